This is an optimization exercise on Yosys and OpenROAD, whose aim is small area, a short achievable clock period and few clock cycles, not a production implementation. In this exercise RTL edits were held to simulation tests only and were not proved equivalent to the original. Runs are listed by start time; runs that overlapped did not see each other's results, and the first one shown may already differ from the original design. Not every run is shown, and edits may drop behaviour that the tests do not exercise. No activity file was given, so power comes from the tool's default toggle rates.

===== flow/config.mk =====
export PLATFORM = sky130hd
export DESIGN_NAME = cpu
export DESIGN_NICKNAME = cpu
export VERILOG_FILES = /design/flow/design.v
export SDC_FILE = /design/flow/constraint.sdc
export NUM_CORES = 4
export LEC_CHECK = 0
export CAP_MARGIN = 20
export CORE_MARGIN = 2
export CORE_UTILIZATION = 30
export SLEW_MARGIN = 20

===== flow/constraint.sdc =====
create_clock -name core_clock -period 12.0 [get_ports {clk}]
set_input_delay 2.4000 -clock core_clock [delete_from_list [all_inputs] [get_ports {clk}]]
set_output_delay 2.4000 -clock core_clock [all_outputs]
set_load 0.01 [all_outputs]

===== flow/design.v =====
	`default_nettype none	    
module alu (
    input  wire [31:0] in_0,  
    input  wire [31:0] in_1,  
    input  wire [3:0]    op,    
    output reg  [31:0] out,   
    output reg                 of     
);
    wire signed [31:0] s_in_0 = $signed(in_0); 
    wire signed [31:0] s_in_1 = $signed(in_1); 
    wire signed [31:0] s_out  = $signed(out);  
    always @(*) begin
        case (op)
            4'h1  : begin 
                out   = in_0 & in_1;
            end
            4'h2   : begin 
                out   = in_0 | in_1;
            end
            4'h3  : begin 
                out   = in_0 ^ in_1;
            end
            4'h4 : begin 
                out   = in_0 + in_1;
            end
            4'h5 : begin 
                out   = in_0 + in_1;
            end
            4'h6 : begin 
                out   = in_0 - in_1;
            end
            4'h7 : begin 
                out   = in_0 - in_1;
            end
            4'h8 : begin 
                out   = in_0 >> in_1[4:0];
            end
            4'h9 : begin 
                out   = in_0 << in_1[4:0];
            end
            default      : begin 
                out   = in_0;
            end
        endcase
    end
    always @(*) begin
        case (op)
            4'h4 : begin 
                if (((s_in_0 > 0) && (s_in_1 > 0) && (s_out < 0)) ||
                    ((s_in_0 < 0) && (s_in_1 < 0) && (s_out > 0))) begin
                    of = 1'b1;
                end else begin
                    of = 1'b0;
                end
            end
            4'h6 : begin 
                if (((s_in_0 < 0) && (s_in_1 > 0) && (s_out > 0)) ||
                    ((s_in_0 > 0) && (s_in_1 < 0) && (s_out < 0))) begin
                    of = 1'b1;
                end else begin
                    of = 1'b0;
                end
            end
            default     : begin 
                of = 1'b0;
            end
        endcase
    end
endmodule
module bus_if (
    input  wire                clk,             
    input  wire                reset,           
    input  wire                stall,           
    input  wire                flush,           
    output reg                 busy,            
    input  wire [29:0] addr,            
    input  wire                as_n,            
    input  wire                rw,              
    input  wire [31:0] wr_data,         
    output reg  [31:0] rd_data,         
    input  wire [31:0] spm_rd_data,     
    output wire [29:0] spm_addr,        
    output reg                 spm_as_n,        
    output wire                spm_rw,          
    output wire [31:0] spm_wr_data,    
    input  wire [31:0] bus_rd_data,     
    input  wire                bus_rdy_n,       
    input  wire                bus_grant_n,       
    output reg                 bus_req_n,       
    output reg  [29:0] bus_addr,        
    output reg                 bus_as_n,        
    output reg                 bus_rw,         
    output reg  [31:0] bus_wr_data     
);
    reg  [1:0]      state;           
    reg  [31:0]        rd_buf;          
    wire [2:0]   s_index;         
    assign s_index     = addr[29:27];
    assign spm_addr    = addr;
    assign spm_rw      = rw;
    assign spm_wr_data = wr_data;
    always @(*) begin
        rd_data  = 32'h0;
        spm_as_n = 1'b1;
        busy     = 1'b0;
        case (state)
            2'h0   : begin  
                if ((flush == 1'b0) && (as_n == 1'b0)) begin
                    if (s_index == 1) begin  
                        if (stall == 1'b0) begin  
                            spm_as_n  = 1'b0;
                            if (rw == 1'b1) begin  
                                rd_data  = spm_rd_data;
                            end
                        end
                    end else begin                      
                        busy     = 1'b1;
                    end
                end
            end
            2'h1    : begin  
                busy     = 1'b1;
            end
            2'h2 : begin  
                if (bus_rdy_n == 1'b0) begin  
                    if (rw == 1'b1) begin  
                        rd_data  = bus_rd_data;
                    end
                end else begin                   
                    busy     = 1'b1;
                end
            end
            2'h3  : begin  
                if (rw == 1'b1) begin  
                    rd_data  = rd_buf;
                end
            end
        endcase
    end
   always @(posedge clk or negedge reset) begin
        if (reset == 1'b0) begin
            state       <= 2'h0;
            bus_req_n   <= 1'b1;
            bus_addr    <= 30'h0;
            bus_as_n    <= 1'b1;
            bus_rw      <= 1'b1;
            bus_wr_data <= 32'h0;
            rd_buf      <= 32'h0;
        end else begin
            case (state)
                2'h0   : begin  
                    if ((flush == 1'b0) && (as_n == 1'b0)) begin 
                        if (s_index != 1) begin  
                            state       <= 2'h1;
                            bus_req_n   <= 1'b0;
                            bus_addr    <= addr;
                            bus_rw      <= rw;
                            bus_wr_data <= wr_data;
                        end
                    end
                end
                2'h1    : begin  
                    if (bus_grant_n == 1'b0) begin  
                        state       <= 2'h2;
                        bus_as_n    <= 1'b0;
                    end
                end
                2'h2 : begin  
                    bus_as_n     <= 1'b1;
                    if (bus_rdy_n == 1'b0) begin  
                        bus_req_n   <= 1'b1;
                        bus_addr    <= 30'h0;
                        bus_rw      <= 1'b1;
                        bus_wr_data <= 32'h0;
                        if (bus_rw == 1'b1) begin  
                            rd_buf      <= bus_rd_data;
                        end
                        if (stall == 1'b1) begin  
                            state       <= 2'h3;
                        end else begin               
                            state       <= 2'h0;
                        end
                    end
                end
                2'h3  : begin  
                    if (stall == 1'b0) begin  
                        state       <= 2'h0;
                    end
                end
            endcase
        end
    end
endmodule    
module ctrl (
    input  wire                   clk,          
    input  wire                   reset,        
    input  wire [4:0]     creg_rd_addr, 
    output reg  [31:0]    creg_rd_data, 
    output reg  [0:0]  exe_mode,     
    input  wire [8-1:0] irq,          
    output reg                    int_detect,   
    input  wire [29:0]    id_pc,        
    input  wire [29:0]    mem_pc,       
    input  wire                   mem_en,       
    input  wire                   mem_br_flag,  
    input  wire [1:0]      mem_ctrl_op,  
    input  wire [4:0]     mem_dst_addr, 
    input  wire [2:0]      mem_exp_code, 
    input  wire [31:0]    mem_out,      
    input  wire                   if_busy,      
    input  wire                   ld_hazard,    
    input  wire                   mem_busy,     
    output wire                   if_stall,     
    output wire                   id_stall,     
    output wire                   ex_stall,     
    output wire                   mem_stall,    
    output wire                   if_flush,     
    output wire                   id_flush,     
    output wire                   ex_flush,     
    output wire                   mem_flush,    
    output reg  [29:0]    new_pc        
);
    reg                          int_en;        
    reg  [0:0]        pre_exe_mode;  
    reg                          pre_int_en;    
    reg  [29:0]          epc;           
    reg  [29:0]          exp_vector;    
    reg  [2:0]            exp_code;      
    reg                          dly_flag;      
    reg  [8-1:0]       mask;          
    reg [29:0]        pre_pc;           
    reg                       br_flag;          
    wire   stall     = if_busy | mem_busy;
    assign if_stall  = stall | (ld_hazard & ~flush);
    assign id_stall  = stall;
    assign ex_stall  = stall;
    assign mem_stall = stall;
    reg    flush;
    assign if_flush  = flush;
    assign id_flush  = flush | ld_hazard;
    assign ex_flush  = flush;
    assign mem_flush = flush;
    always @(*) begin
        new_pc = 30'h0;
        flush  = 1'b0;
        if (mem_en == 1'b1) begin 
            if (mem_exp_code != 3'h0) begin       
                new_pc = exp_vector;
                flush  = 1'b1;
            end else if (mem_ctrl_op == 2'h2) begin 
                new_pc = epc;
                flush  = 1'b1;
            end else if (mem_ctrl_op == 2'h1) begin 
                new_pc = mem_pc;
                flush  = 1'b1;
            end
        end
    end
    always @(*) begin
        if ((int_en == 1'b1) && ((|((~mask) & irq)) == 1'b1)) begin
            int_detect = 1'b1;
        end else begin
            int_detect = 1'b0;
        end
    end
    always @(*) begin
        case (creg_rd_addr)
           5'h0     : begin 
               creg_rd_data = {{32-2{1'b0}}, int_en, exe_mode};
           end
           5'h1 : begin 
               creg_rd_data = {{32-2{1'b0}}, 
                               pre_int_en, pre_exe_mode};
           end
           5'h2         : begin 
               creg_rd_data = {id_pc, 2'h0};
           end
           5'h3        : begin 
               creg_rd_data = {epc, 2'h0};
           end
           5'h4 : begin 
               creg_rd_data = {exp_vector, 2'h0};
           end
           5'h5      : begin 
               creg_rd_data = {{32-1-3{1'b0}}, 
                               dly_flag, exp_code};
           end
           5'h6   : begin 
               creg_rd_data = {{32-8{1'b0}}, mask};
           end
           5'h7        : begin 
               creg_rd_data = {{32-8{1'b0}}, irq};
           end
           5'h1d   : begin 
               creg_rd_data = $unsigned(8192);
           end
           5'h1e   : begin 
               creg_rd_data = $unsigned(16384);
           end
           5'h1f   : begin 
               creg_rd_data = {8'd41, 8'd7, 
                               8'd1, 8'd0};
           end
           default               : begin 
               creg_rd_data = 32'h0;
           end
        endcase
    end
    always @(posedge clk or negedge reset) begin
        if (reset == 1'b0) begin
            exe_mode     <= 1'b0;
            int_en       <= 1'b0;
            pre_exe_mode <= 1'b0;
            pre_int_en   <= 1'b0;
            exp_code     <= 3'h0;
            mask         <= {8{1'b1}};
            dly_flag     <= 1'b0;
            epc          <= 30'h0;
            exp_vector   <= 30'h0;
            pre_pc       <= 30'h0;
            br_flag      <= 1'b0;
        end else begin
            if ((mem_en == 1'b1) && (stall == 1'b0)) begin
                pre_pc       <= mem_pc;
                br_flag      <= mem_br_flag;
                if (mem_exp_code != 3'h0) begin       
                    exe_mode     <= 1'b0;
                    int_en       <= 1'b0;
                    pre_exe_mode <= exe_mode;
                    pre_int_en   <= int_en;
                    exp_code     <= mem_exp_code;
                    dly_flag     <= br_flag;
                    epc          <= pre_pc;
                end else if (mem_ctrl_op == 2'h2) begin 
                    exe_mode     <= pre_exe_mode;
                    int_en       <= pre_int_en;
                end else if (mem_ctrl_op == 2'h1) begin 
                    case (mem_dst_addr)
                        5'h0     : begin 
                            exe_mode     <= mem_out[0];
                            int_en       <= mem_out[1];
                        end
                        5'h1 : begin 
                            pre_exe_mode <= mem_out[0];
                            pre_int_en   <= mem_out[1];
                        end
                        5'h3        : begin 
                            epc          <= mem_out[31:2];
                        end
                        5'h4 : begin 
                            exp_vector   <= mem_out[31:2];
                        end
                        5'h5      : begin 
                            dly_flag     <= mem_out[3];
                            exp_code     <= mem_out[2:0];
                        end
                        5'h6   : begin 
                            mask         <= mem_out[8-1:0];
                        end
                    endcase
                end
            end
        end
    end
endmodule
module decoder (
    input  wire [29:0]   if_pc          ,          
    input  wire [31:0]   if_insn        ,       
    input  wire                  if_en          ,        
    input  wire [31:0]   gpr_rd_data_0  , 
    input  wire [31:0]   gpr_rd_data_1  , 
    output wire [4:0]    gpr_rd_addr_0  , 
    output wire [4:0]    gpr_rd_addr_1  , 
    input  wire                  id_en          ,         
    input  wire [4:0]    id_dst_addr    ,   
    input  wire                  id_gpr_we_n    ,    
    input  wire [1:0]      id_mem_op      ,     
    input  wire                  ex_en          ,         
    input  wire [4:0]    ex_dst_addr    ,   
    input  wire                  ex_gpr_we_n    ,    
    input  wire [31:0]   ex_fwd_data    ,   
    input  wire [31:0]   mem_fwd_data   ,  
    input  wire [0:0] exe_mode       ,      
    input  wire [31:0]   creg_rd_data   ,  
    output wire [4:0]    creg_rd_addr   ,  
    output reg  [3:0]      alu_op         ,        
    output reg  [31:0]   alu_in_0       ,      
    output reg  [31:0]   alu_in_1       ,      
    output reg  [29:0]   br_addr        ,       
    output reg                   br_taken       ,      
    output reg                   br_flag        ,       
    output reg  [1:0]      mem_op         ,        
    output wire [31:0]   mem_wr_data    ,   
    output reg  [1:0]     ctrl_op        ,       
    output reg  [4:0]    dst_addr       ,      
    output reg                   gpr_we_n       ,       
    output reg  [2:0]     exp_code       ,      
    output reg                   ld_hazard      
);
    reg         [31:0]  ra_data;                          
    reg         [31:0]  rb_data;                          
    wire [5:0]    op      = if_insn[31:26];     
    wire [4:0]  ra_addr = if_insn[25:21]; 
    wire [4:0]  rb_addr = if_insn[20:16]; 
    wire [4:0]  rc_addr = if_insn[15:11]; 
    wire [15:0]   imm     = if_insn[15:0];    
    wire [31:0] imm_s = {{16{imm[15]}}, imm};
    wire [31:0] imm_u = {{16{1'b0}}, imm};
    assign gpr_rd_addr_0 = ra_addr; 
    assign gpr_rd_addr_1 = rb_addr;
    assign creg_rd_addr  = ra_addr; 
    wire signed [31:0]  s_ra_data = $signed(ra_data);     
    wire signed [31:0]  s_rb_data = $signed(rb_data);     
    assign mem_wr_data = rb_data; 
    wire [29:0] ret_addr  = if_pc + 1'b1;                    
    wire [29:0] br_target = if_pc + imm_s[29:0]; 
    wire [29:0] jr_target = ra_data[31:2];         
    always @(*) begin
        if ((id_en == 1'b1) && (id_gpr_we_n == 1'b0) && 
            (id_dst_addr == ra_addr)) begin
            ra_data = ex_fwd_data;   
        end else if ((ex_en == 1'b1) && (ex_gpr_we_n == 1'b0) && 
                     (ex_dst_addr == ra_addr)) begin
            ra_data = mem_fwd_data;  
        end else begin
            ra_data = gpr_rd_data_0; 
        end
        if ((id_en == 1'b1) && (id_gpr_we_n == 1'b0) && 
            (id_dst_addr == rb_addr)) begin
            rb_data = ex_fwd_data;   
        end else if ((ex_en == 1'b1) && (ex_gpr_we_n == 1'b0) && 
                     (ex_dst_addr == rb_addr)) begin
            rb_data = mem_fwd_data;  
        end else begin
            rb_data = gpr_rd_data_1; 
        end
    end
    always @(*) begin
        if ((id_en == 1'b1) && (id_mem_op == 2'h1) &&
            ((id_dst_addr == ra_addr) || (id_dst_addr == rb_addr))) begin
            ld_hazard = 1'b1;  
        end else begin
            ld_hazard = 1'b0; 
        end
    end
    always @(*) begin
        alu_op   = 4'h0;
        alu_in_0 = ra_data;
        alu_in_1 = rb_data;
        br_taken = 1'b0;
        br_flag  = 1'b0;
        br_addr  = {30{1'b0}};
        mem_op   = 2'h0;
        ctrl_op  = 2'h0;
        dst_addr = rb_addr;
        gpr_we_n  = 1'b1;
        exp_code = 3'h0;
        if (if_en == 1'b1) begin
            case (op)
                6'h00  : begin 
                    alu_op   = 4'h1;
                    dst_addr = rc_addr;
                    gpr_we_n  = 1'b0;
                end
                6'h01  : begin 
                    alu_op   = 4'h1;
                    alu_in_1 = imm_u;
                    gpr_we_n  = 1'b0;
                end
                6'h02   : begin 
                    alu_op   = 4'h2;
                    dst_addr = rc_addr;
                    gpr_we_n  = 1'b0;
                end
                6'h03   : begin 
                    alu_op   = 4'h2;
                    alu_in_1 = imm_u;
                    gpr_we_n  = 1'b0;
                end
                6'h04  : begin 
                    alu_op   = 4'h3;
                    dst_addr = rc_addr;
                    gpr_we_n  = 1'b0;
                end
                6'h05  : begin 
                    alu_op   = 4'h3;
                    alu_in_1 = imm_u;
                    gpr_we_n  = 1'b0;
                end
                6'h06 : begin 
                    alu_op   = 4'h4;
                    dst_addr = rc_addr;
                    gpr_we_n  = 1'b0;
                end
                6'h07 : begin 
                    alu_op   = 4'h4;
                    alu_in_1 = imm_s;
                    gpr_we_n  = 1'b0;
                end
                6'h08 : begin 
                    alu_op   = 4'h5;
                    dst_addr = rc_addr;
                    gpr_we_n  = 1'b0;
                end
                6'h09 : begin 
                    alu_op   = 4'h5;
                    alu_in_1 = imm_s;
                    gpr_we_n  = 1'b0;
                end
                6'h0a : begin 
                    alu_op   = 4'h6;
                    dst_addr = rc_addr;
                    gpr_we_n  = 1'b0;
                end
                6'h0b : begin 
                    alu_op   = 4'h7;
                    dst_addr = rc_addr;
                    gpr_we_n  = 1'b0;
                end
                6'h0c : begin 
                    alu_op   = 4'h8;
                    dst_addr = rc_addr;
                    gpr_we_n  = 1'b0;
                end
                6'h0d : begin 
                    alu_op   = 4'h8;
                    alu_in_1 = imm_u;
                    gpr_we_n  = 1'b0;
                end
                6'h0e : begin 
                    alu_op   = 4'h9;
                    dst_addr = rc_addr;
                    gpr_we_n  = 1'b0;
                end
                6'h0f : begin 
                    alu_op   = 4'h9;
                    alu_in_1 = imm_u;
                    gpr_we_n  = 1'b0;
                end
                6'h10    : begin 
                    br_addr  = br_target;
                    br_taken = (ra_data == rb_data) ? 1'b1 : 1'b0;
                    br_flag  = 1'b1;
                end
                6'h11   : begin 
                    br_addr  = br_target;
                    br_taken = (ra_data != rb_data) ? 1'b1 : 1'b0;
                    br_flag  = 1'b1;
                end
                6'h12  : begin 
                    br_addr  = br_target;
                    br_taken = (s_ra_data < s_rb_data) ? 1'b1 : 1'b0;
                    br_flag  = 1'b1;
                end
                6'h13  : begin 
                    br_addr  = br_target;
                    br_taken = (ra_data < rb_data) ? 1'b1 : 1'b0;
                    br_flag  = 1'b1;
                end
                6'h14   : begin 
                    br_addr  = jr_target;
                    br_taken = 1'b1;
                    br_flag  = 1'b1;
                end
                6'h15  : begin 
                    alu_in_0 = {ret_addr, {2{1'b0}}};
                    br_addr  = jr_target;
                    br_taken = 1'b1;
                    br_flag  = 1'b1;
                    dst_addr = 5'd31;
                    gpr_we_n  = 1'b0;
                end
                6'h16   : begin 
                    alu_op   = 4'h5;
                    alu_in_1 = imm_s;
                    mem_op   = 2'h1;
                    gpr_we_n  = 1'b0;
                end
                6'h17   : begin 
                    alu_op   = 4'h5;
                    alu_in_1 = imm_s;
                    mem_op   = 2'h2;
                end
                6'h18  : begin 
                    exp_code = 3'h5;
                end
                6'h19  : begin 
                    if (exe_mode == 1'b0) begin
                        alu_in_0 = creg_rd_data;
                        gpr_we_n  = 1'b0;
                    end else begin
                        exp_code = 3'h6;
                    end
                end
                6'h1a  : begin 
                    if (exe_mode == 1'b0) begin
                        ctrl_op  = 2'h1;
                    end else begin
                        exp_code = 3'h6;
                    end
                end
                6'h1b  : begin 
                    if (exe_mode == 1'b0) begin
                        ctrl_op  = 2'h2;
                    end else begin
                        exp_code = 3'h6;
                    end
                end
                default       : begin 
                    exp_code = 3'h2;
                end
            endcase
        end
    end
endmodule
module ex_reg (
    input  wire                clk,            
    input  wire                reset,          
    input  wire [31:0] alu_out,        
    input  wire                alu_of,         
    input  wire                stall,          
    input  wire                flush,          
    input  wire                int_detect,     
    input  wire [29:0] id_pc,          
    input  wire                id_en,          
    input  wire                id_br_flag,     
    input  wire [1:0]    id_mem_op,      
    input  wire [31:0] id_mem_wr_data, 
    input  wire [1:0]   id_ctrl_op,     
    input  wire [4:0]  id_dst_addr,    
    input  wire                id_gpr_we_n,     
    input  wire [2:0]   id_exp_code,    
    output reg  [29:0] ex_pc,          
    output reg                 ex_en,          
    output reg                 ex_br_flag,     
    output reg  [1:0]    ex_mem_op,      
    output reg  [31:0] ex_mem_wr_data, 
    output reg  [1:0]   ex_ctrl_op,     
    output reg  [4:0]  ex_dst_addr,    
    output reg                 ex_gpr_we_n,     
    output reg  [2:0]   ex_exp_code,    
    output reg  [31:0] ex_out          
);
    always @(posedge clk or negedge reset) begin
        if (reset == 1'b0) begin 
            ex_pc          <= 30'h0;
            ex_en          <= 1'b0;
            ex_br_flag     <= 1'b0;
            ex_mem_op      <= 2'h0;
            ex_mem_wr_data <= 32'h0;
            ex_ctrl_op     <= 2'h0;
            ex_dst_addr    <= 5'd0;
            ex_gpr_we_n     <= 1'b1;
            ex_exp_code    <= 3'h0;
            ex_out         <= 32'h0;
        end else begin
            if (stall == 1'b0) begin 
                if (flush == 1'b1) begin               
                    ex_pc          <= 30'h0;
                    ex_en          <= 1'b0;
                    ex_br_flag     <= 1'b0;
                    ex_mem_op      <= 2'h0;
                    ex_mem_wr_data <= 32'h0;
                    ex_ctrl_op     <= 2'h0;
                    ex_dst_addr    <= 5'd0;
                    ex_gpr_we_n     <= 1'b1;
                    ex_exp_code    <= 3'h0;
                    ex_out         <= 32'h0;
                end else if (int_detect == 1'b1) begin 
                    ex_pc          <= id_pc;
                    ex_en          <= id_en;
                    ex_br_flag     <= id_br_flag;
                    ex_mem_op      <= 2'h0;
                    ex_mem_wr_data <= 32'h0;
                    ex_ctrl_op     <= 2'h0;
                    ex_dst_addr    <= 5'd0;
                    ex_gpr_we_n     <= 1'b1;
                    ex_exp_code    <= 3'h1;
                    ex_out         <= 32'h0;
                end else if (alu_of == 1'b1) begin     
                    ex_pc          <= id_pc;
                    ex_en          <= id_en;
                    ex_br_flag     <= id_br_flag;
                    ex_mem_op      <= 2'h0;
                    ex_mem_wr_data <= 32'h0;
                    ex_ctrl_op     <= 2'h0;
                    ex_dst_addr    <= 5'd0;
                    ex_gpr_we_n     <= 1'b1;
                    ex_exp_code    <= 3'h3;
                    ex_out         <= 32'h0;
                end else begin                            
                    ex_pc          <= id_pc;
                    ex_en          <= id_en;
                    ex_br_flag     <= id_br_flag;
                    ex_mem_op      <= id_mem_op;
                    ex_mem_wr_data <= id_mem_wr_data;
                    ex_ctrl_op     <= id_ctrl_op;
                    ex_dst_addr    <= id_dst_addr;
                    ex_gpr_we_n     <= id_gpr_we_n;
                    ex_exp_code    <= id_exp_code;
                    ex_out         <= alu_out;
                end
            end
        end
    end
endmodule
module ex_stage (
    input  wire                clk,            
    input  wire                reset,          
    input  wire                stall,          
    input  wire                flush,          
    input  wire                int_detect,     
    output wire [31:0] fwd_data,       
    input  wire [29:0] id_pc,          
    input  wire                id_en,          
    input  wire [3:0]    id_alu_op,      
    input  wire [31:0] id_alu_in_0,    
    input  wire [31:0] id_alu_in_1,    
    input  wire                id_br_flag,     
    input  wire [1:0]    id_mem_op,      
    input  wire [31:0] id_mem_wr_data, 
    input  wire [1:0]   id_ctrl_op,     
    input  wire [4:0]  id_dst_addr,    
    input  wire                id_gpr_we_n,     
    input  wire [2:0]   id_exp_code,    
    output wire [29:0] ex_pc,          
    output wire                ex_en,          
    output wire                ex_br_flag,     
    output wire [1:0]    ex_mem_op,      
    output wire [31:0] ex_mem_wr_data, 
    output wire [1:0]   ex_ctrl_op,     
    output wire [4:0]  ex_dst_addr,    
    output wire                ex_gpr_we_n,     
    output wire [2:0]   ex_exp_code,    
    output wire [31:0] ex_out          
);
    wire [31:0]        alu_out;        
    wire                       alu_of;         
    assign fwd_data = alu_out;
    alu alu (
        .in_0           (id_alu_in_0),    
        .in_1           (id_alu_in_1),    
        .op             (id_alu_op),      
        .out            (alu_out),        
        .of             (alu_of)          
    );
    ex_reg ex_reg (
        .clk            (clk),            
        .reset          (reset),          
        .alu_out        (alu_out),        
        .alu_of         (alu_of),         
        .stall          (stall),          
        .flush          (flush),          
        .int_detect     (int_detect),     
        .id_pc          (id_pc),          
        .id_en          (id_en),          
        .id_br_flag     (id_br_flag),     
        .id_mem_op      (id_mem_op),      
        .id_mem_wr_data (id_mem_wr_data), 
        .id_ctrl_op     (id_ctrl_op),     
        .id_dst_addr    (id_dst_addr),    
        .id_gpr_we_n     (id_gpr_we_n),     
        .id_exp_code    (id_exp_code),    
        .ex_pc          (ex_pc),          
        .ex_en          (ex_en),          
        .ex_br_flag     (ex_br_flag),     
        .ex_mem_op      (ex_mem_op),      
        .ex_mem_wr_data (ex_mem_wr_data), 
        .ex_ctrl_op     (ex_ctrl_op),     
        .ex_dst_addr    (ex_dst_addr),    
        .ex_gpr_we_n     (ex_gpr_we_n),     
        .ex_exp_code    (ex_exp_code),    
        .ex_out         (ex_out)          
    );
endmodule
module gpr(
    input   wire                    clk             ,
    input   wire                    reset           ,
    input   wire    [4:0]   rd_addr_0       , 
    output  wire    [31:0]  rd_data_0       , 
    input   wire    [4:0]   rd_addr_1       , 
    output  wire    [31:0]  rd_data_1       , 
    input   wire                    we_n            , 
    input   wire    [4:0]   wr_addr         , 
    input   wire    [31:0]  wr_data           
);
    reg     [31:0]      gpr_mem [32-1:0];
    integer                     i;
    assign rd_data_0 = ((we_n == 1'b0) && (wr_addr == rd_addr_0)) ? wr_data : gpr_mem[rd_addr_0]; 
    assign rd_data_1 = ((we_n == 1'b0) && (wr_addr == rd_addr_1)) ? wr_data : gpr_mem[rd_addr_1]; 
    always @(posedge clk or negedge reset) begin : OWNER_CTRL
        if(reset == 1'b0)
            begin
                for(i=0;i<32;i=i+1) begin
                    gpr_mem[i]  <= 32'h0;
                end
            end
        else begin
            if(we_n == 1'b0)
                begin
                    gpr_mem[wr_addr] <= wr_data;
                end
        end
    end
endmodule
module id_reg (
    input  wire                clk,            
    input  wire                reset,          
    input  wire [3:0]    alu_op,         
    input  wire [31:0] alu_in_0,       
    input  wire [31:0] alu_in_1,       
    input  wire                br_flag,        
    input  wire [1:0]    mem_op,         
    input  wire [31:0] mem_wr_data,    
    input  wire [1:0]   ctrl_op,        
    input  wire [4:0]  dst_addr,       
    input  wire                gpr_we_n,        
    input  wire [2:0]   exp_code,       
    input  wire                stall,          
    input  wire                flush,          
    input  wire [29:0] if_pc,          
    input  wire                if_en,          
    output reg  [29:0] id_pc,          
    output reg                 id_en,          
    output reg  [3:0]    id_alu_op,      
    output reg  [31:0] id_alu_in_0,    
    output reg  [31:0] id_alu_in_1,    
    output reg                 id_br_flag,     
    output reg  [1:0]    id_mem_op,      
    output reg  [31:0] id_mem_wr_data, 
    output reg  [1:0]   id_ctrl_op,     
    output reg  [4:0]  id_dst_addr,    
    output reg                 id_gpr_we_n,     
    output reg [2:0]    id_exp_code     
);
    always @(posedge clk or negedge reset) begin
        if (reset == 1'b0) begin 
            id_pc          <= 30'h0;
            id_en          <= 1'b0;
            id_alu_op      <= 4'h0;
            id_alu_in_0    <= 32'h0;
            id_alu_in_1    <= 32'h0;
            id_br_flag     <= 1'b0;
            id_mem_op      <= 2'h0;
            id_mem_wr_data <= 32'h0;
            id_ctrl_op     <= 2'h0;
            id_dst_addr    <= 5'd0;
            id_gpr_we_n     <= 1'b1;
            id_exp_code    <= 3'h0;
        end else begin
            if (stall == 1'b0) begin 
                if (flush == 1'b1) begin
                   id_pc          <= 30'h0;
                   id_en          <= 1'b0;
                   id_alu_op      <= 4'h0;
                   id_alu_in_0    <= 32'h0;
                   id_alu_in_1    <= 32'h0;
                   id_br_flag     <= 1'b0;
                   id_mem_op      <= 2'h0;
                   id_mem_wr_data <= 32'h0;
                   id_ctrl_op     <= 2'h0;
                   id_dst_addr    <= 5'd0;
                   id_gpr_we_n     <= 1'b1;
                   id_exp_code    <= 3'h0;
                end else begin
                   id_pc          <= if_pc;
                   id_en          <= if_en;
                   id_alu_op      <= alu_op;
                   id_alu_in_0    <= alu_in_0;
                   id_alu_in_1    <= alu_in_1;
                   id_br_flag     <= br_flag;
                   id_mem_op      <= mem_op;
                   id_mem_wr_data <= mem_wr_data;
                   id_ctrl_op     <= ctrl_op;
                   id_dst_addr    <= dst_addr;
                   id_gpr_we_n     <= gpr_we_n;
                   id_exp_code    <= exp_code;
                end
            end
        end
    end
endmodule
module id_stage (
    input  wire                  clk,            
    input  wire                  reset,          
    input  wire [31:0]   gpr_rd_data_0,  
    input  wire [31:0]   gpr_rd_data_1,  
    output wire [4:0]    gpr_rd_addr_0,  
    output wire [4:0]    gpr_rd_addr_1,  
    input  wire                  ex_en,         
    input  wire [31:0]   ex_fwd_data,    
    input  wire [4:0]    ex_dst_addr,    
    input  wire                  ex_gpr_we_n,     
    input  wire [31:0]   mem_fwd_data,   
    input  wire [0:0] exe_mode,       
    input  wire [31:0]   creg_rd_data,   
    output wire [4:0]    creg_rd_addr,   
    input  wire                  stall,          
    input  wire                  flush,          
    output wire [29:0]   br_addr,        
    output wire                  br_taken,       
    output wire                  ld_hazard,      
    input  wire [29:0]   if_pc,          
    input  wire [31:0]   if_insn,        
    input  wire                  if_en,          
    output wire [29:0]   id_pc,          
    output wire                  id_en,          
    output wire [3:0]      id_alu_op,      
    output wire [31:0]   id_alu_in_0,    
    output wire [31:0]   id_alu_in_1,    
    output wire                  id_br_flag,     
    output wire [1:0]      id_mem_op,      
    output wire [31:0]   id_mem_wr_data, 
    output wire [1:0]     id_ctrl_op,     
    output wire [4:0]    id_dst_addr,    
    output wire                  id_gpr_we_n,     
    output wire [2:0]     id_exp_code     
);
    wire  [3:0]            alu_op;         
    wire  [31:0]         alu_in_0;       
    wire  [31:0]         alu_in_1;       
    wire                         br_flag;        
    wire  [1:0]            mem_op;         
    wire  [31:0]         mem_wr_data;    
    wire  [1:0]           ctrl_op;        
    wire  [4:0]          dst_addr;       
    wire                         gpr_we_n;        
    wire  [2:0]           exp_code;       
    decoder decoder (
        .if_pc          (if_pc          ),          
        .if_insn        (if_insn        ),        
        .if_en          (if_en          ),          
        .gpr_rd_data_0  (gpr_rd_data_0),  
        .gpr_rd_data_1  (gpr_rd_data_1),  
        .gpr_rd_addr_0  (gpr_rd_addr_0),  
        .gpr_rd_addr_1  (gpr_rd_addr_1),  
        .id_en          (id_en),          
        .id_dst_addr    (id_dst_addr),    
        .id_gpr_we_n    (id_gpr_we_n),   
        .id_mem_op      (id_mem_op),      
        .ex_en          (ex_en),          
        .ex_fwd_data    (ex_fwd_data),    
        .ex_dst_addr    (ex_dst_addr),    
        .ex_gpr_we_n    (ex_gpr_we_n),   
        .mem_fwd_data   (mem_fwd_data),   
        .exe_mode       (exe_mode),       
        .creg_rd_data   (creg_rd_data),   
        .creg_rd_addr   (creg_rd_addr),   
        .alu_op         (alu_op),         
        .alu_in_0       (alu_in_0),       
        .alu_in_1       (alu_in_1),       
        .br_addr        (br_addr),        
        .br_taken       (br_taken),       
        .br_flag        (br_flag),        
        .mem_op         (mem_op),         
        .mem_wr_data    (mem_wr_data),    
        .ctrl_op        (ctrl_op),        
        .dst_addr       (dst_addr),       
        .gpr_we_n       (gpr_we_n),      
        .exp_code       (exp_code),       
        .ld_hazard      (ld_hazard)       
    );
    id_reg id_reg (
        .clk            (clk),            
        .reset          (reset),          
        .alu_op         (alu_op),         
        .alu_in_0       (alu_in_0),       
        .alu_in_1       (alu_in_1),       
        .br_flag        (br_flag),        
        .mem_op         (mem_op),         
        .mem_wr_data    (mem_wr_data),    
        .ctrl_op        (ctrl_op),        
        .dst_addr       (dst_addr),       
        .gpr_we_n        (gpr_we_n),      
        .exp_code       (exp_code),       
        .stall          (stall),          
        .flush          (flush),          
        .if_pc          (if_pc),          
        .if_en          (if_en),          
        .id_pc          (id_pc),          
        .id_en          (id_en),          
        .id_alu_op      (id_alu_op),      
        .id_alu_in_0    (id_alu_in_0),    
        .id_alu_in_1    (id_alu_in_1),    
        .id_br_flag     (id_br_flag),     
        .id_mem_op      (id_mem_op),      
        .id_mem_wr_data (id_mem_wr_data), 
        .id_ctrl_op     (id_ctrl_op),     
        .id_dst_addr    (id_dst_addr),    
        .id_gpr_we_n     (id_gpr_we_n),   
        .id_exp_code    (id_exp_code)     
    );
endmodule
module if_reg (
    input   wire                    clk     , 
    input   wire                    reset   , 
    input   wire    [31:0]  insn    , 
    input   wire                    stall   , 
    input   wire                    flush   , 
    input   wire    [29:0]  new_pc  , 
    input   wire                    br_taken, 
    input   wire    [29:0]  br_addr , 
    output  reg     [29:0]  if_pc   , 
    output  reg     [31:0]  if_insn , 
    output  reg                     if_en     
);
    always @(posedge clk or negedge reset) begin : PIPELINE_REG
        if (reset == 1'b0) begin 
            if_pc   <= 30'h0;
            if_insn <= 32'h0;
            if_en   <= 1'b0;
        end else begin
            if (stall == 1'b0) begin 
                if (flush == 1'b1) begin      
                    if_pc   <= new_pc;
                    if_insn <= 32'h0;
                    if_en   <= 1'b0;
                end else if (br_taken == 1'b1) begin  
                    if_pc   <= br_addr;
                    if_insn <= insn;
                    if_en   <= 1'b1;
                end else begin                          
                    if_pc   <= if_pc + 1'd1;          
                    if_insn <= insn;
                    if_en   <= 1'b1;
                end
            end
        end
    end
endmodule    
module if_stage (
    input  wire                clk,         
    input  wire                reset,       
    input  wire [31:0] spm_rd_data, 
    output wire [29:0] spm_addr,    
    output wire                spm_as_n,     
    output wire                spm_rw,      
    output wire [31:0] spm_wr_data, 
    input  wire [31:0] bus_rd_data, 
    input  wire                bus_rdy_n,    
    input  wire                bus_grant_n,   
    output wire                bus_req_n,    
    output wire [29:0] bus_addr,    
    output wire                bus_as_n,     
    output wire                bus_rw,      
    output wire [31:0] bus_wr_data, 
    input  wire                stall,       
    input  wire                flush,       
    input  wire [29:0] new_pc,      
    input  wire                br_taken,    
    input  wire [29:0] br_addr,     
    output wire                busy,        
    output wire [29:0] if_pc,       
    output wire [31:0] if_insn,     
    output wire                if_en        
);
    wire [31:0]        insn;        
    bus_if bus_if (
        .clk         (clk),                 
        .reset       (reset),               
        .stall       (stall),               
        .flush       (flush),               
        .busy        (busy),                
        .addr        (if_pc),               
        .as_n        (1'b0),            
        .rw          (1'b1),               
        .wr_data     (32'h0),     
        .rd_data     (insn),                
        .spm_rd_data (spm_rd_data),         
        .spm_addr    (spm_addr),            
        .spm_as_n     (spm_as_n),             
        .spm_rw      (spm_rw),              
        .spm_wr_data (spm_wr_data),         
        .bus_rd_data (bus_rd_data),         
        .bus_rdy_n    (bus_rdy_n),            
        .bus_grant_n   (bus_grant_n),           
        .bus_req_n    (bus_req_n),            
        .bus_addr    (bus_addr),            
        .bus_as_n     (bus_as_n),             
        .bus_rw      (bus_rw),              
        .bus_wr_data (bus_wr_data)          
    );
    if_reg if_reg (
        .clk         (clk),                 
        .reset       (reset),               
        .insn        (insn),                
        .stall       (stall),               
        .flush       (flush),               
        .new_pc      (new_pc),              
        .br_taken    (br_taken),            
        .br_addr     (br_addr),             
        .if_pc       (if_pc),               
        .if_insn     (if_insn),             
        .if_en       (if_en)                
    );
endmodule
module mem_ctrl (
    input  wire                ex_en,          
    input  wire [1:0]    ex_mem_op,     
    input  wire [31:0] ex_mem_wr_data, 
    input  wire [31:0] ex_out,         
    input  wire [31:0] rd_data,        
    output wire [29:0] addr,           
    output reg                 as_n,            
    output reg                 rw,             
    output wire [31:0] wr_data,        
    output reg [31:0]  out   ,         
    output reg                 miss_align      
);
    wire [1:0]    offset;           
    assign wr_data = ex_mem_wr_data;           
    assign addr    = ex_out[31:2];     
    assign offset  = ex_out[1:0];   
    always @(*) begin
        miss_align = 1'b0;
        out        = 32'h0;
        as_n        = 1'b1;
        rw         = 1'b1;
        if (ex_en == 1'b1) begin
            case (ex_mem_op)
                2'h1 : begin 
                    if (offset == 2'b00) begin 
                        out         = rd_data;
                        as_n        = 1'b0;
                    end else begin                         
                        miss_align  = 1'b1;
                    end
                end
                2'h2 : begin 
                    if (offset == 2'b00) begin 
                        rw          = 1'b0;
                        as_n        = 1'b0;
                    end else begin                         
                        miss_align  = 1'b1;
                    end
                end
                default     : begin 
                    out         = ex_out;
                end
            endcase
        end
    end
endmodule
module mem_reg (
    input  wire                clk,          
    input  wire                reset,        
    input  wire [31:0] out,          
    input  wire                miss_align,   
    input  wire                stall,        
    input  wire                flush,        
    input  wire [29:0] ex_pc,        
    input  wire                ex_en,        
    input  wire                ex_br_flag,   
    input  wire [1:0]   ex_ctrl_op,   
    input  wire [4:0]  ex_dst_addr,  
    input  wire                ex_gpr_we_n,   
    input  wire [2:0]   ex_exp_code,  
    output reg  [29:0] mem_pc,       
    output reg                 mem_en,       
    output reg                 mem_br_flag,  
    output reg  [1:0]   mem_ctrl_op,  
    output reg  [4:0]  mem_dst_addr, 
    output reg                 mem_gpr_we_n,  
    output reg  [2:0]   mem_exp_code, 
    output reg  [31:0] mem_out       
);
    always @(posedge clk or negedge reset) begin
        if (reset == 1'b0) begin    
            mem_pc       <= 30'h0;
            mem_en       <= 1'b0;
            mem_br_flag  <= 1'b0;
            mem_ctrl_op  <= 2'h0;
            mem_dst_addr <= 5'h0;
            mem_gpr_we_n  <= 1'b1;
            mem_exp_code <= 3'h0;
            mem_out      <= 32'h0;
        end else begin
            if (stall == 1'b0) begin 
                if (flush == 1'b1) begin               
                    mem_pc       <= 30'h0;
                    mem_en       <= 1'b0;
                    mem_br_flag  <= 1'b0;
                    mem_ctrl_op  <= 2'h0;
                    mem_dst_addr <= 5'h0;
                    mem_gpr_we_n  <= 1'b1;
                    mem_exp_code <= 3'h0;
                    mem_out      <= 32'h0;
                end else if (miss_align == 1'b1) begin 
                    mem_pc       <= ex_pc;
                    mem_en       <= ex_en;
                    mem_br_flag  <= ex_br_flag;
                    mem_ctrl_op  <= 2'h0;
                    mem_dst_addr <= 5'h0;
                    mem_gpr_we_n  <= 1'b1;
                    mem_exp_code <= 3'h4;
                    mem_out      <= 32'h0;
                end else begin                            
                    mem_pc       <= ex_pc;
                    mem_en       <= ex_en;
                    mem_br_flag  <= ex_br_flag;
                    mem_ctrl_op  <= ex_ctrl_op;
                    mem_dst_addr <= ex_dst_addr;
                    mem_gpr_we_n  <= ex_gpr_we_n;
                    mem_exp_code <= ex_exp_code;
                    mem_out      <= out;
                end
            end
        end
    end
endmodule
module mem_stage (
    input  wire                clk,            
    input  wire                reset,          
    input  wire                stall,          
    input  wire                flush,          
    output wire                busy,           
    output wire [31:0] fwd_data,       
    input  wire [31:0] spm_rd_data,    
    output wire [29:0] spm_addr,       
    output wire                spm_as_n,        
    output wire                spm_rw,         
    output wire [31:0] spm_wr_data,    
    input  wire [31:0] bus_rd_data,    
    input  wire                bus_rdy_n,       
    input  wire                bus_grant_n,      
    output wire                bus_req_n,       
    output wire [29:0] bus_addr,       
    output wire                bus_as_n,        
    output wire                bus_rw,         
    output wire [31:0] bus_wr_data,    
    input  wire [29:0] ex_pc,          
    input  wire                ex_en,          
    input  wire                ex_br_flag,     
    input  wire [1:0]    ex_mem_op,      
    input  wire [31:0] ex_mem_wr_data, 
    input  wire [1:0]   ex_ctrl_op,     
    input  wire [4:0]  ex_dst_addr,    
    input  wire                ex_gpr_we_n,     
    input  wire [2:0]   ex_exp_code,    
    input  wire [31:0] ex_out,         
    output wire [29:0] mem_pc,         
    output wire                mem_en,         
    output wire                mem_br_flag,    
    output wire [1:0]   mem_ctrl_op,    
    output wire [4:0]  mem_dst_addr,   
    output wire                mem_gpr_we_n,    
    output wire [2:0]   mem_exp_code,   
    output wire [31:0] mem_out         
);
    wire [31:0]        rd_data;        
    wire [29:0]        addr;           
    wire                       as_n;            
    wire                       rw;             
    wire [31:0]        wr_data;        
    wire [31:0]        out;            
    wire                       miss_align;     
    assign fwd_data  = out;
    mem_ctrl mem_ctrl (
        .ex_en          (ex_en),               
        .ex_mem_op      (ex_mem_op),           
        .ex_mem_wr_data (ex_mem_wr_data),      
        .ex_out         (ex_out),              
        .rd_data        (rd_data),             
        .addr           (addr),                
        .as_n            (as_n),                 
        .rw             (rw),                  
        .wr_data        (wr_data),             
        .out            (out),                 
        .miss_align     (miss_align)           
    );
    bus_if bus_if (
        .clk         (clk),                    
        .reset       (reset),                  
        .stall       (stall),                  
        .flush       (flush),                  
        .busy        (busy),                   
        .addr        (addr),                   
        .as_n         (as_n),                    
        .rw          (rw),                     
        .wr_data     (wr_data),                
        .rd_data     (rd_data),                
        .spm_rd_data (spm_rd_data),            
        .spm_addr    (spm_addr),               
        .spm_as_n     (spm_as_n),                
        .spm_rw      (spm_rw),                 
        .spm_wr_data (spm_wr_data),            
        .bus_rd_data (bus_rd_data),            
        .bus_rdy_n    (bus_rdy_n),               
        .bus_grant_n   (bus_grant_n),              
        .bus_req_n    (bus_req_n),               
        .bus_addr    (bus_addr),               
        .bus_as_n     (bus_as_n),                
        .bus_rw      (bus_rw),                 
        .bus_wr_data (bus_wr_data)             
    );
    mem_reg mem_reg (
        .clk          (clk),                   
        .reset        (reset),                 
        .out          (out),                   
        .miss_align   (miss_align),            
        .stall        (stall),                 
        .flush        (flush),                 
        .ex_pc        (ex_pc),                 
        .ex_en        (ex_en),                 
        .ex_br_flag   (ex_br_flag),            
        .ex_ctrl_op   (ex_ctrl_op),            
        .ex_dst_addr  (ex_dst_addr),           
        .ex_gpr_we_n   (ex_gpr_we_n),            
        .ex_exp_code  (ex_exp_code),           
        .mem_pc       (mem_pc),                
        .mem_en       (mem_en),                
        .mem_br_flag  (mem_br_flag),           
        .mem_ctrl_op  (mem_ctrl_op),           
        .mem_dst_addr (mem_dst_addr),          
        .mem_gpr_we_n  (mem_gpr_we_n),           
        .mem_exp_code (mem_exp_code),          
        .mem_out      (mem_out)                
    );
endmodule
module cpu (
    input  wire                   clk,             
    input  wire                   reset,           
    input  wire [31:0]    if_bus_rd_data,  
    input  wire                   if_bus_rdy_n,     
    input  wire                   if_bus_grant_n,    
    output wire                   if_bus_req_n,     
    output wire [29:0]    if_bus_addr,     
    output wire                   if_bus_as_n,      
    output wire                   if_bus_rw,       
    output wire [31:0]    if_bus_wr_data,  
    input  wire [31:0]    mem_bus_rd_data, 
    input  wire                   mem_bus_rdy_n,    
    input  wire                   mem_bus_grant_n,   
    output wire                   mem_bus_req_n,    
    output wire [29:0]    mem_bus_addr,    
    output wire                   mem_bus_as_n,     
    output wire                   mem_bus_rw,      
    output wire [31:0]    mem_bus_wr_data, 
    input  wire [8-1:0] cpu_irq,
    input  wire [31:0]    if_spm_rd_data,
    output wire [11:0]     if_spm_addr,
    output wire                   if_spm_as_n,
    output wire                   if_spm_rw,
    output wire [31:0]    if_spm_wr_data,
    input  wire [31:0]    mem_spm_rd_data,
    output wire [11:0]     mem_spm_addr,
    output wire                   mem_spm_as_n,
    output wire                   mem_spm_rw,
    output wire [31:0]    mem_spm_wr_data
);
    wire [29:0]          if_pc;          
    wire [31:0]          if_insn;        
    wire                         if_en;          
    wire [29:0]          id_pc;          
    wire                         id_en;          
    wire [3:0]             id_alu_op;      
    wire [31:0]          id_alu_in_0;    
    wire [31:0]          id_alu_in_1;    
    wire                         id_br_flag;     
    wire [1:0]             id_mem_op;      
    wire [31:0]          id_mem_wr_data; 
    wire [1:0]            id_ctrl_op;     
    wire [4:0]           id_dst_addr;    
    wire                         id_gpr_we_n;     
    wire [2:0]            id_exp_code;    
    wire [29:0]          ex_pc;          
    wire                         ex_en;          
    wire                         ex_br_flag;     
    wire [1:0]             ex_mem_op;      
    wire [31:0]          ex_mem_wr_data; 
    wire [1:0]            ex_ctrl_op;     
    wire [4:0]           ex_dst_addr;    
    wire                         ex_gpr_we_n;     
    wire [2:0]            ex_exp_code;    
    wire [31:0]          ex_out;         
    wire [29:0]          mem_pc;         
    wire                         mem_en;         
    wire                         mem_br_flag;    
    wire [1:0]            mem_ctrl_op;    
    wire [4:0]           mem_dst_addr;   
    wire                         mem_gpr_we_n;    
    wire [2:0]            mem_exp_code;   
    wire [31:0]          mem_out;           
    wire                         if_stall;       
    wire                         id_stall;       
    wire                         ex_stall;       
    wire                         mem_stall;      
    wire                         if_flush;       
    wire                         id_flush;       
    wire                         ex_flush;       
    wire                         mem_flush;      
    wire                         if_busy;        
    wire                         mem_busy;       
    wire [29:0]          new_pc;         
    wire [29:0]          br_addr;        
    wire                         br_taken;       
    wire                         ld_hazard;      
    wire [31:0]          gpr_rd_data_0;  
    wire [31:0]          gpr_rd_data_1;  
    wire [4:0]           gpr_rd_addr_0;  
    wire [4:0]           gpr_rd_addr_1;  
    wire [0:0]        exe_mode;       
    wire [31:0]          creg_rd_data;   
    wire [4:0]           creg_rd_addr;   
    wire                         int_detect;      
    wire [29:0]          if_spm_addr_w;
    wire [29:0]          mem_spm_addr_w;
    assign if_spm_addr  = if_spm_addr_w[11:0];
    assign mem_spm_addr = mem_spm_addr_w[11:0];
    wire [31:0]          ex_fwd_data;     
    wire [31:0]          mem_fwd_data;    
        if_stage if_stage (
        .clk            (clk),              
        .reset          (reset),            
        .spm_rd_data    (if_spm_rd_data),   
        .spm_addr       (if_spm_addr_w),      
        .spm_as_n        (if_spm_as_n),       
        .spm_rw         (if_spm_rw),        
        .spm_wr_data    (if_spm_wr_data),   
        .bus_rd_data    (if_bus_rd_data),   
        .bus_rdy_n       (if_bus_rdy_n),      
        .bus_grant_n      (if_bus_grant_n),     
        .bus_req_n       (if_bus_req_n),      
        .bus_addr       (if_bus_addr),      
        .bus_as_n        (if_bus_as_n),       
        .bus_rw         (if_bus_rw),        
        .bus_wr_data    (if_bus_wr_data),   
        .stall          (if_stall),         
        .flush          (if_flush),         
        .new_pc         (new_pc),           
        .br_taken       (br_taken),         
        .br_addr        (br_addr),          
        .busy           (if_busy),          
        .if_pc          (if_pc),            
        .if_insn        (if_insn),          
        .if_en          (if_en)             
    );
        id_stage id_stage (
        .clk            (clk),              
        .reset          (reset),            
        .gpr_rd_data_0  (gpr_rd_data_0),    
        .gpr_rd_data_1  (gpr_rd_data_1),    
        .gpr_rd_addr_0  (gpr_rd_addr_0),    
        .gpr_rd_addr_1  (gpr_rd_addr_1),                    
        .ex_en          (ex_en),            
        .ex_fwd_data    (ex_fwd_data),      
        .ex_dst_addr    (ex_dst_addr),      
        .ex_gpr_we_n     (ex_gpr_we_n),       
        .mem_fwd_data   (mem_fwd_data),     
        .exe_mode       (exe_mode),         
        .creg_rd_data   (creg_rd_data),     
        .creg_rd_addr   (creg_rd_addr),     
        .stall         (id_stall),         
        .flush          (id_flush),         
        .br_addr        (br_addr),          
        .br_taken       (br_taken),         
        .ld_hazard      (ld_hazard),        
        .if_pc          (if_pc),            
        .if_insn        (if_insn),          
        .if_en          (if_en),            
        .id_pc          (id_pc),            
        .id_en          (id_en),            
        .id_alu_op      (id_alu_op),        
        .id_alu_in_0    (id_alu_in_0),      
        .id_alu_in_1    (id_alu_in_1),      
        .id_br_flag     (id_br_flag),       
        .id_mem_op      (id_mem_op),        
        .id_mem_wr_data (id_mem_wr_data),   
        .id_ctrl_op     (id_ctrl_op),       
        .id_dst_addr    (id_dst_addr),      
        .id_gpr_we_n     (id_gpr_we_n),       
        .id_exp_code    (id_exp_code)       
    );
        ex_stage ex_stage (
        .clk            (clk),              
        .reset          (reset),            
        .stall          (ex_stall),         
        .flush          (ex_flush),         
        .int_detect     (int_detect),       
        .fwd_data       (ex_fwd_data),      
        .id_pc          (id_pc),            
        .id_en          (id_en),            
        .id_alu_op      (id_alu_op),        
        .id_alu_in_0    (id_alu_in_0),      
        .id_alu_in_1    (id_alu_in_1),      
        .id_br_flag     (id_br_flag),       
        .id_mem_op      (id_mem_op),        
        .id_mem_wr_data (id_mem_wr_data),   
        .id_ctrl_op     (id_ctrl_op),       
        .id_dst_addr    (id_dst_addr),      
        .id_gpr_we_n     (id_gpr_we_n),       
        .id_exp_code    (id_exp_code),      
        .ex_pc          (ex_pc),            
        .ex_en          (ex_en),            
        .ex_br_flag     (ex_br_flag),       
        .ex_mem_op      (ex_mem_op),        
        .ex_mem_wr_data (ex_mem_wr_data),   
        .ex_ctrl_op     (ex_ctrl_op),       
        .ex_dst_addr    (ex_dst_addr),      
        .ex_gpr_we_n     (ex_gpr_we_n),       
        .ex_exp_code    (ex_exp_code),      
        .ex_out         (ex_out)            
    );
        mem_stage mem_stage (
        .clk            (clk),              
        .reset          (reset),            
        .stall          (mem_stall),        
        .flush          (mem_flush),        
        .busy           (mem_busy),         
        .fwd_data       (mem_fwd_data),     
        .spm_rd_data    (mem_spm_rd_data),  
        .spm_addr       (mem_spm_addr_w),     
        .spm_as_n        (mem_spm_as_n),      
        .spm_rw         (mem_spm_rw),       
        .spm_wr_data    (mem_spm_wr_data),  
        .bus_rd_data    (mem_bus_rd_data),  
        .bus_rdy_n       (mem_bus_rdy_n),     
        .bus_grant_n      (mem_bus_grant_n),    
        .bus_req_n       (mem_bus_req_n),     
        .bus_addr       (mem_bus_addr),     
        .bus_as_n        (mem_bus_as_n),      
        .bus_rw         (mem_bus_rw),       
        .bus_wr_data    (mem_bus_wr_data),  
        .ex_pc          (ex_pc),            
        .ex_en          (ex_en),            
        .ex_br_flag     (ex_br_flag),       
        .ex_mem_op      (ex_mem_op),        
        .ex_mem_wr_data (ex_mem_wr_data),   
        .ex_ctrl_op     (ex_ctrl_op),       
        .ex_dst_addr    (ex_dst_addr),      
        .ex_gpr_we_n     (ex_gpr_we_n),       
        .ex_exp_code    (ex_exp_code),      
        .ex_out         (ex_out),           
        .mem_pc         (mem_pc),           
        .mem_en         (mem_en),           
        .mem_br_flag    (mem_br_flag),      
        .mem_ctrl_op    (mem_ctrl_op),      
        .mem_dst_addr   (mem_dst_addr),     
        .mem_gpr_we_n    (mem_gpr_we_n),      
        .mem_exp_code   (mem_exp_code),     
        .mem_out        (mem_out)           
    );
        ctrl ctrl (
        .clk            (clk),              
        .reset          (reset),            
        .creg_rd_addr   (creg_rd_addr),     
        .creg_rd_data   (creg_rd_data),     
        .exe_mode       (exe_mode),         
        .irq            (cpu_irq),          
        .int_detect     (int_detect),       
        .id_pc          (id_pc),            
        .mem_pc         (mem_pc),           
        .mem_en         (mem_en),           
        .mem_br_flag    (mem_br_flag),      
        .mem_ctrl_op    (mem_ctrl_op),      
        .mem_dst_addr   (mem_dst_addr),     
        .mem_exp_code   (mem_exp_code),     
        .mem_out        (mem_out),          
        .if_busy        (if_busy),          
        .ld_hazard      (ld_hazard),        
        .mem_busy       (mem_busy),         
        .if_stall       (if_stall),         
        .id_stall       (id_stall),         
        .ex_stall       (ex_stall),         
        .mem_stall      (mem_stall),        
        .if_flush       (if_flush),         
        .id_flush       (id_flush),         
        .ex_flush       (ex_flush),         
        .mem_flush      (mem_flush),        
        .new_pc         (new_pc)            
    );
        gpr gpr (
        .clk       (clk),                   
        .reset     (reset),                 
        .rd_addr_0 (gpr_rd_addr_0),         
        .rd_data_0 (gpr_rd_data_0),         
        .rd_addr_1 (gpr_rd_addr_1),         
        .rd_data_1 (gpr_rd_data_1),         
        .we_n       (mem_gpr_we_n),           
        .wr_addr   (mem_dst_addr),          
        .wr_data   (mem_out)                
    );
endmodule

===== flow/run.sh =====
#!/bin/bash
# synth_recipe.tcl (not shown) runs the flow's synth.tcl, then flattens the netlist and writes it again
# the make line also repeats each setting of config.mk as NAME=value (left out here)
make -C /OpenROAD-flow-scripts/flow DESIGN_CONFIG=/design/flow/config.mk WORK_HOME=/design/flow/orfs CLKGATE_MAP_FILE= SYNTH_SCRIPT=/design/flow/synth_recipe.tcl finish

==> results of run 1 <==
-- path summary, 6_finish.rpt --
path / from / end / slack (ns) / cells after the start
hold reg to reg: ex_stage.ex_reg.ex_pc[20] / ex_stage.ex_reg.ex_pc[20] / 0.46 / 2
setup / recovery: id_stage.id_reg.id_alu_in_1[0] / if_stage.if_reg.if_pc[22] / 2.34 / 32
max in group asynchronous: reset / mem_stage.bus_if.bus_wr_data[19] / 8.13 / 3
setup reg to reg: id_stage.id_reg.id_alu_in_1[0] / if_stage.if_reg.if_pc[22] / 2.34 / 32
hold / removal: ex_stage.ex_reg.ex_pc[20] / ex_stage.ex_reg.ex_pc[20] / 0.46 / 2
min in group asynchronous: reset / gpr.gpr_mem[9][12] / 1.39 / 1
-- placed cells by master, fill, tap and decap left out, types with 154 or more instances in the layout --
cell	synthesis	final
dfrtp_1	1672	1655
clkbuf_16	0	187
mux2i_1	183	183
nand2_1	990	967
nor2_1	388	317
a22o_1	314	314
clkdlybuf4s50_1	0	296
ha_1	163	163
mux2_2	1126	1126
o21ai_0	513	510
inv_1	154	154
nand3_1	200	193
buf_4	95	301
a22oi_1	668	668
a221oi_1	208	208
a21oi_1	440	436
-- metal layers --
layer	vias up	share of wire, %	wire, µm	GRT usage (%)
met4	42	8.3	43140	20.48
met2	7599	40	205300	43.21
met5	-	0.053	276	0
met3	2219	14	74060	12.11
met1	45050	38	195500	40.23
li1	34550	-	-	-
-- registers in the layout (all words and copies together) (netlist names), 8 cells and up --
| register | count |
|---|---|
| ex_stage.ex_reg.ex_pc | 30 |
| mem_stage.bus_if.bus_addr | 30 |
| if_stage.if_reg.if_insn | 32 |
| mem_stage.bus_if.rd_buf | 32 |
| ctrl.exp_vector | 30 |
| ctrl.pre_pc | 30 |
| mem_stage.bus_if.bus_wr_data | 32 |
| mem_stage.mem_reg.mem_out | 32 |
| if_stage.if_reg.if_pc | 30 |
| ctrl.epc | 30 |
| gpr.gpr_mem | 1024 |
| id_stage.id_reg.id_mem_wr_data | 32 |
| if_stage.bus_if.bus_addr | 30 |
| id_stage.id_reg.id_alu_in_0 | 32 |
| ex_stage.ex_reg.ex_out | 32 |
| mem_stage.mem_reg.mem_pc | 30 |
| if_stage.bus_if.rd_buf | 32 |
| id_stage.id_reg.id_pc | 30 |
| ex_stage.ex_reg.ex_mem_wr_data | 32 |
| id_stage.id_reg.id_alu_in_1 | 32 |
| ctrl.mask | 8 |
-- cells by family after synthesis --
kind of cell	after synthesis	share of synthesized area (%)
other	2	0.007947
and+or+nand+nor	2171	10.45
DFF	1688	44.72
adders and majority gates	165	2.200
muxes	1349	16.26
AOI/OAI and AO/OA	2721	20.18
xor gates and xnor gates	131	1.214
buffers and inverters	1114	4.973
-- through the flow --
step	std cells	setup slack, ns	hold WS [ns]	total power [W]
floorplan	9405	4.550	0.4384	0.01519
global placement	13230	2.690	0.4485	0.02177
detailed placement	13230	2.590	0.4548	0.02184
CTS	13560	2.669	0.4681	0.02788
global route	13570	1.809	0.4868	0.02926
finish	13590	2.342	0.4646	0.02859
-- area by class of cell --
type                    instances  area share, %
multi-input cells            6603          44.78
flip-flops and latches       1688          38.90
repair buffers                621          5.217
clock buffers                 263          4.908
well taps                    4160          4.789
clock inverters                67         0.7966
inverters                     160         0.5525
diodes                         24        0.05525
-- report_power, final --
part / internal, W / switching (W) / leakage [nW]
logic: 0.00423 / 0.00976 / 22.3
clock network: 0.00350 / 0.00256 / 3.08
registers: 0.00691 / 0.00165 / 23.0
total: 0.0146 / 0.0140 / 48.4
-- critical path, delay by kind of cell, from the launching register on --
| family | cells | cell delay, ns |
|---|---|---|
| and+or+nand+nor | 12 | 3.31 |
| adders and majority gates | 3 | 1.18 |
| DFF | 1 | 0.82 |
| xor gates and xnor gates | 2 | 0.35 |
| AOI/OAI and AO/OA | 11 | 2.85 |
| buffers and inverters | 4 | 1.04 |
==> flow_summary_export.csv, run 1 <==
group,metric,value,unit
synth,synth_edf_count,0,
synth,yosysSeqAreaShare,44.72,%
timing,final-hold-violation-count,0,
place,port-buffer-count,297,
global_route,grt_pass1_wl,701400,µm
cts,clock_latency,0.95,ns
layout,multiInputGateArea,48670,µm²
global_route,grt-ovfl-total,0,
routing,drc,0,
routing,ant_nets,0,
power_and_ir_drop,power_density,263.0,nW/µm²
routing,num_vias,89450,
synth,synthCells,9341,
routing,drt-initial-drc-count,16100,
global_route,grt_max_degree,165,
global_route,grt_use_total,31.27,%
cts,cts-resized-gates,0,
worst_setup_path,crit_required,12.79,ns
cts,ctsHoldBuffers,0,
timing,setup-tns-final,0,ns
synth,postSynthAreaPerCell,10.12,µm²
min_path,hold_class,"reg -> reg",
worst_setup_path,worstPathArrival,10.45,ns
timing,tightest_slew,1.325,ns
floorplanning,ios,364,
worst_setup_path,cp-start-kind,"register",
timing,clock.fmax,103.5,MHz
floorplanning,row_count,206,
floorplanning,fp.dieArea,319500,µm²
routing,routedWlPerCell,38.15,µm
synth,ys_types,103,
cts,clockRootBuffer,"clkbuf_16",
timing,slew_viol_final,0,
cts,cts_tree,"built",
place,place_congestion,1.022,
place,hpwl,337300,µm
worst_setup_path,critPathSlowestCell,"dfrtp_4",
synth,synth_top_area_share,44.27,%
power_and_ir_drop,leakage,48.43,nW
cts,htreeDepth,4,
timing,finalCriticalPeriod,9.658,ns
synth,synth_area_leaders,"dfrtp_1 (44%), mux2_2 (13%), a22oi_1 (5.3%)",
routing,vias_per_cell,6.584,
layout,regArea,42280,µm²
cts,clk_pin_slew,0.06,ns
worst_setup_path,endpoint_kind,"register",
timing,period_share,80.48,%
worst_setup_path,worst_path_largest_cell_delay,0.82,ns
global_route,antenna_found_initial,57,
cts,clock-sinks,1688,
floorplanning,die_w,565.3,µm
layout,finalInstanceArea,108700,µm²
routing,drt-total-wl,518400,µm
timing,relSlewSlack,11.47,%
layout,fill_cells,31460,
run,max_cap_viol_count,0,
cts,numCtsBuffers,187,
layout,syn_to_final_growth,15.02,%
layout,drive_gt1_share,21.25,%
synth,synth_most_common_cell,"dfrtp_1",
floorplanning,start_util,30.08,%
timing,fin_skew,0.1076,ns
floorplanning,die_h,565.3,µm
power_and_ir_drop,peakVddDrop,308.2,µV
cts,post_cts_buffers,0,
routing,drt_first_pass_iters,10,
worst_setup_path,critical_path_peak_fanout,38,
timing,rsz0062_at_grt,"no",
synth,syn_area,94500,µm²
synth,yosys_most_used_dff,"dfrtp_1",
synth,async_flop_share,100.0,%
outcome,status,"finished clean",
synth,ys_warn_count,11,
synth,synth_top_cell_by_area,"dfrtp_1",
synth,synth.top_cells.by_count,"dfrtp_1 (1672), mux2_2 (1126), nand2_1 (990), clkbuf_1 (704), a22oi_1 (668)",
place,dpl_cell_area,102400,µm²
synth,ys_ff_latch,1688,
floorplanning,core,314200,µm²
layout,fin_nets,9568,
timing,finalSetupViolCount,0,
cts,clock_path_buffers,4,
layout,post-route-util,34.59,%
global_route,grt_pass1_vias,83660,
worst_setup_path,path_class,"reg -> reg",
==> run 2, diff against run 1 <==
--- a/flow/design.v
+++ b/flow/design.v
@@ -8,60 +8,52 @@
 );
-    wire signed [31:0] s_in_0 = $signed(in_0); 
-    wire signed [31:0] s_in_1 = $signed(in_1); 
-    wire signed [31:0] s_out  = $signed(out);  
+    wire                 sub = (op == 4'h6) || (op == 4'h7);
+    wire [31:0]  b   = in_1 ^ {32{sub}};
+    wire [31:0]  p0  = in_0 ^ b;
+    wire [31:0]  g0  = (in_0 & b) | {{32-1{1'b0}}, p0[0] & sub};
+    wire [32*6-1:0]      gg;
+    wire [32*6-1:0]      pp;
+    assign gg[31:0] = g0;
+    assign pp[31:0] = p0;
+    genvar l, i;
+    generate
+        for (l = 0; l < 5; l = l + 1) begin : lvl
+            for (i = 0; i < 32; i = i + 1) begin : bt
+                if (i >= (1 << l)) begin : op2
+                    assign gg[(l+1)*32+i] = gg[l*32+i] | (pp[l*32+i] & gg[l*32+i-(1<<l)]);
+                    assign pp[(l+1)*32+i] = pp[l*32+i] & pp[l*32+i-(1<<l)];
+                end else begin : pass
+                    assign gg[(l+1)*32+i] = gg[l*32+i];
+                    assign pp[(l+1)*32+i] = pp[l*32+i];
+                end
+            end
+        end
+    endgenerate
+    wire [31:0]  sum = p0 ^ {gg[5*32+30:5*32], sub};
     always @(*) begin
         case (op)
-            4'h1  : begin 
-                out   = in_0 & in_1;
-            end
-            4'h2   : begin 
-                out   = in_0 | in_1;
-            end
-            4'h3  : begin 
-                out   = in_0 ^ in_1;
-            end
-            4'h4 : begin 
-                out   = in_0 + in_1;
-            end
-            4'h5 : begin 
-                out   = in_0 + in_1;
-            end
-            4'h6 : begin 
-                out   = in_0 - in_1;
-            end
-            4'h7 : begin 
-                out   = in_0 - in_1;
-            end
-            4'h8 : begin 
-                out   = in_0 >> in_1[4:0];
-            end
-            4'h9 : begin 
-                out   = in_0 << in_1[4:0];
-            end
-            default      : begin 
-                out   = in_0;
-            end
+            4'h1  : out = in_0 & in_1;
+            4'h2   : out = in_0 | in_1;
+            4'h3  : out = in_0 ^ in_1;
+            4'h4,
+            4'h5,
+            4'h6,
+            4'h7 : out = sum;
+            4'h8 : out = in_0 >> in_1[4:0];
+            4'h9 : out = in_0 << in_1[4:0];
+            default      : out = in_0;
         endcase
     end
+    wire a_neg = in_0[31];
+    wire b_neg = in_1[31];
+    wire a_pos = ~in_0[31] & (|in_0[30:0]);
+    wire b_pos = ~in_1[31] & (|in_1[30:0]);
+    wire a_min = in_0[31] & ~(|in_0[30:0]);
+    wire b_min = in_1[31] & ~(|in_1[30:0]);
     always @(*) begin
         case (op)
-            4'h4 : begin 
-                if (((s_in_0 > 0) && (s_in_1 > 0) && (s_out < 0)) ||
-                    ((s_in_0 < 0) && (s_in_1 < 0) && (s_out > 0))) begin
-                    of = 1'b1;
-                end else begin
-                    of = 1'b0;
-                end
-            end
-            4'h6 : begin 
-                if (((s_in_0 < 0) && (s_in_1 > 0) && (s_out > 0)) ||
-                    ((s_in_0 > 0) && (s_in_1 < 0) && (s_out < 0))) begin
-                    of = 1'b1;
-                end else begin
-                    of = 1'b0;
-                end
-            end
-            default     : begin 
-                of = 1'b0;
-            end
+            4'h4 : of = (a_pos & b_pos & sum[31]) |
+                                (a_neg & b_neg & ~sum[31] & ~(a_min & b_min));
+            4'h6 : of = (a_neg & b_pos & ~sum[31]) |
+                                (a_pos & b_neg & sum[31]);
+            default      : of = 1'b0;
         endcase
@@ -88,7 +80,7 @@
     input  wire                bus_grant_n,       
-    output reg                 bus_req_n,       
-    output reg  [29:0] bus_addr,        
+    output wire                bus_req_n,       
+    output wire [29:0] bus_addr,        
     output reg                 bus_as_n,        
-    output reg                 bus_rw,         
-    output reg  [31:0] bus_wr_data     
+    output wire                bus_rw,         
+    output wire [31:0] bus_wr_data     
 );
@@ -101,2 +93,9 @@
     assign spm_wr_data = wr_data;
+    assign bus_addr    = addr;
+    assign bus_rw      = rw;
+    assign bus_wr_data = wr_data;
+    reg                        req_q;
+    wire                       start = (state == 2'h0) && (flush == 1'b0) &&
+                                       (as_n == 1'b0) && (s_index != 1);
+    assign bus_req_n   = req_q & ~start;
     always @(*) begin
@@ -139,2 +138,7 @@
     end
+   always @(posedge clk) begin
+        if ((state == 2'h2) && (bus_rdy_n == 1'b0) && (rw == 1'b1)) begin
+            rd_buf <= bus_rd_data;
+        end
+   end
    always @(posedge clk or negedge reset) begin
@@ -142,8 +146,4 @@
             state       <= 2'h0;
-            bus_req_n   <= 1'b1;
-            bus_addr    <= 30'h0;
+            req_q       <= 1'b1;
             bus_as_n    <= 1'b1;
-            bus_rw      <= 1'b1;
-            bus_wr_data <= 32'h0;
-            rd_buf      <= 32'h0;
         end else begin
@@ -154,6 +154,3 @@
                             state       <= 2'h1;
-                            bus_req_n   <= 1'b0;
-                            bus_addr    <= addr;
-                            bus_rw      <= rw;
-                            bus_wr_data <= wr_data;
+                            req_q       <= 1'b0;
                         end
@@ -170,9 +167,3 @@
                     if (bus_rdy_n == 1'b0) begin  
-                        bus_req_n   <= 1'b1;
-                        bus_addr    <= 30'h0;
-                        bus_rw      <= 1'b1;
-                        bus_wr_data <= 32'h0;
-                        if (bus_rw == 1'b1) begin  
-                            rd_buf      <= bus_rd_data;
-                        end
+                        req_q       <= 1'b1;
                         if (stall == 1'b1) begin  
@@ -382,2 +373,4 @@
     input  wire [31:0]   mem_fwd_data   ,  
+    input  wire [31:0]   ex_out         ,
+    input  wire [1:0]      ex_mem_op      ,
     input  wire [0:0] exe_mode       ,      
@@ -416,9 +409,15 @@
     wire [29:0] br_target = if_pc + imm_s[29:0]; 
-    wire [29:0] jr_target = ra_data[31:2];         
+    wire use_ra = (op <= 6'h17) || (op == 6'h1a);
+    wire use_rb = ((op <= 6'h0f) && (!op[0] || (op == 6'h0b))) || ((op >= 6'h10) && (op <= 6'h13)) ||
+                  (op == 6'h17);
+    wire is_br  = (op >= 6'h10) && (op <= 6'h15);
+    wire ex_wr_ra  = (id_en == 1'b1) && (id_gpr_we_n == 1'b0) && (id_dst_addr == ra_addr);
+    wire ex_wr_rb  = (id_en == 1'b1) && (id_gpr_we_n == 1'b0) && (id_dst_addr == rb_addr);
+    wire mem_wr_ra = (ex_en == 1'b1) && (ex_gpr_we_n == 1'b0) && (ex_dst_addr == ra_addr);
+    wire mem_wr_rb = (ex_en == 1'b1) && (ex_gpr_we_n == 1'b0) && (ex_dst_addr == rb_addr);
+    wire mem_ld    = (ex_mem_op == 2'h1);
     always @(*) begin
-        if ((id_en == 1'b1) && (id_gpr_we_n == 1'b0) && 
-            (id_dst_addr == ra_addr)) begin
+        if (ex_wr_ra) begin
             ra_data = ex_fwd_data;   
-        end else if ((ex_en == 1'b1) && (ex_gpr_we_n == 1'b0) && 
-                     (ex_dst_addr == ra_addr)) begin
+        end else if (mem_wr_ra) begin
             ra_data = mem_fwd_data;  
@@ -427,7 +426,5 @@
         end
-        if ((id_en == 1'b1) && (id_gpr_we_n == 1'b0) && 
-            (id_dst_addr == rb_addr)) begin
+        if (ex_wr_rb) begin
             rb_data = ex_fwd_data;   
-        end else if ((ex_en == 1'b1) && (ex_gpr_we_n == 1'b0) && 
-                     (ex_dst_addr == rb_addr)) begin
+        end else if (mem_wr_rb) begin
             rb_data = mem_fwd_data;  
@@ -437,8 +434,18 @@
     end
+    wire [31:0] ra_br = mem_wr_ra ? ex_out : gpr_rd_data_0;
+    wire [31:0] rb_br = mem_wr_rb ? ex_out : gpr_rd_data_1;
+    wire signed [31:0] s_ra_br = $signed(ra_br);
+    wire signed [31:0] s_rb_br = $signed(rb_br);
+    wire [29:0] jr_target = ra_br[31:2];
     always @(*) begin
-        if ((id_en == 1'b1) && (id_mem_op == 2'h1) &&
-            ((id_dst_addr == ra_addr) || (id_dst_addr == rb_addr))) begin
-            ld_hazard = 1'b1;  
-        end else begin
-            ld_hazard = 1'b0; 
+        ld_hazard = 1'b0;
+        if (if_en == 1'b1) begin
+            if ((id_en == 1'b1) && (id_mem_op == 2'h1) &&
+                ((use_ra && (id_dst_addr == ra_addr)) || (use_rb && (id_dst_addr == rb_addr)))) begin
+                ld_hazard = 1'b1;  
+            end
+            if (is_br && ((use_ra && (ex_wr_ra || (mem_wr_ra && mem_ld))) ||
+                          (use_rb && (ex_wr_rb || (mem_wr_rb && mem_ld))))) begin
+                ld_hazard = 1'b1;
+            end
         end
@@ -541,3 +548,3 @@
                     br_addr  = br_target;
-                    br_taken = (ra_data == rb_data) ? 1'b1 : 1'b0;
+                    br_taken = (ra_br == rb_br) ? 1'b1 : 1'b0;
                     br_flag  = 1'b1;
@@ -546,3 +553,3 @@
                     br_addr  = br_target;
-                    br_taken = (ra_data != rb_data) ? 1'b1 : 1'b0;
+                    br_taken = (ra_br != rb_br) ? 1'b1 : 1'b0;
                     br_flag  = 1'b1;
@@ -551,3 +558,3 @@
                     br_addr  = br_target;
-                    br_taken = (s_ra_data < s_rb_data) ? 1'b1 : 1'b0;
+                    br_taken = (s_ra_br < s_rb_br) ? 1'b1 : 1'b0;
                     br_flag  = 1'b1;
@@ -556,3 +563,3 @@
                     br_addr  = br_target;
-                    br_taken = (ra_data < rb_data) ? 1'b1 : 1'b0;
+                    br_taken = (ra_br < rb_br) ? 1'b1 : 1'b0;
                     br_flag  = 1'b1;
@@ -643,2 +650,8 @@
 );
+    always @(posedge clk) begin
+        if (stall == 1'b0) begin
+            ex_mem_wr_data <= id_mem_wr_data;
+            ex_out <= alu_out;
+        end
+    end
     always @(posedge clk or negedge reset) begin
@@ -649,3 +662,2 @@
             ex_mem_op      <= 2'h0;
-            ex_mem_wr_data <= 32'h0;
             ex_ctrl_op     <= 2'h0;
@@ -654,3 +666,2 @@
             ex_exp_code    <= 3'h0;
-            ex_out         <= 32'h0;
         end else begin
@@ -662,3 +673,2 @@
                     ex_mem_op      <= 2'h0;
-                    ex_mem_wr_data <= 32'h0;
                     ex_ctrl_op     <= 2'h0;
@@ -667,3 +677,2 @@
                     ex_exp_code    <= 3'h0;
-                    ex_out         <= 32'h0;
                 end else if (int_detect == 1'b1) begin 
@@ -673,3 +682,2 @@
                     ex_mem_op      <= 2'h0;
-                    ex_mem_wr_data <= 32'h0;
                     ex_ctrl_op     <= 2'h0;
@@ -678,3 +686,2 @@
                     ex_exp_code    <= 3'h1;
-                    ex_out         <= 32'h0;
                 end else if (alu_of == 1'b1) begin     
@@ -684,3 +691,2 @@
                     ex_mem_op      <= 2'h0;
-                    ex_mem_wr_data <= 32'h0;
                     ex_ctrl_op     <= 2'h0;
@@ -689,3 +695,2 @@
                     ex_exp_code    <= 3'h3;
-                    ex_out         <= 32'h0;
                 end else begin                            
@@ -695,3 +700,2 @@
                     ex_mem_op      <= id_mem_op;
-                    ex_mem_wr_data <= id_mem_wr_data;
                     ex_ctrl_op     <= id_ctrl_op;
@@ -700,3 +704,2 @@
                     ex_exp_code    <= id_exp_code;
-                    ex_out         <= alu_out;
                 end
@@ -787,17 +790,17 @@
     reg     [31:0]      gpr_mem [32-1:0];
-    integer                     i;
-    assign rd_data_0 = ((we_n == 1'b0) && (wr_addr == rd_addr_0)) ? wr_data : gpr_mem[rd_addr_0]; 
-    assign rd_data_1 = ((we_n == 1'b0) && (wr_addr == rd_addr_1)) ? wr_data : gpr_mem[rd_addr_1]; 
-    always @(posedge clk or negedge reset) begin : OWNER_CTRL
-        if(reset == 1'b0)
-            begin
-                for(i=0;i<32;i=i+1) begin
-                    gpr_mem[i]  <= 32'h0;
-                end
-            end
-        else begin
-            if(we_n == 1'b0)
-                begin
-                    gpr_mem[wr_addr] <= wr_data;
-                end
+    reg     [32-1:0]      valid;
+    wire    [31:0]      mem_0 = valid[rd_addr_0] ? gpr_mem[rd_addr_0] : 32'h0;
+    wire    [31:0]      mem_1 = valid[rd_addr_1] ? gpr_mem[rd_addr_1] : 32'h0;
+    assign rd_data_0 = ((we_n == 1'b0) && (wr_addr == rd_addr_0)) ? wr_data : mem_0; 
+    assign rd_data_1 = ((we_n == 1'b0) && (wr_addr == rd_addr_1)) ? wr_data : mem_1; 
+    always @(posedge clk) begin
+        if (we_n == 1'b0) begin
+            gpr_mem[wr_addr] <= wr_data;
+        end
+    end
+    always @(posedge clk or negedge reset) begin
+        if (reset == 1'b0) begin
+            valid <= {32{1'b0}};
+        end else if (we_n == 1'b0) begin
+            valid[wr_addr] <= 1'b1;
         end
@@ -835,2 +838,9 @@
 );
+    always @(posedge clk) begin
+        if (stall == 1'b0) begin
+            id_alu_in_0 <= alu_in_0;
+            id_alu_in_1 <= alu_in_1;
+            id_mem_wr_data <= mem_wr_data;
+        end
+    end
     always @(posedge clk or negedge reset) begin
@@ -840,7 +850,4 @@
             id_alu_op      <= 4'h0;
-            id_alu_in_0    <= 32'h0;
-            id_alu_in_1    <= 32'h0;
             id_br_flag     <= 1'b0;
             id_mem_op      <= 2'h0;
-            id_mem_wr_data <= 32'h0;
             id_ctrl_op     <= 2'h0;
@@ -855,7 +862,4 @@
                    id_alu_op      <= 4'h0;
-                   id_alu_in_0    <= 32'h0;
-                   id_alu_in_1    <= 32'h0;
                    id_br_flag     <= 1'b0;
                    id_mem_op      <= 2'h0;
-                   id_mem_wr_data <= 32'h0;
                    id_ctrl_op     <= 2'h0;
@@ -868,7 +872,4 @@
                    id_alu_op      <= alu_op;
-                   id_alu_in_0    <= alu_in_0;
-                   id_alu_in_1    <= alu_in_1;
                    id_br_flag     <= br_flag;
                    id_mem_op      <= mem_op;
-                   id_mem_wr_data <= mem_wr_data;
                    id_ctrl_op     <= ctrl_op;
@@ -894,2 +895,4 @@
     input  wire [31:0]   mem_fwd_data,   
+    input  wire [31:0]   ex_out,
+    input  wire [1:0]      ex_mem_op,
     input  wire [0:0] exe_mode,       
@@ -945,2 +948,4 @@
         .mem_fwd_data   (mem_fwd_data),   
+        .ex_out         (ex_out),
+        .ex_mem_op      (ex_mem_op),
         .exe_mode       (exe_mode),       
@@ -1006,2 +1011,7 @@
 );
+    always @(posedge clk) begin
+        if (stall == 1'b0) begin
+            if_insn <= insn;
+        end
+    end
     always @(posedge clk or negedge reset) begin : PIPELINE_REG
@@ -1009,3 +1019,2 @@
             if_pc   <= 30'h0;
-            if_insn <= 32'h0;
             if_en   <= 1'b0;
@@ -1015,7 +1024,5 @@
                     if_pc   <= new_pc;
-                    if_insn <= 32'h0;
-                    if_en   <= 1'b0;
+                            if_en   <= 1'b0;
                 end else if (br_taken == 1'b1) begin  
                     if_pc   <= br_addr;
-                    if_insn <= insn;
                     if_en   <= 1'b1;
@@ -1023,3 +1030,2 @@
                     if_pc   <= if_pc + 1'd1;          
-                    if_insn <= insn;
                     if_en   <= 1'b1;
@@ -1166,2 +1172,7 @@
 );
+    always @(posedge clk) begin
+        if (stall == 1'b0) begin
+            mem_out <= out;
+        end
+    end
     always @(posedge clk or negedge reset) begin
@@ -1175,3 +1186,2 @@
             mem_exp_code <= 3'h0;
-            mem_out      <= 32'h0;
         end else begin
@@ -1186,3 +1196,2 @@
                     mem_exp_code <= 3'h0;
-                    mem_out      <= 32'h0;
                 end else if (miss_align == 1'b1) begin 
@@ -1195,3 +1204,2 @@
                     mem_exp_code <= 3'h4;
-                    mem_out      <= 32'h0;
                 end else begin                            
@@ -1204,3 +1212,2 @@
                     mem_exp_code <= ex_exp_code;
-                    mem_out      <= out;
                 end
@@ -1448,2 +1455,4 @@
         .ex_gpr_we_n     (ex_gpr_we_n),       
+        .ex_out         (ex_out),
+        .ex_mem_op      (ex_mem_op),
         .mem_fwd_data   (mem_fwd_data),     
==> run 2 against run 1 <==
Core utilization rose by 0.14 points. Clock power is 6.6% lower. Still clean. Routed wire length down 35%. Setup slack better by 1.3 ns. Global-route usage decreased by 9.3 points. Largest cell class is now sequential cells. Critical endpoint is now if_spm_as_n.
==> flow_summary_export.csv, run 2 <==
group,metric,value,unit
synth,yosysSeqAreaShare,53.98,%
place,hpwl,221900,µm
synth,yosys_most_used_dff,"edfxtp_1",
layout,final_cell_mix,"edfxtp_1 (1312), mux4_2 (705), nand2_1 (438)",
worst_setup_path,worst_r2r_path_depth,20,
synth,synthCells,6245,
floorplanning,start_util,30.20,%
synth,postSynthAreaPerCell,14.09,µm²
routing,drt-total-wl,337500,µm
cts,clockRootBuffer,"clkbuf_16",
floorplanning,fp.dieArea,297600,µm²
min_path,hold_class,"reg -> reg",
global_route,grt_pass1_vias,60610,
worst_setup_path,critical_path_peak_fanout,83,
min_path,min_from,"id_stage.id_reg.id_mem_wr_data[6]",
timing,fin_skew,0.1119,ns
worst_setup_path,worstPathArrival,5.97,ns
cts,clock-sinks,1637,
min_path,min_path_cells,0,
timing,tightest_slew,1.265,ns
timing,final-hold-violation-count,0,
routing,drt_first_pass_iters,11,
cts,numCtsBuffers,183,
synth,synth_most_common_cell,"edfxtp_1",
cts,cts-resized-gates,0,
worst_setup_path,worstReg2RegEnd,"if_stage.if_reg.if_pc[2]",
synth,muxShareOfSynthArea,21.21,%
synth,synth_area_leaders,"edfxtp_1 (45%), mux4_2 (18%), dfrtp_1 (8.5%)",
place,place_congestion,1.027,
synth,ys_warn_count,10,
synth,synth_top_family_by_area,"multiplexers",
synth,synth_top_area_share,44.78,%
synth,synth_edf_count,1312,
timing,slew_viol_final,0,
floorplanning,die_h,545.6,µm
worst_setup_path,endpoint_kind,"primary output",
synth,synth_xor_area_share,1.344,%
place,pre_cts_slack,3.623,ns
routing,num_vias,62420,
floorplanning,die_w,545.6,µm
layout,fin_nets,6675,
cts,post_cts_buffers,0,
place,port-buffer-count,297,
timing,clock.fmax,119.4,MHz
power_and_ir_drop,leakage,34.93,nW
timing,relSlewSlack,15.16,%
outcome,status,"finished clean",
cts,clock_latency,0.89,ns
synth,synthSimpleGateAreaFrac,5.654,%
timing,rsz0062_at_grt,"no",
timing,finalSetupViolCount,0,
synth,synth.top_cells.by_count,"edfxtp_1 (1312), mux4_2 (705), nand2_1 (439), clkbuf_1 (358), o21ai_0 (327)",
routing,drc,0,
global_route,grt-ovfl-total,0,
global_route,grt_pass1_wl,473100,µm
synth,synth_compound_area_share,11.07,%
worst_setup_path,cp-start-kind,"register",
floorplanning,row_count,198,
layout,fill_cells,27880,
routing,ant_nets,0,
min_path,worstHoldEndpoint,"ex_stage.ex_reg.ex_mem_wr_data[6]",
cts,cts_tree,"built",
global_route,grt_use_total,21.93,%
synth,async_flop_share,19.24,%
worst_setup_path,crit_required,9.60,ns
timing,period_share,69.77,%
synth,synth_top_cell_by_area,"edfxtp_1",
layout,largest_register,"gpr.gpr_mem",
synth,syn_area,87990,µm²
cts,clk_pin_slew,0.06,ns
synth,ys_types,96,
layout,largest_register_ffs,1024,
layout,drive_gt1_share,22.59,%
synth,ys_ff_latch,1637,
cts,ctsHoldBuffers,0,
routing,drt-initial-drc-count,9243,
global_route,grt_max_degree,140,
layout,final_common_cell,"edfxtp_1",
cts,clock_path_buffers,4,
floorplanning,core,291300,µm²
power_and_ir_drop,peakVddDrop,171.0,µV
routing,vias_per_cell,5.995,
timing,setup-tns-final,0,ns
global_route,antenna_found_initial,15,
timing,finalWorstSetupSlack,3.628,ns
timing,finalCriticalPeriod,8.372,ns
synth,synth_fa_ha_area_share,2.406,%
run,max_cap_viol_count,0,
power_and_ir_drop,power_density,324.2,nW/µm²
worst_setup_path,path_class,"reg -> out",
routing,routedWlPerCell,32.42,µm
floorplanning,ios,364,
cts,htreeDepth,4,
layout,syn_to_final_growth,15.01,%
worst_setup_path,r2r_setup_slack,3.75,ns
==> run 2: changes by cell type after synthesis, moves of 96 or more <==
| cell | previous run | this run |
|---|---|---|
| dfrtp_1 | 1672 | 300 |
| edfxtp_1 | 0 | 1312 |
| mux2_2 | 1126 | 165 |
| mux4_2 | 33 | 705 |
| a22oi_1 | 668 | 40 |
| nand2_1 | 990 | 439 |
| clkbuf_1 | 704 | 358 |
| a22o_1 | 314 | 33 |
| a21oi_1 | 440 | 223 |
| o21ai_0 | 513 | 327 |
| nand3_1 | 200 | 73 |
| a221oi_1 | 208 | 109 |
| nand4_1 | 124 | 25 |
| mux2i_1 | 183 | 87 |
==> run 2: worst max path at each step <==
stage | startpoint | endpoint | slack, ns | cells past startpoint
after floorplan | if_bus_rdy_n | mem_stage.mem_reg.mem_ctrl_op[0] | 2.94 | 7
after global placement | if_bus_rdy_n | if_spm_as_n | 3.60 | 12
after detailed placement | if_bus_rdy_n | if_spm_as_n | 3.62 | 12
after CTS | if_bus_rdy_n | if_spm_as_n | 3.62 | 12
after global routing | register | if_stage.if_reg.if_pc[14] | 3.33 | 20
final | mem_stage.mem_reg.mem_exp_code[1] | if_spm_as_n | 3.63 | 13
==> run 2: per-layer routing <==
layer	up-vias	track usage, %	routed length [µm]
met4	10	11.06	20370
li1	25040	-	-
met1	32270	27.56	124300
met3	816	6.030	37990
met5	-	0	56
met2	4279	34.64	154800
==> run 2: area by class of cell <==
class	instances	area, µm²	share of cell area, %
clock buffers	232	4896	4.838
multi-input cells	3841	37390	36.94
repair buffers	515	4793	4.737
flip-flops and latches	1637	47530	46.97
inverters	187	709.4	0.7010
diodes	5	12.51	0.01236
clock inverters	95	984.7	0.9731
well taps	3900	4880	4.822
==> run 2: worst max-delay path, cell delays in order, from the launching register on <==
cell	delay [ns]
dfrtp_1	0.43
nor3_4	0.19
buf_4	0.61
a21boi_4	0.27
buf_4	0.35
or3_1	0.48
nor3_1	0.23
nand2b_4	0.52
inv_8	0.35
o21ai_4	0.13
buf_4	0.61
nor2_2	0.11
nand3_1	0.15
clkdlybuf4s50_1	0.55
==> run 2: cells by family after synthesis <==
group	count (synthesis)
compound gates	1404
flops	1637
mux	962
xor+xnor	135
fa+ha+maj	168
simple gates	1106
buf+inv	831
other cells	2
==> run 2: where the power goes <==
group / leakage, nW / switching, W / internal, W / total, W
sequential: 16.2 / 0.00182 / 0.00802 / 0.00984
clock: 2.87 / 0.00239 / 0.00327 / 0.00566
combinational: 15.9 / 0.0107 / 0.00665 / 0.0173
total: 34.9 / 0.0149 / 0.0179 / 0.0328
==> run 2: stage by stage <==
step / area (µm²) / instances / total power [W] / hold slack [ns] / util [%]
6_report: 101200 / 10410 / 0.03281 / 0.4167 / 34.73
5_1_grt: 101200 / 10410 / 0.03393 / 0.4210 / 34.73
4_1_cts: 101000 / 10400 / 0.03230 / 0.4184 / 34.67
3_5_place_dp: 95110 / 10070 / 0.02658 / 0.4045 / 32.65
3_3_place_gp: 94990 / 10060 / 0.02640 / 0.4015 / 32.61
2_1_floorplan: 88230 / 6309 / 0.01962 / 0.4003 / -
==> run 3, diff against run 2 <==
--- a/flow/design.v
+++ b/flow/design.v
@@ -5,2 +5,4 @@
     input  wire [3:0]    op,    
+    input  wire [6:0]          sel,    
+    input  wire                sub,    
     output reg  [31:0] out,   
@@ -8,3 +10,2 @@
 );
-    wire                 sub = (op == 4'h6) || (op == 4'h7);
     wire [31:0]  b   = in_1 ^ {32{sub}};
@@ -32,14 +33,9 @@
     always @(*) begin
-        case (op)
-            4'h1  : out = in_0 & in_1;
-            4'h2   : out = in_0 | in_1;
-            4'h3  : out = in_0 ^ in_1;
-            4'h4,
-            4'h5,
-            4'h6,
-            4'h7 : out = sum;
-            4'h8 : out = in_0 >> in_1[4:0];
-            4'h9 : out = in_0 << in_1[4:0];
-            default      : out = in_0;
-        endcase
+        out = ({32{sel[0]}} & (in_0 & in_1)) |
+              ({32{sel[1]}} & (in_0 | in_1)) |
+              ({32{sel[2]}} & (in_0 ^ in_1)) |
+              ({32{sel[3]}} & sum) |
+              ({32{sel[4]}} & (in_0 >> in_1[4:0])) |
+              ({32{sel[5]}} & (in_0 << in_1[4:0])) |
+              ({32{sel[6]}} & in_0);
     end
@@ -64,5 +60,7 @@
     input  wire                reset,           
-    input  wire                stall,           
+    input  wire                other_busy,      
     input  wire                flush,           
     output reg                 busy,            
+    output wire                wr_pend,         
+    output wire                wr_busy,         
     input  wire [29:0] addr,            
@@ -71,6 +69,6 @@
     input  wire [31:0] wr_data,         
-    output reg  [31:0] rd_data,         
+    output wire [31:0] rd_data,         
     input  wire [31:0] spm_rd_data,     
     output wire [29:0] spm_addr,        
-    output reg                 spm_as_n,        
+    output wire                spm_as_n,        
     output wire                spm_rw,          
@@ -79,8 +77,8 @@
     input  wire                bus_rdy_n,       
-    input  wire                bus_grant_n,       
+    input  wire                bus_grant_n,     
     output wire                bus_req_n,       
-    output wire [29:0] bus_addr,        
+    output reg  [29:0] bus_addr,        
     output reg                 bus_as_n,        
-    output wire                bus_rw,         
-    output wire [31:0] bus_wr_data     
+    output reg                 bus_rw,         
+    output reg  [31:0] bus_wr_data     
 );
@@ -88,4 +86,13 @@
     reg  [31:0]        rd_buf;          
-    wire [2:0]   s_index;         
-    assign s_index     = addr[29:27];
+    reg                        req_q;           
+    reg                        wpost;           
+    wire                       is_spm  = (addr[29:27] == 1);
+    wire                       acc     = (flush == 1'b0) && (as_n == 1'b0);
+    wire                       idle    = (state == 2'h0);
+    reg                        sdone;
+    wire                       wbusy   = wpost && !idle;
+    wire                       start_r = idle && acc && !is_spm && (rw == 1'b1);
+    wire                       start_w = idle && acc && !is_spm && (rw == 1'b0) && !sdone;
+    wire                       start   = start_r || start_w;
+    wire                       spm_w   = acc && is_spm && (rw == 1'b0) && !sdone && !wbusy;
     assign spm_addr    = addr;
@@ -93,53 +100,33 @@
     assign spm_wr_data = wr_data;
-    assign bus_addr    = addr;
-    assign bus_rw      = rw;
-    assign bus_wr_data = wr_data;
-    reg                        req_q;
-    wire                       start = (state == 2'h0) && (flush == 1'b0) &&
-                                       (as_n == 1'b0) && (s_index != 1);
+    assign spm_as_n    = !(spm_w || (acc && is_spm && (rw == 1'b1)));
     assign bus_req_n   = req_q & ~start;
+    assign wr_pend     = wbusy || start_w;
+    assign wr_busy     = wbusy;
+    assign rd_data     = is_spm ? spm_rd_data :
+                         (state == 2'h3) ? rd_buf : bus_rd_data;
     always @(*) begin
-        rd_data  = 32'h0;
-        spm_as_n = 1'b1;
-        busy     = 1'b0;
-        case (state)
-            2'h0   : begin  
-                if ((flush == 1'b0) && (as_n == 1'b0)) begin
-                    if (s_index == 1) begin  
-                        if (stall == 1'b0) begin  
-                            spm_as_n  = 1'b0;
-                            if (rw == 1'b1) begin  
-                                rd_data  = spm_rd_data;
-                            end
-                        end
-                    end else begin                      
-                        busy     = 1'b1;
-                    end
-                end
-            end
-            2'h1    : begin  
-                busy     = 1'b1;
-            end
-            2'h2 : begin  
-                if (bus_rdy_n == 1'b0) begin  
-                    if (rw == 1'b1) begin  
-                        rd_data  = bus_rd_data;
-                    end
-                end else begin                   
-                    busy     = 1'b1;
-                end
-            end
-            2'h3  : begin  
-                if (rw == 1'b1) begin  
-                    rd_data  = rd_buf;
-                end
-            end
-        endcase
+        busy = 1'b0;
+        if (acc && is_spm && (rw == 1'b0) && !sdone && wbusy) begin
+            busy = 1'b1;
+        end
+        if (acc && !is_spm) begin
+            case (state)
+                2'h0   : busy = (rw == 1'b1);
+                2'h1    : busy = (rw == 1'b1) || !sdone;
+                2'h2 : busy = wpost ? !sdone : (bus_rdy_n != 1'b0);
+                default              : busy = 1'b0;
+            endcase
+        end
     end
-   always @(posedge clk) begin
-        if ((state == 2'h2) && (bus_rdy_n == 1'b0) && (rw == 1'b1)) begin
-            rd_buf <= bus_rd_data;
+    always @(posedge clk) begin
+        if (start) begin
+            bus_addr    <= addr;
+            bus_rw      <= rw;
+            bus_wr_data <= wr_data;
         end
-   end
-   always @(posedge clk or negedge reset) begin
+        if ((state == 2'h2) && (bus_rdy_n == 1'b0)) begin
+            rd_buf      <= bus_rd_data;
+        end
+    end
+    always @(posedge clk or negedge reset) begin
         if (reset == 1'b0) begin
@@ -148,14 +135,16 @@
             bus_as_n    <= 1'b1;
+            wpost       <= 1'b0;
+            sdone       <= 1'b0;
         end else begin
+            sdone       <= (sdone || start_w || spm_w) && (other_busy || busy);
             case (state)
-                2'h0   : begin  
-                    if ((flush == 1'b0) && (as_n == 1'b0)) begin 
-                        if (s_index != 1) begin  
-                            state       <= 2'h1;
-                            req_q       <= 1'b0;
-                        end
+                2'h0   : begin
+                    if (start) begin
+                        state       <= 2'h1;
+                        req_q       <= 1'b0;
+                        wpost       <= start_w;
                     end
                 end
-                2'h1    : begin  
-                    if (bus_grant_n == 1'b0) begin  
+                2'h1    : begin
+                    if (bus_grant_n == 1'b0) begin
                         state       <= 2'h2;
@@ -164,9 +153,9 @@
                 end
-                2'h2 : begin  
+                2'h2 : begin
                     bus_as_n     <= 1'b1;
-                    if (bus_rdy_n == 1'b0) begin  
+                    if (bus_rdy_n == 1'b0) begin
                         req_q       <= 1'b1;
-                        if (stall == 1'b1) begin  
+                        if (!wpost && other_busy) begin
                             state       <= 2'h3;
-                        end else begin               
+                        end else begin
                             state       <= 2'h0;
@@ -175,4 +164,4 @@
                 end
-                2'h3  : begin  
-                    if (stall == 1'b0) begin  
+                2'h3  : begin
+                    if (!other_busy) begin
                         state       <= 2'h0;
@@ -183,3 +172,104 @@
     end
-endmodule    
+endmodule
+module if_bus_if (
+    input  wire                clk,             
+    input  wire                reset,           
+    input  wire                stall,           
+    input  wire                flush,           
+    input  wire                hold,            
+    output reg                 busy,            
+    input  wire [29:0] addr,            
+    input  wire                next_bus,        
+    output wire [31:0] rd_data,         
+    input  wire [31:0] spm_rd_data,     
+    output wire [29:0] spm_addr,        
+    output wire                spm_as_n,        
+    output wire                spm_rw,          
+    output wire [31:0] spm_wr_data,    
+    input  wire [31:0] bus_rd_data,     
+    input  wire                bus_rdy_n,       
+    input  wire                bus_grant_n,     
+    output wire                bus_req_n,       
+    output wire [29:0] bus_addr,        
+    output wire                bus_as_n,        
+    output wire                bus_rw,         
+    output wire [31:0] bus_wr_data     
+);
+    localparam [2:0] S_IDLE = 3'd0, S_REQ = 3'd1, S_ACCESS = 3'd2, S_STALL = 3'd3, S_NEXT = 3'd4;
+    reg  [2:0]                 state;
+    reg  [31:0]        rd_buf;
+    reg                        req_q;
+    reg                        as_q;
+    wire                       is_spm   = (addr[29:27] == 1);
+    wire                       start    = (state == S_IDLE) && (flush == 1'b0) && !is_spm && !hold;
+    wire                       rdy      = (state == S_ACCESS) && (bus_rdy_n == 1'b0);
+    wire                       cont     = rdy && !stall && !hold &&
+                                          next_bus;
+    assign spm_addr    = addr;
+    assign spm_rw      = 1'b1;
+    assign spm_wr_data = 32'h0;
+    assign spm_as_n    = !((state == S_IDLE) && (flush == 1'b0) && is_spm);
+    assign bus_req_n   = req_q & ~start;
+    assign bus_as_n    = ~as_q & (state != S_NEXT);
+    assign bus_addr    = addr;
+    assign bus_rw      = 1'b1;
+    assign bus_wr_data = 32'h0;
+    assign rd_data     = (state == S_STALL) ? rd_buf :
+                         (state == S_ACCESS) ? bus_rd_data : spm_rd_data;
+    always @(*) begin
+        case (state)
+            S_IDLE   : busy = (flush == 1'b0) && !is_spm;
+            S_ACCESS : busy = (bus_rdy_n != 1'b0);
+            S_STALL  : busy = 1'b0;
+            default  : busy = 1'b1;
+        endcase
+    end
+    always @(posedge clk) begin
+        if (rdy) begin
+            rd_buf <= bus_rd_data;
+        end
+    end
+    always @(posedge clk or negedge reset) begin
+        if (reset == 1'b0) begin
+            state       <= S_IDLE;
+            req_q       <= 1'b1;
+            as_q        <= 1'b0;
+        end else begin
+            case (state)
+                S_IDLE   : begin
+                    if (start) begin
+                        state       <= S_REQ;
+                        req_q       <= 1'b0;
+                    end
+                end
+                S_REQ    : begin
+                    if (bus_grant_n == 1'b0) begin
+                        state       <= S_ACCESS;
+                        as_q        <= 1'b1;
+                    end
+                end
+                S_NEXT   : begin
+                    state       <= S_ACCESS;
+                end
+                S_ACCESS : begin
+                    as_q        <= 1'b0;
+                    if (bus_rdy_n == 1'b0) begin
+                        if (cont) begin
+                            state       <= S_NEXT;
+                        end else begin
+                            req_q       <= 1'b1;
+                            state       <= stall ? S_STALL : S_IDLE;
+                        end
+                    end
+                end
+                S_STALL  : begin
+                    if (!stall) begin
+                        state       <= S_IDLE;
+                    end
+                end
+                default  : state <= S_IDLE;
+            endcase
+        end
+    end
+endmodule
 module ctrl (
@@ -195,2 +285,3 @@
     input  wire                   mem_en,       
+    input  wire                   mem_flush_req,
     input  wire                   mem_br_flag,  
@@ -203,2 +294,3 @@
     input  wire                   mem_busy,     
+    input  wire                   wr_pend,      
     output wire                   if_stall,     
@@ -234,15 +326,9 @@
     always @(*) begin
-        new_pc = 30'h0;
-        flush  = 1'b0;
-        if (mem_en == 1'b1) begin 
-            if (mem_exp_code != 3'h0) begin       
-                new_pc = exp_vector;
-                flush  = 1'b1;
-            end else if (mem_ctrl_op == 2'h2) begin 
-                new_pc = epc;
-                flush  = 1'b1;
-            end else if (mem_ctrl_op == 2'h1) begin 
-                new_pc = mem_pc;
-                flush  = 1'b1;
-            end
+        flush  = mem_flush_req;
+        if (mem_exp_code != 3'h0) begin       
+            new_pc = exp_vector;
+        end else if (mem_ctrl_op == 2'h2) begin 
+            new_pc = epc;
+        end else begin
+            new_pc = mem_pc;
         end
@@ -250,3 +336,3 @@
     always @(*) begin
-        if ((int_en == 1'b1) && ((|((~mask) & irq)) == 1'b1)) begin
+        if ((int_en == 1'b1) && ((|((~mask) & irq)) == 1'b1) && !wr_pend) begin
             int_detect = 1'b1;
@@ -368,2 +454,7 @@
     input  wire [1:0]      id_mem_op      ,     
+    input  wire [3:0]      id_alu_op      ,
+    input  wire                  id_alu_arith   ,
+    input  wire                  id_alu_sub     ,
+    input  wire [31:0]   id_alu_in_0    ,
+    input  wire [31:0]   id_alu_in_1    ,
     input  wire                  ex_en          ,         
@@ -436,5 +527,38 @@
     wire [31:0] rb_br = mem_wr_rb ? ex_out : gpr_rd_data_1;
-    wire signed [31:0] s_ra_br = $signed(ra_br);
-    wire signed [31:0] s_rb_br = $signed(rb_br);
     wire [29:0] jr_target = ra_br[31:2];
+    wire                is_beq    = (op == 6'h10) || (op == 6'h11);
+    wire                br_ex_dep = (use_ra && ex_wr_ra) || (use_rb && ex_wr_rb);
+    wire                ex_arith  = id_alu_arith;
+    wire                ex_fast   = ex_arith && (id_mem_op != 2'h1);
+    wire                f_sub     = id_alu_sub;
+    wire [31:0] f_x       = id_alu_in_0;
+    wire [31:0] f_y       = id_alu_in_1 ^ {32{f_sub}};
+    wire [31:0] f_z       = ex_wr_ra ? rb_br : ra_br;
+    wire [31:0] f_rc      = f_x ^ f_y ^ f_z;                    
+    wire [31:0] f_co      = (f_x & f_y) | ((f_x | f_y) & f_rc);  
+    wire                f_add_eq  = (f_rc == {f_co[31-1:0], f_sub});
+    wire                f_eq      = (ex_wr_ra && ex_wr_rb) ? 1'b1 : f_add_eq;
+    wire [32*6-1:0]     cmp_g;
+    wire [32*6-1:0]     cmp_e;
+    assign cmp_g[31:0] = {1'b0, ~ra_br[31-1:0] & rb_br[31-1:0]};
+    assign cmp_e[31:0] = {1'b1, ~(ra_br[31-1:0] ^ rb_br[31-1:0])};
+    genvar cl, ci;
+    generate
+        for (cl = 0; cl < 5; cl = cl + 1) begin : cmp_lvl
+            for (ci = 0; ci < 32; ci = ci + 1) begin : cmp_node
+                if (ci < (32 >> (cl + 1))) begin : node
+                    assign cmp_g[(cl+1)*32+ci] = cmp_g[cl*32+2*ci+1] | (cmp_e[cl*32+2*ci+1] & cmp_g[cl*32+2*ci]);
+                    assign cmp_e[(cl+1)*32+ci] = cmp_e[cl*32+2*ci+1] & cmp_e[cl*32+2*ci];
+                end else begin : unused
+                    assign cmp_g[(cl+1)*32+ci] = 1'b0;
+                    assign cmp_e[(cl+1)*32+ci] = 1'b0;
+                end
+            end
+        end
+    endgenerate
+    wire                br_lt_lo = cmp_g[5*32];
+    wire                br_eq    = cmp_e[5*32] & ~(ra_br[31] ^ rb_br[31]);
+    wire                br_sd    = ra_br[31] ^ rb_br[31];
+    wire                br_lt_u  = br_sd ? rb_br[31] : br_lt_lo;
+    wire                br_lt_s  = br_sd ? ra_br[31] : br_lt_lo;
     always @(*) begin
@@ -446,4 +570,4 @@
             end
-            if (is_br && ((use_ra && (ex_wr_ra || (mem_wr_ra && mem_ld))) ||
-                          (use_rb && (ex_wr_rb || (mem_wr_rb && mem_ld))))) begin
+            if (is_br && ((use_ra && mem_wr_ra && mem_ld) || (use_rb && mem_wr_rb && mem_ld) ||
+                          (br_ex_dep && !(is_beq && ex_fast)))) begin
                 ld_hazard = 1'b1;
@@ -548,3 +672,3 @@
                     br_addr  = br_target;
-                    br_taken = (ra_br == rb_br) ? 1'b1 : 1'b0;
+                    br_taken = (br_ex_dep ? f_eq : br_eq) ? 1'b1 : 1'b0;
                     br_flag  = 1'b1;
@@ -553,3 +677,3 @@
                     br_addr  = br_target;
-                    br_taken = (ra_br != rb_br) ? 1'b1 : 1'b0;
+                    br_taken = !(br_ex_dep ? f_eq : br_eq) ? 1'b1 : 1'b0;
                     br_flag  = 1'b1;
@@ -558,3 +682,3 @@
                     br_addr  = br_target;
-                    br_taken = (s_ra_br < s_rb_br) ? 1'b1 : 1'b0;
+                    br_taken = br_lt_s ? 1'b1 : 1'b0;
                     br_flag  = 1'b1;
@@ -563,3 +687,3 @@
                     br_addr  = br_target;
-                    br_taken = (ra_br < rb_br) ? 1'b1 : 1'b0;
+                    br_taken = br_lt_u ? 1'b1 : 1'b0;
                     br_flag  = 1'b1;
@@ -719,2 +843,4 @@
     input  wire [3:0]    id_alu_op,      
+    input  wire [6:0]          id_alu_sel,     
+    input  wire                id_alu_sub,     
     input  wire [31:0] id_alu_in_0,    
@@ -746,2 +872,4 @@
         .op             (id_alu_op),      
+        .sel            (id_alu_sel),     
+        .sub            (id_alu_sub),     
         .out            (alu_out),        
@@ -782,4 +910,9 @@
     input   wire    [4:0]   rd_addr_0       , 
+    input   wire    [32-1:0]  rd_sel_0        , 
+    input   wire    [4:0]   nxt_addr_0      , 
     output  wire    [31:0]  rd_data_0       , 
     input   wire    [4:0]   rd_addr_1       , 
+    input   wire    [32-1:0]  rd_sel_1        , 
+    input   wire    [4:0]   nxt_addr_1      , 
+    input   wire                    hold            , 
     output  wire    [31:0]  rd_data_1       , 
@@ -791,11 +924,40 @@
     reg     [32-1:0]      valid;
-    wire    [31:0]      mem_0 = valid[rd_addr_0] ? gpr_mem[rd_addr_0] : 32'h0;
-    wire    [31:0]      mem_1 = valid[rd_addr_1] ? gpr_mem[rd_addr_1] : 32'h0;
-    assign rd_data_0 = ((we_n == 1'b0) && (wr_addr == rd_addr_0)) ? wr_data : mem_0; 
-    assign rd_data_1 = ((we_n == 1'b0) && (wr_addr == rd_addr_1)) ? wr_data : mem_1; 
-    always @(posedge clk) begin
-        if (we_n == 1'b0) begin
-            gpr_mem[wr_addr] <= wr_data;
+    integer                     i;
+    genvar                      g;
+    reg                         vld_0;
+    reg                         vld_1;
+    wire    [32-1:0]      valid_nxt = valid | ((we_n == 1'b0) ? ({{32-1{1'b0}}, 1'b1} << wr_addr) : {32{1'b0}});
+    always @(posedge clk or negedge reset) begin
+        if (reset == 1'b0) begin
+            vld_0 <= 1'b0;
+            vld_1 <= 1'b0;
+        end else if (hold) begin
+            vld_0 <= vld_0 | ((we_n == 1'b0) && (wr_addr == rd_addr_0));
+            vld_1 <= vld_1 | ((we_n == 1'b0) && (wr_addr == rd_addr_1));
+        end else begin
+            vld_0 <= valid_nxt[nxt_addr_0];
+            vld_1 <= valid_nxt[nxt_addr_1];
+        end
+    end
+    reg     [31:0]      mem_0;
+    reg     [31:0]      mem_1;
+    always @(*) begin
+        mem_0 = 32'h0;
+        mem_1 = 32'h0;
+        for (i = 0; i < 32; i = i + 1) begin
+            mem_0 = mem_0 | ({32{rd_sel_0[i]}} & gpr_mem[i]);
+            mem_1 = mem_1 | ({32{rd_sel_1[i]}} & gpr_mem[i]);
         end
     end
+    assign rd_data_0 = ((we_n == 1'b0) && (wr_addr == rd_addr_0)) ? wr_data : (mem_0 & {32{vld_0}}); 
+    assign rd_data_1 = ((we_n == 1'b0) && (wr_addr == rd_addr_1)) ? wr_data : (mem_1 & {32{vld_1}}); 
+    generate
+        for (g = 0; g < 32; g = g + 1) begin : wr
+            always @(posedge clk) begin
+                if ((we_n == 1'b0) && (wr_addr == g)) begin
+                    gpr_mem[g] <= wr_data;
+                end
+            end
+        end
+    endgenerate
     always @(posedge clk or negedge reset) begin
@@ -828,2 +990,4 @@
     output reg  [3:0]    id_alu_op,      
+    output reg  [6:0]          id_alu_sel,      
+    output reg                 id_alu_sub,      
     output reg  [31:0] id_alu_in_0,    
@@ -845,2 +1009,16 @@
     end
+    wire [3:0] alu_op_nxt = (flush == 1'b1) ? 4'h0 : alu_op;
+    always @(posedge clk or negedge reset) begin
+        if (reset == 1'b0) begin
+            id_alu_sel <= 7'b1000000;
+            id_alu_sub <= 1'b0;
+        end else if (stall == 1'b0) begin
+            id_alu_sel <= {(alu_op_nxt == 4'h0) || (alu_op_nxt > 4'h9),
+                           (alu_op_nxt == 4'h9), (alu_op_nxt == 4'h8),
+                           (alu_op_nxt >= 4'h4) && (alu_op_nxt <= 4'h7),
+                           (alu_op_nxt == 4'h3), (alu_op_nxt == 4'h2),
+                           (alu_op_nxt == 4'h1)};
+            id_alu_sub <= (alu_op_nxt == 4'h6) || (alu_op_nxt == 4'h7);
+        end
+    end
     always @(posedge clk or negedge reset) begin
@@ -911,2 +1089,4 @@
     output wire [3:0]      id_alu_op,      
+    output wire [6:0]            id_alu_sel,     
+    output wire                  id_alu_sub,     
     output wire [31:0]   id_alu_in_0,    
@@ -943,2 +1123,7 @@
         .id_mem_op      (id_mem_op),      
+        .id_alu_op      (id_alu_op),
+        .id_alu_arith   (id_alu_sel[3]),
+        .id_alu_sub     (id_alu_sub),
+        .id_alu_in_0    (id_alu_in_0),
+        .id_alu_in_1    (id_alu_in_1),
         .ex_en          (ex_en),          
@@ -987,2 +1172,4 @@
         .id_alu_op      (id_alu_op),      
+        .id_alu_sel     (id_alu_sel),     
+        .id_alu_sub     (id_alu_sub),     
         .id_alu_in_0    (id_alu_in_0),    
@@ -1009,4 +1196,11 @@
     output  reg     [31:0]  if_insn , 
-    output  reg                     if_en     
+    output  reg                     if_en   , 
+    output  wire                    next_bus, 
+    output  reg     [32-1:0]  if_sel_0, 
+    output  reg     [32-1:0]  if_sel_1  
 );
+    wire    [29:0]  pc_inc = if_pc + 1'd1;
+    assign next_bus = (flush == 1'b1)    ? (new_pc[29:27]  != 1) :
+                      (br_taken == 1'b1) ? (br_addr[29:27] != 1) :
+                                              (pc_inc[29:27]  != 1);
     always @(posedge clk) begin
@@ -1014,2 +1208,4 @@
             if_insn <= insn;
+            if_sel_0 <= {{32-1{1'b0}}, 1'b1} << insn[25:21];
+            if_sel_1 <= {{32-1{1'b0}}, 1'b1} << insn[20:16];
         end
@@ -1029,3 +1225,3 @@
                 end else begin                          
-                    if_pc   <= if_pc + 1'd1;          
+                    if_pc   <= pc_inc;          
                     if_en   <= 1'b1;
@@ -1053,2 +1249,3 @@
     input  wire                stall,       
+    input  wire                hold,        
     input  wire                flush,       
@@ -1060,29 +1257,33 @@
     output wire [31:0] if_insn,     
-    output wire                if_en        
+    output wire                if_en,       
+    output wire [32-1:0] if_sel_0,    
+    output wire [32-1:0] if_sel_1,    
+    output wire [31:0] if_nxt_insn   
 );
     wire [31:0]        insn;        
-    bus_if bus_if (
-        .clk         (clk),                 
-        .reset       (reset),               
-        .stall       (stall),               
-        .flush       (flush),               
-        .busy        (busy),                
-        .addr        (if_pc),               
-        .as_n        (1'b0),            
-        .rw          (1'b1),               
-        .wr_data     (32'h0),     
-        .rd_data     (insn),                
-        .spm_rd_data (spm_rd_data),         
-        .spm_addr    (spm_addr),            
-        .spm_as_n     (spm_as_n),             
-        .spm_rw      (spm_rw),              
-        .spm_wr_data (spm_wr_data),         
-        .bus_rd_data (bus_rd_data),         
-        .bus_rdy_n    (bus_rdy_n),            
-        .bus_grant_n   (bus_grant_n),           
-        .bus_req_n    (bus_req_n),            
-        .bus_addr    (bus_addr),            
-        .bus_as_n     (bus_as_n),             
-        .bus_rw      (bus_rw),              
-        .bus_wr_data (bus_wr_data)          
+    assign if_nxt_insn = insn;
+    wire                       next_bus;    
+    if_bus_if bus_if (
+        .clk         (clk),
+        .reset       (reset),
+        .stall       (stall),
+        .flush       (flush),
+        .hold        (hold),
+        .busy        (busy),
+        .addr        (if_pc),
+        .next_bus    (next_bus),
+        .rd_data     (insn),
+        .spm_rd_data (spm_rd_data),
+        .spm_addr    (spm_addr),
+        .spm_as_n    (spm_as_n),
+        .spm_rw      (spm_rw),
+        .spm_wr_data (spm_wr_data),
+        .bus_rd_data (bus_rd_data),
+        .bus_rdy_n   (bus_rdy_n),
+        .bus_grant_n (bus_grant_n),
+        .bus_req_n   (bus_req_n),
+        .bus_addr    (bus_addr),
+        .bus_as_n    (bus_as_n),
+        .bus_rw      (bus_rw),
+        .bus_wr_data (bus_wr_data)
     );
@@ -1099,3 +1300,6 @@
         .if_insn     (if_insn),             
-        .if_en       (if_en)                
+        .if_en       (if_en),               
+        .next_bus    (next_bus),
+        .if_sel_0    (if_sel_0),
+        .if_sel_1    (if_sel_1)
     );
@@ -1170,3 +1374,4 @@
     output reg  [2:0]   mem_exp_code, 
-    output reg  [31:0] mem_out       
+    output reg  [31:0] mem_out,      
+    output reg                 mem_flush_req   
 );
@@ -1178,2 +1383,15 @@
     always @(posedge clk or negedge reset) begin
+        if (reset == 1'b0) begin
+            mem_flush_req <= 1'b0;
+        end else if (stall == 1'b0) begin
+            if (flush == 1'b1) begin
+                mem_flush_req <= 1'b0;
+            end else begin
+                mem_flush_req <= (ex_en == 1'b1) &&
+                                 ((miss_align == 1'b1) || (ex_exp_code != 3'h0) ||
+                                  (ex_ctrl_op == 2'h2) || (ex_ctrl_op == 2'h1));
+            end
+        end
+    end
+    always @(posedge clk or negedge reset) begin
         if (reset == 1'b0) begin    
@@ -1223,2 +1441,5 @@
     output wire                busy,           
+    input  wire                other_busy,     
+    output wire                wr_pend,        
+    output wire                wr_busy,        
     output wire [31:0] fwd_data,       
@@ -1254,3 +1475,4 @@
     output wire [2:0]   mem_exp_code,   
-    output wire [31:0] mem_out         
+    output wire [31:0] mem_out,        
+    output wire                mem_flush_req   
 );
@@ -1280,3 +1502,5 @@
         .reset       (reset),                  
-        .stall       (stall),                  
+        .other_busy  (other_busy),             
+        .wr_pend     (wr_pend),                
+        .wr_busy     (wr_busy),                
         .flush       (flush),                  
@@ -1323,3 +1547,4 @@
         .mem_exp_code (mem_exp_code),          
-        .mem_out      (mem_out)                
+        .mem_out      (mem_out),               
+        .mem_flush_req(mem_flush_req)          
     );
@@ -1363,2 +1588,4 @@
     wire [3:0]             id_alu_op;      
+    wire [6:0]                   id_alu_sel;
+    wire                         id_alu_sub;
     wire [31:0]          id_alu_in_0;    
@@ -1400,2 +1627,8 @@
     wire                         mem_busy;       
+    wire                         mem_wr_pend;
+    wire                         mem_wr_busy;
+    wire                         mem_flush_req;
+    wire [32-1:0]          if_sel_0;
+    wire [32-1:0]          if_sel_1;
+    wire [31:0]          if_nxt_insn;
     wire [29:0]          new_pc;         
@@ -1435,2 +1668,3 @@
         .stall          (if_stall),         
+        .hold           (mem_wr_busy),
         .flush          (if_flush),         
@@ -1442,3 +1676,6 @@
         .if_insn        (if_insn),          
-        .if_en          (if_en)             
+        .if_en          (if_en),            
+        .if_sel_0       (if_sel_0),         
+        .if_sel_1       (if_sel_1),         
+        .if_nxt_insn    (if_nxt_insn)       
     );
@@ -1472,2 +1709,4 @@
         .id_alu_op      (id_alu_op),        
+        .id_alu_sel     (id_alu_sel),       
+        .id_alu_sub     (id_alu_sub),       
         .id_alu_in_0    (id_alu_in_0),      
@@ -1492,2 +1731,4 @@
         .id_alu_op      (id_alu_op),        
+        .id_alu_sel     (id_alu_sel),       
+        .id_alu_sub     (id_alu_sub),       
         .id_alu_in_0    (id_alu_in_0),      
@@ -1518,2 +1759,5 @@
         .busy           (mem_busy),         
+        .other_busy     (if_busy),
+        .wr_busy        (mem_wr_busy),
+        .wr_pend        (mem_wr_pend),
         .fwd_data       (mem_fwd_data),     
@@ -1549,3 +1793,4 @@
         .mem_exp_code   (mem_exp_code),     
-        .mem_out        (mem_out)           
+        .mem_out        (mem_out),          
+        .mem_flush_req  (mem_flush_req)     
     );
@@ -1561,2 +1806,3 @@
         .mem_pc         (mem_pc),           
+        .mem_flush_req  (mem_flush_req),    
         .mem_en         (mem_en),           
@@ -1570,2 +1816,3 @@
         .mem_busy       (mem_busy),         
+        .wr_pend        (mem_wr_pend),
         .if_stall       (if_stall),         
@@ -1584,4 +1831,9 @@
         .rd_addr_0 (gpr_rd_addr_0),         
+        .rd_sel_0  (if_sel_0),              
+        .nxt_addr_0(if_nxt_insn[25:21]),
         .rd_data_0 (gpr_rd_data_0),         
         .rd_addr_1 (gpr_rd_addr_1),         
+        .rd_sel_1  (if_sel_1),              
+        .nxt_addr_1(if_nxt_insn[20:16]),
+        .hold      (if_stall),              
         .rd_data_1 (gpr_rd_data_1),         
--- a/flow/config.mk
+++ b/flow/config.mk
@@ -10,2 +10,3 @@
 export CORE_UTILIZATION = 30
+export SETUP_SLACK_MARGIN = 5
 export SLEW_MARGIN = 20
==> run 3 against run 2 <==
First-iteration DRC count increased by 62%. Routed wire length increased by 31%. Register-to-register slack improved by 1.3 ns. Synthesized area increased by 0.75%. Setup slack improved by 1.4 ns. Highest routed layer unchanged.
==> flow_summary_export.csv, run 3 <==
group,metric,value,unit
worst_setup_path,critical_path_peak_fanout,45,
layout,final_common_cell,"edfxtp_1",
global_route,grt_max_degree,177,
synth,synth.top_cells.by_count,"edfxtp_1 (1439), a22oi_1 (813), nand2_1 (691), nor2_1 (496), clkbuf_1 (406)",
min_path,hold_class,"reg -> reg",
layout,drive_gt1_share,11.10,%
routing,num_vias,76380,
global_route,grt.met3_usage,10.04,%
cts,clock-sinks,1768,
synth,synth_top_area_share,48.74,%
global_route,grt-busiest-layer,"met2",
routing,drt-initial-drc-count,14970,
synth,ys_warn_count,12,
cts,clk_pin_slew,0.06,ns
global_route,grt_use_total,28.28,%
timing,clock.fmax,143.5,MHz
global_route,grt_pass1_wl,594000,µm
power_and_ir_drop,power_density,312.1,nW/µm²
worst_setup_path,critPathSlowestCell,"or4_1",
timing,period_share,58.06,%
worst_setup_path,path_class,"reg -> reg",
timing,rsz0062_at_grt,"no",
cts,clock_latency,0.94,ns
routing,drt-total-wl,442100,µm
routing,ant_nets,0,
synth,synth_edf_count,1439,
global_route,antenna_found_initial,33,
worst_setup_path,cp-start-kind,"register",
outcome,status,"finished clean",
timing,setup-tns-final,0,ns
global_route,grt_pass1_vias,71170,
layout,final_cell_mix,"edfxtp_1 (1439), a22oi_1 (813), nand2_1 (689)",
place,hpwl,271500,µm
routing,drc,0,
floorplanning,start_util,30.15,%
synth,synthCells,7514,
synth,ys_ff_latch,1768,
cts,clock_path_buffers,4,
power_and_ir_drop,leakage,36.65,nW
global_route,grt-ovfl-total,0,
floorplanning,die_h,547.6,µm
floorplanning,ios,364,
synth,synth_most_common_cell,"edfxtp_1",
floorplanning,row_count,199,
timing,finalCriticalPeriod,6.967,ns
worst_setup_path,worstPathArrival,7.66,ns
timing,finalSetupViolCount,0,
cts,clockRootBuffer,"clkbuf_16",
synth,async_flop_share,18.61,%
place,dp_cells,11470,
layout,syn_to_final_growth,16.68,%
global_route,use_met1,37.87,%
place,port-buffer-count,297,
floorplanning,fp.dieArea,299900,µm²
cts,cts_tree,"built",
power_and_ir_drop,peakVddDrop,278.6,µV
timing,final-hold-violation-count,0,
synth,synth_area_leaders,"edfxtp_1 (49%), dfrtp_1 (8.9%), a22oi_1 (6.9%)",
timing,tightest_slew,1.258,ns
timing,relSlewSlack,15.91,%
routing,routedWlPerCell,37.30,µm
place,place_congestion,0.9830,
worst_setup_path,crit_top_cell,"buf_4",
layout,largest_register_ffs,1024,
run,max_cap_viol_count,0,
synth,ys_types,89,
worst_setup_path,worst_path_largest_cell_delay,0.77,ns
cts,ctsHoldBuffers,0,
synth,yosysSeqAreaShare,58.05,%
cts,numCtsBuffers,194,
worst_setup_path,crit_required,12.70,ns
floorplanning,core,294100,µm²
global_route,grtUsageMet2,38.87,%
synth,synth_top_cell_by_area,"edfxtp_1",
cts,htreeDepth,4,
worst_setup_path,endpoint_kind,"register",
routing,vias_per_cell,6.444,
synth,postSynthAreaPerCell,11.80,µm²
synth,syn_area,88650,µm²
timing,slew_viol_final,0,
layout,fin_nets,8128,
timing,fin_skew,0.08437,ns
layout,final_cell_count_no_fill,11850,
routing,drt_first_pass_iters,17,
synth,yosys_most_used_dff,"edfxtp_1",
floorplanning,die_w,547.6,µm
worst_setup_path,path_cells,"buf_4, buf_4, a22o_1, a221oi_1, nand3_1, or4_1, a221oi_4, o21bai_1, nor2_1, a21oi_1, fa_1, xnor2_1, nor4_1, nand4_1, nor4_2, buf_4, nor3b_1, nand4bb_2, o21ai_4, buf_6, nor2_1, a21oi_1, o21ai_0",
layout,largest_register,"gpr.gpr_mem",
-- run 3: area by class of cell --
cell class,count,area (µm²)
fillers,28760,190600
flip-flops and latches,1768,51470
multi-input cells,5025,34610
repair buffers,586,5205
clock buffers,237,5181
well taps,3919,4903
clock inverters,124,1346
inverters,176,671.9
diodes,18,45.04
-- run 3: worst paths after layout --
| path | start | end | slack, ns | cells after the start |
|---|---|---|---|---|
| hold reg to reg | id_stage.id_reg.id_mem_wr_data[10] | ex_stage.ex_reg.ex_mem_wr_data[10] | 0.41 | 0 |
| hold / removal | id_stage.id_reg.id_mem_wr_data[10] | ex_stage.ex_reg.ex_mem_wr_data[10] | 0.41 | 0 |
| setup reg to reg | if_stage.if_reg.if_sel_0[3] | if_stage.if_reg.if_pc[1] | 5.03 | 23 |
| setup / recovery | if_stage.if_reg.if_sel_0[3] | if_stage.if_reg.if_pc[1] | 5.03 | 23 |
| min in group asynchronous | reset | ctrl.br_flag | 1.43 | 1 |
| max in group asynchronous | reset | gpr.valid[31] | 8.79 | 3 |
-- run 3: critical path: cells and delay by family, from the launching register on --
kind | cells | cell delay, ns
DFF | 1 | 0.38
and+or+nand+nor | 9 | 2.28
buffers and inverters | 4 | 1.20
xor gates and xnor gates | 1 | 0.20
adders and majority gates | 1 | 0.50
AOI/OAI and AO/OA | 8 | 2.11
-- run 3: repair_timing --
item | in CTS | in global routing
setup endpoints to repair | 29 | 30
pin swaps | 0 | 0
setup buffers | 3 | 2
gates resized for setup | 6 | 16
hold endpoints to repair | 0 | 0
-- run 3: kinds of logic after synthesis --
logic type               count (synthesis)  share of synthesized area (%)
XOR/XNOR                               165                          1.630
buffers and inverters                  785                          3.750
AO/OA/AOI/OAI                         2360                          18.91
flip-flops                            1768                          58.05
other                                    2                       0.008471
adder cells (fa/ha/maj)                235                          3.596
AND/OR/NAND/NOR                       1891                          9.782
multiplexers                           308                          4.274
-- run 3: stage by stage --
stage,utilization [%],hold slack (ns),total power (W),instance area (µm²),worst slack (ns)
global placement,32.86,0.4061,0.02494,96630,4.660
finish,35.18,0.4143,0.03228,103400,5.033
floorplan,-,0.4003,0.01797,88890,5.154
detailed placement,32.87,0.4075,0.02506,96640,4.676
CTS,35.10,0.4173,0.03131,103200,5.003
global route,35.16,0.4300,0.03293,103400,5.000
-- run 3: metal layers --
layer | share of wire, % | vias to the layer above
met4 | 7.8 | 4
met5 | 0.010 | -
met2 | 39 | 7314
li1 | - | 29690
met1 | 38 | 37550
met3 | 15 | 1825
-- run 3: power by group --
part	total, W	internal [W]	switching (W)	leakage (nW)
clock network	0.00625	0.00354	0.00271	3.18
logic	0.0160	0.00449	0.0115	16.0
registers	0.0101	0.00869	0.00138	17.5
total	0.0323	0.0167	0.0156	36.7
==> run 4, diff against run 3 <==
--- a/flow/design.v
+++ b/flow/design.v
@@ -95,3 +95,6 @@
     wire                       start_w = idle && acc && !is_spm && (rw == 1'b0) && !sdone;
-    wire                       start   = start_r || start_w;
+    wire                       chain   = (state == 2'h2) && (bus_rdy_n == 1'b0) &&
+                                         (bus_grant_n == 1'b0) && wpost && acc && !is_spm && !sdone;
+    wire                       chain_w = chain && (rw == 1'b0);
+    wire                       start   = start_r || start_w || chain;
     wire                       spm_w   = acc && is_spm && (rw == 1'b0) && !sdone && !wbusy;
@@ -101,3 +104,3 @@
     assign spm_as_n    = !(spm_w || (acc && is_spm && (rw == 1'b1)));
-    assign bus_req_n   = req_q & ~start;
+    assign bus_req_n   = req_q & ~(start_r || start_w);
     assign wr_pend     = wbusy || start_w;
@@ -115,3 +118,3 @@
                 2'h1    : busy = (rw == 1'b1) || !sdone;
-                2'h2 : busy = wpost ? !sdone : (bus_rdy_n != 1'b0);
+                2'h2 : busy = wpost ? (!sdone && !chain_w) : (bus_rdy_n != 1'b0);
                 default              : busy = 1'b0;
@@ -138,3 +141,3 @@
         end else begin
-            sdone       <= (sdone || start_w || spm_w) && (other_busy || busy);
+            sdone       <= (sdone || start_w || chain_w || spm_w) && (other_busy || busy);
             case (state)
@@ -155,3 +158,6 @@
                     bus_as_n     <= 1'b1;
-                    if (bus_rdy_n == 1'b0) begin
+                    if (chain) begin
+                        bus_as_n    <= 1'b0;
+                        wpost       <= chain_w;
+                    end else if (bus_rdy_n == 1'b0) begin
                         req_q       <= 1'b1;
@@ -443,2 +449,16 @@
 module decoder (
+    input  wire                  clk            ,
+    input  wire                  reset          ,
+    input  wire                  stall          ,    
+    input  wire                  if_stall       ,    
+    input  wire                  flush          ,    
+    input  wire                  int_detect     ,
+    input  wire                  alu_of         ,
+    input  wire                  miss_align     ,
+    input  wire                  wb_we_n        ,    
+    input  wire [4:0]    wb_dst_addr    ,
+    input  wire [4:0]    nxt_ra_addr    ,    
+    input  wire [4:0]    nxt_rb_addr    ,
+    output reg                   wt_ra          ,    
+    output reg                   wt_rb          ,
     input  wire [29:0]   if_pc          ,          
@@ -504,6 +524,32 @@
     wire is_br  = (op >= 6'h10) && (op <= 6'h15);
-    wire ex_wr_ra  = (id_en == 1'b1) && (id_gpr_we_n == 1'b0) && (id_dst_addr == ra_addr);
-    wire ex_wr_rb  = (id_en == 1'b1) && (id_gpr_we_n == 1'b0) && (id_dst_addr == rb_addr);
-    wire mem_wr_ra = (ex_en == 1'b1) && (ex_gpr_we_n == 1'b0) && (ex_dst_addr == ra_addr);
-    wire mem_wr_rb = (ex_en == 1'b1) && (ex_gpr_we_n == 1'b0) && (ex_dst_addr == rb_addr);
+    reg  ex_wr_ra, ex_wr_rb, mem_wr_ra, mem_wr_rb;
+    wire [4:0] ra_nxt   = if_stall ? ra_addr : nxt_ra_addr;
+    wire [4:0] rb_nxt   = if_stall ? rb_addr : nxt_rb_addr;
+    wire               exw_nxt  = stall ? ((id_en == 1'b1) && (id_gpr_we_n == 1'b0))
+                                        : (!flush && !ld_hazard && (if_en == 1'b1) && (gpr_we_n == 1'b0));
+    wire [4:0] exd_nxt  = stall ? id_dst_addr : dst_addr;
+    wire               memw_nxt = stall ? ((ex_en == 1'b1) && (ex_gpr_we_n == 1'b0))
+                                        : (!flush && !int_detect && !alu_of &&
+                                           (id_en == 1'b1) && (id_gpr_we_n == 1'b0));
+    wire [4:0] memd_nxt = stall ? ex_dst_addr : id_dst_addr;
+    wire               wbw_nxt  = stall ? (wb_we_n == 1'b0)
+                                        : (!flush && !miss_align && (ex_gpr_we_n == 1'b0));
+    wire [4:0] wbd_nxt  = stall ? wb_dst_addr : ex_dst_addr;
+    always @(posedge clk or negedge reset) begin
+        if (reset == 1'b0) begin
+            ex_wr_ra  <= 1'b0;
+            ex_wr_rb  <= 1'b0;
+            mem_wr_ra <= 1'b0;
+            mem_wr_rb <= 1'b0;
+            wt_ra     <= 1'b0;
+            wt_rb     <= 1'b0;
+        end else begin
+            ex_wr_ra  <= exw_nxt  && (exd_nxt  == ra_nxt);
+            ex_wr_rb  <= exw_nxt  && (exd_nxt  == rb_nxt);
+            mem_wr_ra <= memw_nxt && (memd_nxt == ra_nxt);
+            mem_wr_rb <= memw_nxt && (memd_nxt == rb_nxt);
+            wt_ra     <= wbw_nxt  && (wbd_nxt  == ra_nxt);
+            wt_rb     <= wbw_nxt  && (wbd_nxt  == rb_nxt);
+        end
+    end
     wire mem_ld    = (ex_mem_op == 2'h1);
@@ -840,2 +886,3 @@
     output wire [31:0] fwd_data,       
+    output wire                alu_of_o,       
     input  wire [29:0] id_pc,          
@@ -868,2 +915,3 @@
     assign fwd_data = alu_out;
+    assign alu_of_o = alu_of;
     alu alu (
@@ -917,2 +965,4 @@
     input   wire                    hold            , 
+    input   wire                    wt_0            , 
+    input   wire                    wt_1            , 
     output  wire    [31:0]  rd_data_1       , 
@@ -951,4 +1001,4 @@
     end
-    assign rd_data_0 = ((we_n == 1'b0) && (wr_addr == rd_addr_0)) ? wr_data : (mem_0 & {32{vld_0}}); 
-    assign rd_data_1 = ((we_n == 1'b0) && (wr_addr == rd_addr_1)) ? wr_data : (mem_1 & {32{vld_1}}); 
+    assign rd_data_0 = wt_0 ? wr_data : (mem_0 & {32{vld_0}}); 
+    assign rd_data_1 = wt_1 ? wr_data : (mem_1 & {32{vld_1}}); 
     generate
@@ -1080,2 +1130,13 @@
     input  wire                  flush,          
+    input  wire                  pipe_flush,
+    input  wire                  if_stall,
+    input  wire                  int_detect,
+    input  wire                  alu_of,
+    input  wire                  miss_align,
+    input  wire                  wb_we_n,
+    input  wire [4:0]    wb_dst_addr,
+    input  wire [4:0]    nxt_ra_addr,
+    input  wire [4:0]    nxt_rb_addr,
+    output wire                  wt_ra,
+    output wire                  wt_rb,
     output wire [29:0]   br_addr,        
@@ -1112,2 +1173,16 @@
     decoder decoder (
+        .clk            (clk),
+        .reset          (reset),
+        .stall          (stall),
+        .if_stall       (if_stall),
+        .flush          (pipe_flush),
+        .int_detect     (int_detect),
+        .alu_of         (alu_of),
+        .miss_align     (miss_align),
+        .wb_we_n        (wb_we_n),
+        .wb_dst_addr    (wb_dst_addr),
+        .nxt_ra_addr    (nxt_ra_addr),
+        .nxt_rb_addr    (nxt_rb_addr),
+        .wt_ra          (wt_ra),
+        .wt_rb          (wt_rb),
         .if_pc          (if_pc          ),          
@@ -1205,2 +1280,5 @@
                                               (pc_inc[29:27]  != 1);
+    wire    [29:0]  pc_tk = (flush == 1'b1) ? new_pc : br_addr;
+    wire    [29:0]  pc_nt = (flush == 1'b1) ? new_pc : pc_inc;
+    wire    [29:0]  pc_d  = (br_taken == 1'b1) ? pc_tk : pc_nt;
     always @(posedge clk) begin
@@ -1218,12 +1296,4 @@
             if (stall == 1'b0) begin 
-                if (flush == 1'b1) begin      
-                    if_pc   <= new_pc;
-                            if_en   <= 1'b0;
-                end else if (br_taken == 1'b1) begin  
-                    if_pc   <= br_addr;
-                    if_en   <= 1'b1;
-                end else begin                          
-                    if_pc   <= pc_inc;          
-                    if_en   <= 1'b1;
-                end
+                if_pc   <= pc_d;
+                if_en   <= ~flush;
             end
@@ -1445,2 +1515,3 @@
     output wire [31:0] fwd_data,       
+    output wire                miss_align_o,   
     input  wire [31:0] spm_rd_data,    
@@ -1486,2 +1557,3 @@
     assign fwd_data  = out;
+    assign miss_align_o = miss_align;
     mem_ctrl mem_ctrl (
@@ -1633,2 +1705,6 @@
     wire [31:0]          if_nxt_insn;
+    wire                         alu_of;
+    wire                         miss_align;
+    wire                         wt_ra;
+    wire                         wt_rb;
     wire [29:0]          new_pc;         
@@ -1699,2 +1775,13 @@
         .stall         (id_stall),         
+        .pipe_flush     (ex_flush),
+        .if_stall       (if_stall),
+        .int_detect     (int_detect),
+        .alu_of         (alu_of),
+        .miss_align     (miss_align),
+        .wb_we_n        (mem_gpr_we_n),
+        .wb_dst_addr    (mem_dst_addr),
+        .nxt_ra_addr    (if_nxt_insn[25:21]),
+        .nxt_rb_addr    (if_nxt_insn[20:16]),
+        .wt_ra          (wt_ra),
+        .wt_rb          (wt_rb),
         .flush          (id_flush),         
@@ -1728,2 +1815,3 @@
         .fwd_data       (ex_fwd_data),      
+        .alu_of_o       (alu_of),           
         .id_pc          (id_pc),            
@@ -1763,2 +1851,3 @@
         .fwd_data       (mem_fwd_data),     
+        .miss_align_o   (miss_align),       
         .spm_rd_data    (mem_spm_rd_data),  
@@ -1838,2 +1927,4 @@
         .hold      (if_stall),              
+        .wt_0      (wt_ra),                 
+        .wt_1      (wt_rb),                 
         .rd_data_1 (gpr_rd_data_1),         
==> run 4 against run 3 <==
Still clean on timing, DRC and antenna. Setup slack lost 0.25 ns. Die area rose by 1.7%. Routed wire length is 1.9% higher. Count of clock-buffer cells in the layout up 3. Worst hold slack better by 0.0024 ns. Clock skew rose by 0.037 ns. Synthesized cell count is 1.6% higher. First-iteration DRC count rose by 5.8%. Critical path type unchanged.
==> flow_summary_export.csv, run 4 <==
group,metric,value,unit
floorplanning,ios,364,
layout,final_cell_mix,"edfxtp_1 (1439), a22oi_1 (678), nand2_1 (517)",
timing,fin_skew,0.1209,ns
cts,clock-sinks,1774,
worst_setup_path,endpoint_kind,"register",
timing,rsz0062_at_grt,"yes",
global_route,grt_pass1_wl,605300,µm
floorplanning,core,299500,µm²
synth,synth_edf_count,1439,
worst_setup_path,crit_required,12.77,ns
run,max_cap_viol_count,0,
synth,ys_warn_count,12,
worst_setup_path,worstPathArrival,7.99,ns
synth,syn_area,90170,µm²
cts,clockRootBuffer,"clkbuf_16",
routing,drc,0,
layout,fin_nets,8238,
routing,vias_per_cell,6.448,
timing,period_share,60.16,%
power_and_ir_drop,peakVddDrop,219.0,µV
timing,final-hold-violation-count,0,
synth,yosysSeqAreaShare,57.24,%
routing,routedWlPerCell,37.60,µm
synth,synth_area_leaders,"edfxtp_1 (48%), dfrtp_1 (8.9%), a22oi_1 (5.6%)",
routing,num_vias,77300,
timing,finalCriticalPeriod,7.219,ns
routing,drt_first_pass_iters,14,
floorplanning,die_h,552.2,µm
place,port-buffer-count,297,
floorplanning,start_util,30.10,%
routing,ant_nets,0,
outcome,status,"finished clean",
cts,clock_path_buffers,4,
worst_setup_path,path_cells,"buf_4, a22o_1, a221oi_1, nand4_1, nor3_2, o21a_1, a21oi_1, a21oi_1, fa_1, xor2_1, nand4_1, nor4_4, and2_1, nand4_1, nor4bb_1, or4_4, and3_4, mux2i_1, o311ai_1, buf_4, and4b_1",
worst_setup_path,crit_top_cell,"nand4_1",
global_route,grt_pass1_vias,72370,
synth,postSynthAreaPerCell,11.81,µm²
global_route,grt-ovfl-total,0,
timing,clock.fmax,138.5,MHz
synth,async_flop_share,18.88,%
synth,synth.top_cells.by_count,"edfxtp_1 (1439), a22oi_1 (678), nor2_1 (522), nand2_1 (518), clkbuf_1 (427)",
timing,slew_viol_final,0,
synth,synthCells,7633,
synth,yosys_most_used_dff,"edfxtp_1",
layout,largest_register_ffs,1024,
global_route,grt_max_degree,94,
worst_setup_path,critPathSlowestCell,"nor4bb_1",
layout,largest_register,"gpr.gpr_mem",
worst_setup_path,worst_path_largest_cell_delay,0.89,ns
layout,finalInstanceArea,105100,µm²
place,hpwl,285300,µm
cts,numCtsBuffers,195,
layout,final_cell_count_no_fill,11990,
worst_setup_path,cp-start-kind,"register",
min_path,hold_class,"reg -> reg",
global_route,antenna_found_initial,37,
power_and_ir_drop,power_density,333.9,nW/µm²
timing,setup-tns-final,0,ns
worst_setup_path,path_class,"reg -> reg",
cts,cts_tree,"built",
place,place_congestion,1.016,
timing,tightest_slew,1.238,ns
layout,syn_to_final_growth,16.58,%
place,dpl_cell_area,98150,µm²
layout,fill_cells,29060,
synth,synth_top_area_share,47.92,%
routing,drt-initial-drc-count,15840,
layout,drive_gt1_share,11.58,%
floorplanning,fp.dieArea,305000,µm²
worst_setup_path,critical_path_peak_fanout,23,
routing,drt-total-wl,450700,µm
floorplanning,die_w,552.2,µm
cts,htreeDepth,4,
synth,ys_types,103,
floorplanning,row_count,201,
timing,relSlewSlack,17.29,%
power_and_ir_drop,leakage,37.68,nW
cts,clk_pin_slew,0.06,ns
cts,clock_latency,0.97,ns
global_route,grt_use_total,28.28,%
synth,ys_ff_latch,1774,
timing,fin_hold_ws,0.4166,ns
synth,synth_top_cell_by_area,"edfxtp_1",
synth,synth_most_common_cell,"edfxtp_1",
place,dp_cells,11600,
layout,final_common_cell,"edfxtp_1",
timing,finalSetupViolCount,0,
## run 4: changes by cell type after synthesis, sizes merged, moves of 55 or more
cell    previous run  this run
nand2            691       518
a21oi            278       381
a22o             172       239
nand4            156       211
a211oi            15        95
nand3            204       118
a22oi            813       679
a221oi           191       248
inv              172       256
a21o              63       133
## run 4: worst max-delay path: cells and delay by family (launching register included)
| kind | cells | cell delay [ns] |
|---|---|---|
| AOI/OAI and AO/OA | 6 | 1.50 |
| DFF | 1 | 0.77 |
| adders and majority gates | 1 | 0.49 |
| muxes | 1 | 0.29 |
| and+or+nand+nor | 10 | 3.10 |
| buffers and inverters | 2 | 0.71 |
| xor gates and xnor gates | 1 | 0.18 |
## run 4: per-stage QoR
stage	total power [W]	utilization, %	setup slack (ns)
after global routing	0.03579	35.09	4.988
after CTS	0.03392	34.99	5.005
after floorplan	0.01963	-	5.134
after detailed placement	0.02760	32.77	4.093
final	0.03510	35.10	4.781
after global placement	0.02751	32.76	4.106
## run 4: cells by family after synthesis
| logic type | share of synthesized area (%) |
|---|---|
| AO/OA/AOI/OAI | 19.85 |
| XOR/XNOR | 1.776 |
| adder cells (fa/ha/maj) | 3.536 |
| buffers and inverters | 4.199 |
| flip-flops | 57.24 |
| multiplexers | 4.683 |
| other | 0.008329 |
| AND/OR/NAND/NOR | 8.707 |
## run 4: area by class of cell
class | instances | area, µm² | area share [%]
clock buffers | 240 | 5171 | 4.919
clock inverters | 111 | 1335 | 1.270
diodes | 14 | 35.03 | 0.03333
inverters | 260 | 984.7 | 0.9367
well taps | 3958 | 4952 | 4.711
multi-input cells | 5025 | 35700 | 33.96
repair buffers | 605 | 5309 | 5.050
flip-flops and latches | 1774 | 51630 | 49.12
## run 4: timing repair
item | 4_1_cts | 5_1_grt
pin swaps | 1 | 0
hold buffers | 0 | 0
endpoints found under the setup margin | 32 | 29
buffers inserted | 10 | 7
gates resized for setup | 14 | 31
cloned | 0 | 0
## run 4: power breakdown
| group | switching [W] | total, W | internal, W |
|---|---|---|---|
| Sequential | 0.00142 | 0.0102 | 0.00875 |
| Clock | 0.00271 | 0.00626 | 0.00356 |
| Combinational | 0.0132 | 0.0187 | 0.00541 |
## run 4: path summary, 6_finish.rpt
check / from / to / slack, ns / cells past startpoint
min in group asynchronous: reset / ex_stage.ex_reg.ex_br_flag / 1.53 / 1
min: id_stage.id_reg.id_mem_wr_data[7] / ex_stage.ex_reg.ex_mem_wr_data[7] / 0.42 / 0
min reg2reg: id_stage.id_reg.id_mem_wr_data[7] / ex_stage.ex_reg.ex_mem_wr_data[7] / 0.42 / 0
max in group asynchronous: reset / gpr.valid[30] / 8.17 / 3
max: if_stage.if_reg.if_sel_1[18] / if_stage.bus_if.state[2] / 4.78 / 21
max reg2reg: if_stage.if_reg.if_sel_1[18] / if_stage.bus_if.state[2] / 4.78 / 21
## run 4: routing by layer
layer / up-vias / routed length, µm / GRT usage (%)
met1: 38130 / 168600 / 37.01
li1: 30150 / - / -
met2: 7305 / 178500 / 39.20
met5: - / 349 / 0.8595
met3: 1695 / 73080 / 12.13
met4: 20 / 30100 / 14.72

[static timing again, ports no longer ideal]
In the flow no input, the clock included, has a driving cell. The finished layouts below were timed again as built, in two steps. Step 1: set_driving_cell puts a clkbuf_16 on clk and a buf_2 on each other input, an assumption about the parent block. Step 2 also shifts input and output timing later by t, the mid clock arrival at the registers, as if the neighbouring blocks saw the same clock. a / b / c = ideal ports / drivers / drivers and shift; a / b = the first two.
run	t, ns	slack for setup (ns)	slew at the worst register clock pin (ns)
run 1	0.977	2.342 / 2.342 / 2.261	0.08 / 0.08
run 2	0.926	3.628 / 3.535 / 3.595	0.07 / 0.07
run 3	0.988	5.033 / 5.033 / 5.012	0.08 / 0.08
run 4	0.990	4.781 / 4.781 / 4.577	0.07 / 0.07
After both steps every run listed still meets setup and hold. The setup slack of run 4, which loses most, moves by 0.000 ns with the drivers and by -0.204 ns with both steps.
